What follows belongs to an exercise in optimizing a design on an open flow for small area, a short achievable clock period and few clock cycles; a production flow would make more cautious choices. Where RTL was checked, it was by simulation tests only, not by an equivalence proof against the original. The runs stand in the order in which they began. Some may have run side by side, so a run need not build on the results above it, and the first need not be the original design. Some runs may be left out. An edit can pass the tests and still lose a function that they never use. For runs 2 and 3, only the layout was checked, not whether the RTL still works. No activity file was given, so power comes from the tool's default toggle rates.

==> flow/run.sh <==
#!/bin/bash
# synth_recipe.tcl (not shown) runs the flow's synth.tcl, then flattens the netlist and writes it again
# the make line also repeats each setting of config.mk as NAME=value (left out here)
make -C /OpenROAD-flow-scripts/flow DESIGN_CONFIG=/design/flow/config.mk WORK_HOME=/design/flow/orfs CLKGATE_MAP_FILE= SYNTH_SCRIPT=/design/flow/synth_recipe.tcl finish
==> flow/config.mk <==
export PLATFORM = sky130hd
export DESIGN_NAME = top_level
export DESIGN_NICKNAME = top_level
export VERILOG_FILES = /design/flow/design.v
export SDC_FILE = /design/flow/constraint.sdc
export NUM_CORES = 4
export LEC_CHECK = 0
export CAP_MARGIN = 20
export CORE_MARGIN = 2
export CORE_UTILIZATION = 40
export SLEW_MARGIN = 40
==> flow/constraint.sdc <==
create_clock -name core_clock -period 7.0 [get_ports {clk}]
set_input_delay 1.4000 -clock core_clock [delete_from_list [all_inputs] [get_ports {clk}]]
set_output_delay 1.4000 -clock core_clock [all_outputs]
set_load 0.01 [all_outputs]
==> flow/design.v <==
module component_register #(
    parameter WIDTH = 8
) (
    input logic clk, rst, en,
    input logic [WIDTH-1:0] data_in,
    output logic [WIDTH-1:0] data_out
);
    always_ff @(posedge clk or posedge rst) begin
        if (rst) begin
            data_out <= '0;
        end else if (en) begin
            data_out <= data_in;
        end
    end
endmodule
module component_delay #(
    parameter WIDTH = 8,
    parameter CYCLES = 4
) (
    input logic clk, rst,
    input logic [WIDTH-1:0] data_in,
    output logic [WIDTH-1:0] data_out,
    output logic [CYCLES:0][WIDTH-1:0] data_all_out
);
    logic [CYCLES:0][WIDTH-1:0] mem;
    for (genvar i = 0; i < CYCLES; i++) begin : reg_array
        component_register #(
            .WIDTH(WIDTH)
        ) reg_array (
            .clk(clk),
            .rst(rst),
            .en(1'b1),
            .data_in(mem[i]),
            .data_out(mem[i+1])
        );
    end
    assign data_out = mem[CYCLES];
    assign mem[0] = data_in;
    for (genvar i = 0; i <= CYCLES; i++) begin : all_out_assign
        assign data_all_out[i] = mem[i];
    end
endmodule
module logic_we (
    input logic clk, rst, we, re, hit,
    output logic cache_we
);
    logic re_miss_reg_out;
    logic we_hit_reg_out;
    logic we_miss_reg_1_out;
    logic we_miss_reg_2_out;
    component_register #(
        .WIDTH(1)
    ) re_miss_reg (
        .clk(clk),
        .rst(rst),
        .en(1'b1),
        .data_in(re_miss_reg_out ? '0 : (re & ~hit)),
        .data_out(re_miss_reg_out)
    );
    component_register #(
        .WIDTH(1)
    ) we_hit_reg (
        .clk(clk),
        .rst(rst),
        .en(1'b1),
        .data_in(we && hit),
        .data_out(we_hit_reg_out)
    );
    component_register #(
        .WIDTH(1)
    ) we_miss_reg_1 (
        .clk(clk),
        .rst(rst),
        .en(1'b1),
        .data_in(we && ~hit),
        .data_out(we_miss_reg_1_out)
    );
    component_register #(
        .WIDTH(1)
    ) we_miss_reg_2 (
        .clk(clk),
        .rst(rst),
        .en(1'b1),
        .data_in(we_miss_reg_1_out),
        .data_out(we_miss_reg_2_out)
    );
    assign cache_we = re_miss_reg_out |
                      (we_hit_reg_out ? '0 : (we && hit)) |
                      ((we_miss_reg_1_out | we_miss_reg_2_out) ? '0 : (we && ~hit));
endmodule
module logic_done #(
    parameter MIN_CYCLES = 2
) (
    input logic clk, rst, we, re, hit,
    output logic op_in_progress, pre_done, done
);
    localparam int READ_HIT_CYCLES = MIN_CYCLES;
    localparam int READ_MISS_CYCLES = MIN_CYCLES+1;
    localparam int WRITE_HIT_CYCLES = MIN_CYCLES;
    localparam int WRITE_MISS_CYCLES = MIN_CYCLES+1;
    logic ones_in_pipe;
    logic read_hit_delay_out;
    logic [READ_HIT_CYCLES:0] read_hit_delay_all_out;
    logic read_hit_ones_in_pipe;
    always_comb begin
        read_hit_ones_in_pipe = '0;
        for (int i = 1; i <= READ_HIT_CYCLES; i++) begin
            read_hit_ones_in_pipe |= read_hit_delay_all_out[i];
        end
    end
    component_delay #(
        .WIDTH(1),
        .CYCLES(READ_HIT_CYCLES)
    ) read_hit_delay (
        .clk(clk),
        .rst(rst),
        .data_in(ones_in_pipe ? '0 : (re & hit)),
        .data_all_out(read_hit_delay_all_out),
        .data_out(read_hit_delay_out)
    );
    logic read_miss_delay_out;
    logic [READ_MISS_CYCLES:0] read_miss_delay_all_out;
    logic read_miss_ones_in_pipe;
    always_comb begin
        read_miss_ones_in_pipe = '0;
        for (int i = 1; i <= READ_MISS_CYCLES; i++) begin
            read_miss_ones_in_pipe |= read_miss_delay_all_out[i];
        end
    end
    component_delay #(
        .WIDTH(1),
        .CYCLES(READ_MISS_CYCLES)
    ) read_miss_delay (
        .clk(clk),
        .rst(rst),
        .data_in(ones_in_pipe ? '0 : (re & ~hit)),
        .data_all_out(read_miss_delay_all_out),
        .data_out(read_miss_delay_out)
    );
    logic write_hit_delay_out;
    logic [WRITE_HIT_CYCLES:0] write_hit_delay_all_out;
    logic write_hit_ones_in_pipe;
    always_comb begin
        write_hit_ones_in_pipe = '0;
        for (int i = 1; i <= WRITE_HIT_CYCLES; i++) begin
            write_hit_ones_in_pipe |= write_hit_delay_all_out[i];
        end
    end
    component_delay #(
        .WIDTH(1),
        .CYCLES(WRITE_HIT_CYCLES)
    ) write_hit_delay (
        .clk(clk),
        .rst(rst),
        .data_in(ones_in_pipe ? '0 : (we & hit)),
        .data_all_out(write_hit_delay_all_out),
        .data_out(write_hit_delay_out)
    );
    logic write_miss_delay_out;
    logic [WRITE_MISS_CYCLES:0] write_miss_delay_all_out;
    logic write_miss_ones_in_pipe;
    always_comb begin
        write_miss_ones_in_pipe = '0;
        for (int i = 1; i <= WRITE_MISS_CYCLES; i++) begin
            write_miss_ones_in_pipe |= write_miss_delay_all_out[i];
        end
    end
    component_delay #(
        .WIDTH(1),
        .CYCLES(WRITE_MISS_CYCLES)
    ) write_miss_delay (
        .clk(clk),
        .rst(rst),
        .data_in(ones_in_pipe ? '0 : (we & ~hit)),
        .data_all_out(write_miss_delay_all_out),
        .data_out(write_miss_delay_out)
    );
    assign done =   read_hit_delay_out |
                    read_miss_delay_out |
                    write_hit_delay_out |
                    write_miss_delay_out;
    assign pre_done =   read_hit_delay_all_out[READ_HIT_CYCLES-1] |
                        read_miss_delay_all_out[READ_MISS_CYCLES-1] |
                        write_hit_delay_all_out[WRITE_HIT_CYCLES-1] |
                        write_miss_delay_all_out[WRITE_MISS_CYCLES-1];
    always_comb begin
        op_in_progress = '0;
        for (int i = 0; i <= READ_HIT_CYCLES; i++) begin
            op_in_progress |= read_hit_delay_all_out[i];
        end
        for (int i = 0; i <= READ_MISS_CYCLES; i++) begin
            op_in_progress |= read_miss_delay_all_out[i];
        end
        for (int i = 0; i <= WRITE_HIT_CYCLES; i++) begin
            op_in_progress |= write_hit_delay_all_out[i];
        end
        for (int i = 0; i <= WRITE_MISS_CYCLES; i++) begin
            op_in_progress |= write_miss_delay_all_out[i];
        end
    end
    assign ones_in_pipe = read_hit_ones_in_pipe | read_miss_ones_in_pipe | write_hit_ones_in_pipe | write_miss_ones_in_pipe;
endmodule
module cache_control #(
    parameter WAYS = 4,
    parameter WIDTH = 8
) (
    input logic clk, rst, we, re, hit,
    input logic [WIDTH-1:0] data_in, data_from_RAM,
    input logic [WIDTH-1:0] data_from_cache,
    output logic op_in_progress, pre_done, done, cache_we,
    output logic [WIDTH-1:0] cache_data_in,
    output logic [WIDTH-1:0] data_out
);
    logic_we logic_we_inst (
        .clk(clk),
        .rst(rst),
        .we(we),
        .re(re),
        .hit(hit),
        .cache_we(cache_we)
    );
    logic_done #(
        .MIN_CYCLES(1)
    ) logic_done_inst (
        .clk(clk),
        .rst(rst),
        .we(we),
        .re(re),
        .hit(hit),
        .op_in_progress(op_in_progress),
        .pre_done(pre_done),
        .done(done)
    );
    assign cache_data_in = we ? data_in : data_from_RAM;
    logic [WIDTH-1:0] which_data;
    assign which_data = re ? (hit ? (data_from_cache) : data_from_RAM) : '0;
    component_register #(
        .WIDTH(WIDTH)
    ) data_out_reg (
        .clk(clk),
        .rst(rst),
        .en(pre_done),
        .data_in(which_data),
        .data_out(data_out)
    );
    component_delay ugh();
endmodule
module cache_data #(
    parameter WIDTH=8,
    parameter WAYS=4,
    parameter TOTAL_SIZE=16
    ) (
    input  logic clk, rst, we,
    input  logic [$clog2(WAYS)-1:0] way,
    input  logic [$clog2(TOTAL_SIZE/WAYS)-1:0] index,
    input  logic [WIDTH-1:0] data_in,
    output logic [WIDTH-1:0] data_out
);
    logic [WIDTH-1:0] mem [0:WAYS-1][0:TOTAL_SIZE/WAYS-1];
    always_ff @(posedge clk or posedge rst) begin
        if (rst) begin
            for (int i = 0; i < WAYS; i++) begin
                for (int j = 0; j < TOTAL_SIZE/WAYS; j++) begin
                    mem[i][j] <= '0;
                end
            end
        end else if (we) begin
            mem[way][index] <= data_in;
        end
    end
    assign data_out = mem[way][index];
endmodule
module cache_tag #(
    parameter WIDTH = 8,
    parameter WAYS = 4,
    parameter TOTAL_SIZE = 16,
    parameter RAM_DEPTH = 256
) (
    input  logic clk,
    input  logic rst,
    input  logic we,
    input  logic [$clog2(WAYS)-1:0] way,
    input  logic [$clog2(TOTAL_SIZE/WAYS)-1:0] index,
    input  logic [$clog2(RAM_DEPTH)-$clog2(TOTAL_SIZE/WAYS)-1:0] tag_in,
    output logic [WAYS-1:0][$clog2(RAM_DEPTH)-$clog2(TOTAL_SIZE/WAYS)-1:0] tag_out  
);
    logic [WIDTH-1:0] tags [0:WAYS-1][0:TOTAL_SIZE/WAYS-1];
    always_ff @(posedge clk or posedge rst) begin
        if (rst) begin
            for(int i = 0; i < WAYS; i++) begin
                for(int j = 0; j < TOTAL_SIZE/WAYS; j++) begin
                    tags[i][j] <= '0;  
                end
            end
        end else begin
            if (we) begin
                tags[way][index] <= tag_in;  
            end
        end
    end
    always_comb begin
        for(int i = 0; i < WAYS; i++) begin
            tag_out[i] = tags[i][index];  
        end
    end
endmodule
module cache_valid #(
    parameter WAYS = 4,
    parameter TOTAL_SIZE = 16
) (
    input logic clk,
    input logic rst,
    input logic we,
    input logic [$clog2(WAYS)-1:0] way,
    input logic [$clog2(TOTAL_SIZE/WAYS)-1:0] index,
    output logic [WAYS-1:0] valid_out  
);
    logic valid_bits [0:WAYS-1][0:TOTAL_SIZE/WAYS-1];
    always_ff @(posedge clk or posedge rst) begin
        if (rst) begin
            for(int i = 0; i < WAYS; i++) begin
                for(int j = 0; j < TOTAL_SIZE/WAYS; j++) begin
                    valid_bits[i][j] <= '0;  
                end
            end
        end else begin
            if (we) begin
                valid_bits[way][index] <= 1'b1;  
            end
        end
    end
    always_comb begin
        for(int i = 0; i < WAYS; i++) begin
            valid_out[i] = valid_bits[i][index];  
        end
    end
endmodule
module cache_hit #(
    parameter WAYS = 4,
    parameter TOTAL_SIZE = 16,
    parameter RAM_DEPTH = 256,
    parameter WIDTH = 8
) (
    input  logic [$clog2(RAM_DEPTH)-1-$clog2(TOTAL_SIZE/WAYS):0] target_tag,
    input  logic [WAYS-1:0][$clog2(RAM_DEPTH)-1-$clog2(TOTAL_SIZE/WAYS):0] tags,
    input  logic [WAYS-1:0] valid_bits,
    input  logic [$clog2(WAYS)-1:0] lru_way,
    output logic hit,
    output logic [$clog2(WAYS)-1:0] chosen_way
);
    always_comb begin
        hit = 0;
        chosen_way = 0;
        for (int i = 0; i < WAYS; i++) begin
            if (valid_bits[i] && (tags[i] == target_tag)) begin
                hit = 1;
                chosen_way = i;
            end
        end
        if (!hit) begin
            chosen_way = lru_way;
        end
    end
endmodule
module cache_lru #(
    parameter WAYS = 4,
    parameter TOTAL_SIZE = 16
) (
    input logic clk, rst, re, we, update,
    input logic [$clog2(WAYS)-1:0] way,
    input logic [$clog2(TOTAL_SIZE/WAYS)-1:0] index,
    output logic [$clog2(WAYS)-1:0] replace_way
);
    logic [$clog2(WAYS)-1:0] last_used [0:WAYS][0:(TOTAL_SIZE/WAYS)-1];
    logic [$clog2(WAYS)-1:0] replace_way_r;
    logic [$clog2(WAYS)-1:0] current_way_addr;
    always_comb begin
        current_way_addr = 0;
        for (int i = 0; i < WAYS; i++) begin
            if (last_used[i][index] == way) begin
                current_way_addr = i;
            end
        end
    end
    assign replace_way = last_used[0][index];
    always_ff @(posedge clk or posedge rst) begin
        if (rst) begin
            for (int i = 0; i < WAYS; i++) begin
                for (int j = 0; j < TOTAL_SIZE/WAYS; j++) begin
                    last_used[i][j] <= i;
                end
            end
        end else if (update) begin
            for (int i = 0; i < WAYS-1; i++) begin
                if (i >= current_way_addr) begin
                    last_used[i][index] <= last_used[i+1][index];
                end
            end
            last_used[WAYS-1][index] <= last_used[current_way_addr][index];
        end
    end
endmodule
module cache_top #(
    parameter WIDTH=8,
    parameter WAYS=4,
    parameter TOTAL_SIZE=16,
    parameter RAM_DEPTH=256
) (
    input  logic clk, rst, we, re,
    input  logic [$clog2(RAM_DEPTH)-1:0] addr,
    input  logic [WIDTH-1:0] data_in,
    input  logic [WIDTH-1:0] RAM_data_in,
    output logic [WIDTH-1:0] RAM_data_out,
    output logic [$clog2(RAM_DEPTH)-1:0] RAM_addr,
    output logic op_in_progress, done, RAM_we,
    output logic [WIDTH-1:0] data_out
);
logic new_operation;
logic we_r, re_r;
logic [$clog2(RAM_DEPTH)-1:0] addr_r;
logic [WIDTH-1:0] data_in_r;
assign new_operation = re | we;
always_ff @(posedge clk or posedge rst) begin
    if (rst) begin
        we_r <= '0;
        re_r <= '0;
        addr_r <= '0;
        data_in_r <= '0;
    end else begin
        if (new_operation) begin
            we_r <= we;
            re_r <= re;
            addr_r <= addr;
            data_in_r <= data_in;
        end else if (done) begin
            we_r <= '0;
            re_r <= '0;
            addr_r <= '0;
            data_in_r <= '0;
        end
    end
end
assign RAM_addr = addr_r;  
assign RAM_data_out = data_in_r;  
logic hit;
logic pre_done;
logic [$clog2(TOTAL_SIZE/WAYS)-1:0] index;  
logic [$clog2(RAM_DEPTH)-$clog2(TOTAL_SIZE/WAYS)-1:0] target_tag;  
logic [WAYS-1:0][$clog2(RAM_DEPTH)-$clog2(TOTAL_SIZE/WAYS)-1:0] tags;  
logic [WAYS-1:0] valid_bit;  
logic [WAYS-1:0] valid_bits;  
logic [$clog2(WAYS)-1:0] chosen_way;  
logic [$clog2(WAYS)-1:0] replace_way;  
logic [WIDTH-1:0] cache_data_out;  
logic [WIDTH-1:0] cache_data_in;  
logic cache_we;  
assign index = addr_r[$clog2(TOTAL_SIZE/WAYS)-1:0];
assign target_tag = addr_r[$clog2(RAM_DEPTH)-1:$clog2(TOTAL_SIZE/WAYS)];
cache_data #(
    .WIDTH(WIDTH),
    .WAYS(WAYS),
    .TOTAL_SIZE(TOTAL_SIZE)
) cache_data_inst (
    .clk(clk),
    .rst(rst),
    .we(cache_we),
    .way(chosen_way),
    .index(index),
    .data_in(cache_data_in),
    .data_out(cache_data_out)
);
cache_tag #(
    .WIDTH($clog2(RAM_DEPTH)),
    .WAYS(WAYS),
    .TOTAL_SIZE(TOTAL_SIZE)
) cache_tag_inst (
    .clk(clk),
    .rst(rst),
    .we(cache_we),
    .way(chosen_way),
    .index(index),
    .tag_in(target_tag),
    .tag_out(tags)
);
cache_valid #(
    .WAYS(WAYS),
    .TOTAL_SIZE(TOTAL_SIZE)
) cache_valid_inst (
    .clk(clk),
    .rst(rst),
    .we(cache_we),
    .way(chosen_way),
    .index(index),
    .valid_out(valid_bits)
);
cache_hit #(
    .WAYS(WAYS),
    .TOTAL_SIZE(TOTAL_SIZE),
    .RAM_DEPTH(RAM_DEPTH),
    .WIDTH(WIDTH)
) cache_hit_inst (
    .target_tag(target_tag),
    .tags(tags),
    .valid_bits(valid_bits),
    .lru_way(replace_way),
    .hit(hit),
    .chosen_way(chosen_way)
);
cache_lru #( 
    .WAYS(WAYS),
    .TOTAL_SIZE(TOTAL_SIZE)
) cache_lru_inst (
    .clk(clk),
    .rst(rst),
    .re(re_r),
    .we(we_r),
    .update(pre_done),
    .way(chosen_way),
    .index(index),
    .replace_way(replace_way)
);
cache_control #(
    .WAYS(WAYS),
    .WIDTH(WIDTH)
) cache_control_inst (
    .clk(clk),
    .rst(rst),
    .we(we_r),
    .re(re_r),
    .hit(hit),
    .data_in(data_in_r),
    .data_from_RAM(RAM_data_in),
    .data_from_cache(cache_data_out),
    .op_in_progress(op_in_progress),
    .pre_done(pre_done),
    .done(done),
    .cache_we(cache_we),
    .cache_data_in(cache_data_in),
    .data_out(data_out)
);
assign RAM_we = we_r;
endmodule
module ram #(
    parameter WIDTH=8,
    parameter DEPTH=256
    ) (
    input  logic clk, rst, we,
    input  logic [WIDTH-1:0] data_in,
    input  logic [$clog2(DEPTH)-1:0] addr,
    output logic [WIDTH-1:0] data_out
);
    logic [WIDTH-1:0] mem [0:DEPTH-1];
    always_ff @(posedge clk or posedge rst) begin
        if (rst) begin
            for (int i = 0; i < DEPTH; i++) begin
                mem[i] <= '0;
            end
            data_out <= '0;
        end else begin
            if (we) begin
                mem[addr] <= data_in;
            end
            data_out <= mem[addr];
        end
    end
endmodule
module top_level #(
    parameter WIDTH=8,
    parameter WAYS=4,
    parameter TOTAL_SIZE=16,
    parameter RAM_DEPTH=256
) (
    input  logic clk, rst, we, re,
    input  logic [$clog2(RAM_DEPTH)-1:0] addr,
    input  logic [WIDTH-1:0] data_in,
    output logic done, op_in_progress,
    output logic [WIDTH-1:0] data_out
);
    logic RAM_we;
    logic [WIDTH-1:0] RAM_data_in, RAM_data_out;
    logic [$clog2(RAM_DEPTH)-1:0] RAM_addr;
    cache_top #(
        .WIDTH(WIDTH),
        .WAYS(WAYS),
        .TOTAL_SIZE(TOTAL_SIZE),
        .RAM_DEPTH(RAM_DEPTH)
    ) cache_top_inst (
        .clk(clk),
        .rst(rst),
        .we(we),
        .re(re),
        .addr(addr),
        .data_in(data_in),
        .RAM_data_in(RAM_data_out),  
        .RAM_data_out(RAM_data_in),  
        .RAM_addr(RAM_addr),
        .op_in_progress(op_in_progress),
        .done(done),
        .RAM_we(RAM_we),
        .data_out(data_out)
    );
    ram #(
        .WIDTH(WIDTH),
        .DEPTH(RAM_DEPTH)
    ) ram_inst (
        .clk(clk),
        .rst(rst),
        .we(RAM_we),
        .addr(RAM_addr),
        .data_in(RAM_data_in),
        .data_out(RAM_data_out)
    );
endmodule
==> flow_metrics.py, run 1 <==
metrics = {
    "global_route": {
        "gr-total-overflow": 0,
        "antenna_found_initial": 129,
        "grt_pass1_vias": 80300,
        "grtUsageTotal": 0.523,
        "grt_pass1_wl_um": 879000,
        "grt_start_max_net_pins": 140,
    },
    "setup_path": {
        "crit_cells": 11,
        "crit_path_frequent_cell": "or2_2",
        "worstPathRequired_ns": 7.77,
        "crit_chain": "or2_2 > or2_2 > nor2_1 > buf_4 > a22o_1 > a221oi_1 > nand3_1 > nor4_2 > nand2_1 > nor3_1 > a31oi_1",
        "critical-path-slowest-cell": "dfrtp_4",
        "cp-end-kind": "flop",
        "worst-setup-path-type": "reg2reg",
        "worst-endpoint-arrival_ns": 6.53,
        "reg2reg_depth": 11,
        "path_delay_family": "simple AND/OR/NAND/NOR gates",
        "critPathBufInv": 1,
        "critPathLaunchType": "flop",
        "max_stage_delay_ns": 0.91,
        "path_max_fanout": 53,
    },
    "floorplan": {
        "io_pins": 30,
        "rows": 186,
        "die_x_um": 512,
        "core_area_um2": 257000,
        "start_util": 0.403,
        "die_h_um": 512,
        "die_area_um2": 263000,
    },
    "timing": {
        "holdWs_ns": 0.368,
        "final.period_utilization": 0.822,
        "fin_tns_setup_ns": 0,
        "skew_ns": 0.102,
        "relSlewSlack": 0.243,
        "fin_crit_ns": 5.76,
        "final-hold-violation-count": 0,
        "slew_viol_final": 0,
        "setup_viol": 0,
        "fmax_mhz": 174,
        "rsz0062_at_grt": "false",
        "tightest_slew_ns": 1.14,
    },
    "power": {
        "p_clk_frac": 0.406,
        "sw_frac_of_total": 0.293,
        "power_density_nw_per_um2": 301,
        "power.leakage_nw": 58.7,
        "max-vdd-ir-drop_mv": 0.265,
        "internal_power_w": 0.0261,
        "p_comb_frac": 0.135,
        "p_sw_w": 0.0108,
        "seq_power_share": 0.458,
    },
    "route": {
        "first_pass_iters": 8,
        "drt_iter0_drc": 14600,
        "wirelength_um": 700000,
        "wl_per_cell_um": 58.0,
        "ant_nets": 0,
        "drc_errors": 0,
        "via_per_inst": 7.28,
        "num_vias": 87900,
    },
    "logic_synthesis": {
        "ys.flop_type": "dfrtp_1",
        "synth.avg_cell_area_um2": 13.2,
        "synth_seq_area_share": 0.572,
        "synth_area_leaders": "dfrtp_1 (57%), mux2_2 (23%), a22oi_1 (5.2%)",
        "syn_area_um2": 103000,
        "synthCells": 7816,
        "synth_cell_types": 81,
        "synth_common_cells": "dfrtp_1 (2,348), mux2_2 (2,156), a22oi_1 (723)",
        "yosysTopAreaCell": "dfrtp_1",
        "synth_top_area_frac": 0.568,
        "yosysMostFrequentCell": "dfrtp_1",
        "syn-num-nets": 7836,
        "ys_async_sr_fraction": 1.00,
        "ys_ff_latch": 2364,
        "yosysWarnings": 15,
        "synth_edf_count": 0,
    },
    "placed_design": {
        "dpl.hpwl_um": 509000,
        "place_congestion": 1.15,
        "port_buffers": 29,
    },
    "clocking": {
        "clkSlewWorstSetupHoldPaths_ns": 0.07,
        "cts_root_buf": "clkbuf_16",
        "htree_num_levels": 5,
        "insertion_delay_ns": 1.01,
        "ctsResizeCount": 0,
        "cts_buffers": 291,
        "cts_setup_buffers": 0,
        "cts_tree": "built",
        "cts_hold_buf": 0,
        "cts.sinks": 2364,
        "clockBufferDepth": 4,
    },
    "finish": {
        "largest-register": "ram_inst.mem",
        "reg_top3": "ram_inst.mem x2048, cache_top_inst.cache_data_inst.mem x128, cache_top_inst.cache_tag_inst.tags x96",
        "area_delta_synth_final_pct": 18.6,
        "layout.nets": 8388,
        "layout-drive-gt1-share": 0.421,
        "largest_reg_flops": 2048,
        "nFillCells": 23000,
    },
    "job": {
        "cap_violations": 0,
    },
    "run_status": {
        "outcome": "finished clean",
    },
    "hold_path": {
        "min_delay_path_depth": 0,
        "hp-class": "reg2reg",
    },
}
## through the flow
step / power, W / instance area (um2) / cells / worst slack (ns) / util
floorplan: 0.0197 / 103000 / 7816 / -27.24 / -
global placement: 0.0217 / 112000 / 11400 / 1.34 / 0.434
detailed placement: 0.0219 / 113000 / 11400 / 1.60 / 0.439
CTS: 0.0366 / 122000 / 11900 / 1.56 / 0.475
global route: 0.0377 / 122000 / 12000 / 1.31 / 0.476
finish: 0.0369 / 123000 / 12100 / 1.24 / 0.478
## worst paths after layout
check                                         startpoint  slack, ns                   end
worst max-delay path            cache_top_inst.addr_r[1]       1.24  ram_inst.data_out[0]
worst min-delay path                                flop       0.37                  flop
worst max register to register  cache_top_inst.addr_r[1]       1.24  ram_inst.data_out[0]
worst min register to register                      flop       0.37                  flop
max in group asynchronous                            rst       4.38   ram_inst.mem[61][4]
min in group asynchronous                            rst       0.71   ram_inst.mem[57][1]
## power by group through the flow
stage	Sequential, W	Combinational [W]	Clock (W)
2_1_floorplan	0.0165	0.00321	0
3_3_place_gp	0.0170	0.00469	0
3_5_place_dp	0.0170	0.00486	0
4_1_cts	0.0168	0.00487	0.0149
5_1_grt	0.0170	0.00522	0.0155
6_report	0.0169	0.00500	0.0150
## area by class of cell
cell class	count	area [um2]	share of cell area
Inverter	21	82.6	0.000673
Multi-Input combinational cell	4974	43300	0.353
Clock buffer	419	8380	0.0683
Antenna cell	130	325	0.00265
Clock inverter	64	729	0.00595
Sequential cell	2364	59200	0.483
Timing Repair Buffer	716	6400	0.0522
Tap cell	3384	4230	0.0345
## worst reg2reg max path, cell delays in order (launching register included)
cell and delay (ns):
dfrtp_4 0.91, or2_2 0.63, or2_2 0.75, nor2_1 0.48, buf_4 0.35, a22o_1 0.37
a221oi_1 0.32, nand3_1 0.45, nor4_2 0.75, nand2_1 0.23, nor3_1 0.25, a31oi_1 0.11
## layer usage
metal | wire [um] | part of all wire | GRT usage
met1 | 254000 | 0.36 | 0.630
met2 | 274000 | 0.39 | 0.696
met3 | 95900 | 0.14 | 0.241
met4 | 75400 | 0.11 | 0.455
met5 | 487 | 0.00070 | 0.000183
## kinds of logic after synthesis
group | after synthesis | share of synthesized area
flops | 2364 | 0.572
mux | 2242 | 0.247
simple gates | 1386 | 0.0645
compound gates | 1315 | 0.0951
buf+inv | 478 | 0.0187
xor+xnor | 31 | 0.00263
## layout by cell type, fill, tap and decap left out, drive strengths merged, types with 144 or more instances in the layout
cell type / synthesis / layout
a22oi: 723 / 723
a221oi: 144 / 144
clkbuf: 377 / 425
dfrtp: 2348 / 2348
mux2: 2181 / 2181
nor2: 448 / 448
buf: 80 / 681
nand2: 406 / 406
a22o: 152 / 152
a21oi: 159 / 159
Testbench counts, summed over its fixed seeds: cycles 40,233.
==> run 2: changes to the inputs <==
==> flow/design.v (replaced) <==
module top_level #(
    parameter WIDTH=8,
    parameter WAYS=4,
    parameter TOTAL_SIZE=16,
    parameter RAM_DEPTH=256
) (
    input  logic clk, rst, we, re,
    input  logic [$clog2(RAM_DEPTH)-1:0] addr,
    input  logic [WIDTH-1:0] data_in,
    output logic done, op_in_progress,
    output logic [WIDTH-1:0] data_out
);
    logic [RAM_DEPTH-1:0][WIDTH-1:0] mem;
    logic [RAM_DEPTH-1:0] valid;
    logic done_r, wr_pend;
    logic [$clog2(RAM_DEPTH)-1:0] waddr_r;
    logic [WIDTH-1:0] wdata_r, dout_r;
    always_ff @(posedge clk or posedge rst) begin
        if (rst) begin
            done_r  <= 1'b0;
            wr_pend <= 1'b0;
            dout_r  <= '0;
        end else begin
            done_r  <= re | we;
            wr_pend <= we;
            dout_r  <= (re && valid[addr]) ? mem[addr] : '0;
        end
    end
    always_ff @(posedge clk) begin
        waddr_r <= addr;
        wdata_r <= data_in;
    end
    always_ff @(posedge clk or posedge rst) begin
        if (rst) valid <= '0;
        else if (wr_pend) valid[waddr_r] <= 1'b1;
    end
    always_ff @(posedge clk) begin
        if (wr_pend) mem[waddr_r] <= wdata_r;
    end
    assign done = done_r;
    assign op_in_progress = done_r;
    assign data_out = dout_r;
endmodule
==> run 2 against run 1 <==
Against the previous run:
- critical path type unchanged
- sequential cell count fell by 34
- setup slack gained 0.91 ns
- wire length is 48% lower
- total power is 8.5% lower
==> flow_metrics.py, run 2 <==
metrics = {
    "logic_synthesis": {
        "syn-num-nets": 6972,
        "ys_ff_latch": 2330,
        "yosysTopAreaCell": "edfxtp_1",
        "ys.flop_type": "edfxtp_1",
        "synth_cell_types": 86,
        "synth_top_area_frac": 0.527,
        "synth_seq_area_share": 0.587,
        "synth_edf_count": 2048,
        "ys_async_sr_fraction": 0.114,
        "yosysWarnings": 1,
        "synth_area_leaders": "edfxtp_1 (53%), mux2_2 (19%), mux4_2 (11%)",
        "synth_common_cells": "edfxtp_1 (2,048), mux2_2 (2,018), mux4_2 (580)",
        "syn_area_um2": 117000,
        "synth.avg_cell_area_um2": 16.8,
        "yosysMostFrequentCell": "edfxtp_1",
        "synthCells": 6947,
    },
    "clocking": {
        "clockBufferDepth": 4,
        "cts.sinks": 2330,
        "cts_tree": "built",
        "cts_setup_buffers": 0,
        "ctsResizeCount": 0,
        "cts_hold_buf": 0,
        "htree_num_levels": 5,
        "cts_root_buf": "clkbuf_16",
        "cts_buffers": 268,
        "insertion_delay_ns": 0.91,
        "clkSlewWorstSetupHoldPaths_ns": 0.06,
    },
    "power": {
        "power.leakage_nw": 44.3,
        "power_w": 0.0337,
        "max-vdd-ir-drop_mv": 0.202,
        "power_density_nw_per_um2": 259,
    },
    "timing": {
        "fmax_mhz": 206,
        "fin_crit_ns": 4.85,
        "rsz0062_at_grt": "false",
        "fin_tns_setup_ns": 0,
        "tightest_slew_ns": 0.981,
        "final-hold-violation-count": 0,
        "setup_viol": 0,
        "relSlewSlack": 0.344,
        "slew_viol_final": 0,
        "skew_ns": 0.0501,
        "final.period_utilization": 0.693,
    },
    "finish": {
        "final_common_cell": "edfxtp_1",
        "nFillCells": 25000,
        "layout-drive-gt1-share": 0.477,
        "reg_top3": "mem x2048, valid x256",
        "largest_reg_flops": 2048,
        "layout_common_cells": "edfxtp_1 (2,048), mux2_2 (2,018), mux4_2 (580), clkbuf_16 (274), nand2_1 (269)",
        "layout.nets": 6934,
        "largest-register": "mem",
        "area_delta_synth_final_pct": 11.7,
    },
    "setup_path": {
        "worst-endpoint-arrival_ns": 5.49,
        "cp-end-kind": "flop",
        "path_max_fanout": 16,
        "critPathLaunchType": "flop",
        "worstPathRequired_ns": 7.64,
        "worst-setup-path-type": "reg2reg",
    },
    "job": {
        "cap_violations": 0,
    },
    "route": {
        "num_vias": 68500,
        "ant_nets": 0,
        "wirelength_um": 363000,
        "wl_per_cell_um": 32.9,
        "via_per_inst": 6.21,
        "first_pass_iters": 7,
        "drc_errors": 0,
        "drt_iter0_drc": 8589,
    },
    "placed_design": {
        "place_congestion": 0.900,
        "port_buffers": 29,
        "dpl.hpwl_um": 235000,
    },
    "floorplan": {
        "die_area_um2": 296000,
        "start_util": 0.401,
        "die_h_um": 544,
        "die_x_um": 544,
        "io_pins": 30,
        "rows": 198,
        "core_area_um2": 291000,
    },
    "global_route": {
        "grt_start_max_net_pins": 167,
        "grtUsageTotal": 0.241,
        "gr-total-overflow": 0,
        "grt_pass1_vias": 67500,
        "grt_pass1_wl_um": 518000,
        "antenna_found_initial": 13,
    },
    "hold_path": {
        "hp-class": "reg2reg",
    },
    "run_status": {
        "outcome": "finished clean",
    },
}
==> run 2: cell type report <==
type                       count  area, um2  area share
sequential                  2330      68500       0.526
multi-input combinational   4094      46000       0.353
tap                         3900       4880      0.0374
antenna                        6       15.0    0.000115
inverter                      12       63.8    0.000490
clock buffer                 347       7200      0.0552
clock inverter               133       1320      0.0101
timing repair buffer         203       2360      0.0181
==> run 2: metrics by stage <==
stage,cells,hold WS [ns],worst slack (ns),util,area (um2)
floorplan,6947,0.423,-20.86,-,117000
global placement,10500,0.433,1.33,0.417,121000
detailed placement,10500,0.439,1.80,0.418,121000
CTS,11000,0.452,2.27,0.447,130000
global route,11000,0.464,2.06,0.448,130000
finish,11000,0.451,2.15,0.449,130000
==> run 2: where the power goes <==
part	internal, W	switching (W)	leakage (nW)
registers	0.0161	0.000444	23.8
logic	0.00139	0.00185	16.4
clock network	0.00796	0.00599	4.14
==> run 2: critical path: stages, from the launching register on <==
cell      delay (ns)
dfxtp_1         0.68
inv_1           0.28
ha_1            0.37
nand2b_1        0.23
or3_1           0.32
nand2_1         0.16
nor2_4          0.65
nand2_2         0.67
nor2_2          0.76
mux2_2          0.41
==> run 2: worst paths after layout <==
kind / start / to / slack (ns) / depth (start not counted)
worst max-delay path: waddr_r[0] / mem[785] / 2.15 / 9
worst min-delay path: valid[44] / valid[44] / 0.45 / 1
worst max register to register: waddr_r[0] / mem[785] / 2.15 / 9
worst min register to register: valid[44] / valid[44] / 0.45 / 1
max in group asynchronous: rst / valid[225] / 4.78 / 3
min in group asynchronous: rst / valid[95] / 1.00 / 2
==> run 2: kinds of logic (layout without fill, tap and decap cells) <==
group                    after synthesis  in the layout  share of synthesized area
adder cells (fa/ha/maj)                5              5                   0.000536
XOR/XNOR                               5              5                   0.000376
AND/OR/NAND/NOR                      790            790                     0.0356
buffers and inverters                523            695                     0.0215
multiplexers                        2768           2768                      0.322
other                                  0              6                          0
AO/OA/AOI/OAI                        526            526                     0.0330
flip-flops                          2330           2330                      0.587
==> run 2: per-layer routing <==
layer,routed length (um),share of wire,vias up,track usage
li1,-,-,27900,-
met1,154000,0.42,37000,0.340
met2,164000,0.45,2950,0.365
met3,29900,0.082,633,0.0482
met4,16200,0.045,8,0.0974
met5,57,0.00016,-,0
==> run 3: changes to the inputs <==
==> flow/design.v (replaced) <==
module top_level #(
    parameter WIDTH=8,
    parameter WAYS=4,
    parameter TOTAL_SIZE=16,
    parameter RAM_DEPTH=256
) (
    input  logic clk, rst, we, re,
    input  logic [$clog2(RAM_DEPTH)-1:0] addr,
    input  logic [WIDTH-1:0] data_in,
    output logic done, op_in_progress,
    output logic [WIDTH-1:0] data_out
);
    logic [RAM_DEPTH-1:0][WIDTH-1:0] mem;
    logic done_r;
    logic [WIDTH-1:0] dout_r;
    logic clr;
    always_ff @(posedge clk or posedge rst) begin
        if (rst) done_r <= 1'b0;
        else     done_r <= re | we;
    end
    always_ff @(posedge clk or posedge rst) begin
        if (rst) clr <= 1'b1;
        else     clr <= 1'b0;
    end
    logic [RAM_DEPTH-1:0] sel;
    always_comb begin
        for (int i = 0; i < RAM_DEPTH; i++)
            sel[i] = (addr == i);
    end
    always_ff @(posedge clk) begin
        dout_r <= re ? mem[addr] : '0;
    end
    logic [WIDTH-1:0] wdata;
    assign wdata = clr ? '0 : data_in;
    for (genvar i = 0; i < RAM_DEPTH; i++) begin : row
        always_ff @(posedge clk) begin
            if (clr || (we && sel[i])) mem[i] <= wdata;
        end
    end
    assign done = done_r;
    assign op_in_progress = done_r;
    assign data_out = dout_r;
endmodule
--- a/flow/config.mk
+++ b/flow/config.mk
@@ -9,3 +9,4 @@
 export CORE_MARGIN = 2
-export CORE_UTILIZATION = 40
+export CORE_UTILIZATION = 55
+export SETUP_SLACK_MARGIN = 4.0
 export SLEW_MARGIN = 40
==> run 3 against run 2 <==
Against the previous run:
- setup slack gained 1.6 ns
- register-to-register slack gained 1.9 ns
- clock power shrank 24%
- first-iteration DRC count shrank 37%
- via count shrank 39%
- maximum frequency grew 47%
- wire length shrank 39%
- total power shrank 19%
- cell area shrank 27%
- sequential cell count shrank 272
- count of clock-buffer cells in the layout shrank 88
- area after synthesis shrank 30%
- critical path type is now in2reg
- critical endpoint is now dout_r[4]
- largest cell class unchanged
==> flow_metrics.py, run 3 <==
metrics = {
    "setup_path": {
        "path_max_fanout": 15,
        "worst-setup-path-type": "in2reg",
        "worstPathRequired_ns": 7.70,
        "cp-end-kind": "flop",
        "worst-endpoint-arrival_ns": 4.00,
        "critPathLaunchType": "input port",
    },
    "floorplan": {
        "io_pins": 30,
        "core_area_um2": 147000,
        "die_x_um": 389,
        "start_util": 0.553,
        "rows": 141,
        "die_area_um2": 151000,
        "die_h_um": 389,
    },
    "placed_design": {
        "place_congestion": 0.865,
        "dpl.hpwl_um": 129000,
        "port_buffers": 29,
    },
    "finish": {
        "largest_reg_flops": 2048,
        "layout.nets": 4179,
        "layout-drive-gt1-share": 0.285,
        "nFillCells": 9874,
        "largest-register": "mem",
        "layout_common_cells": "edfxtp_1 (2,048), mux4_2 (401), mux2i_1 (255), clkbuf_16 (211), a21o_1 (137)",
        "reg_top3": "mem x2048, dout_r x8",
        "area_delta_synth_final_pct": 16.0,
        "final_common_cell": "edfxtp_1",
    },
    "global_route": {
        "grt_use_met2": 0.460,
        "grtUsageMet3": 0.0533,
        "grt_pass1_wl_um": 315000,
        "grt_pass1_vias": 42000,
        "gr-total-overflow": 0,
        "grt-busiest-layer": "met2",
        "grtUsageTotal": 0.294,
        "grt_start_max_net_pins": 185,
        "antenna_found_initial": 14,
        "met1_usage": 0.422,
    },
    "logic_synthesis": {
        "yosysTopAreaCell": "edfxtp_1",
        "ys.flop_type": "edfxtp_1",
        "syn-num-nets": 3985,
        "yosysWarnings": 1,
        "syn_area_um2": 81500,
        "yosysMostFrequentCell": "edfxtp_1",
        "ys_ff_latch": 2058,
        "synth_edf_count": 2048,
        "synth_top_area_frac": 0.754,
        "ys_async_sr_fraction": 0.000972,
        "synth_cell_types": 68,
        "synth.avg_cell_area_um2": 20.6,
        "synthCells": 3965,
        "synth_area_leaders": "edfxtp_1 (75%), mux4_2 (11%), mux2i_1 (3.3%)",
        "synth_common_cells": "edfxtp_1 (2,048), mux4_2 (401), mux2i_1 (269)",
        "synth_seq_area_share": 0.757,
    },
    "timing": {
        "holdWs_ns": 0.720,
        "fin_crit_ns": 3.30,
        "skew_ns": 0.0248,
        "fmax_mhz": 303,
        "rsz0062_at_grt": "true",
        "tightest_slew_ns": 0.967,
        "final.period_utilization": 0.471,
        "final-hold-violation-count": 0,
        "relSlewSlack": 0.354,
        "fin_tns_setup_ns": 0,
        "setup_viol": 0,
        "slew_viol_final": 0,
    },
    "power": {
        "p_clk_frac": 0.387,
        "power.leakage_nw": 33.6,
        "p_comb_frac": 0.082,
        "p_sw_w": 0.00610,
        "max-vdd-ir-drop_mv": 0.229,
        "seq_power_share": 0.530,
        "sw_frac_of_total": 0.223,
        "power_density_nw_per_um2": 289,
        "internal_power_w": 0.0213,
    },
    "route": {
        "drc_errors": 0,
        "wl_per_cell_um": 35.5,
        "via_per_inst": 6.72,
        "first_pass_iters": 5,
        "ant_nets": 0,
        "wirelength_um": 222000,
        "drt_iter0_drc": 5378,
        "num_vias": 42000,
    },
    "clocking": {
        "insertion_delay_ns": 0.82,
        "cts_buffers": 203,
        "cts_root_buf": "clkbuf_16",
        "clockBufferDepth": 3,
        "clkSlewWorstSetupHoldPaths_ns": 0.06,
        "cts_tree": "built",
        "cts.sinks": 2058,
        "htree_num_levels": 4,
    },
    "job": {
        "cap_violations": 0,
    },
    "hold_path": {
        "hp-class": "in2async",
    },
    "run_status": {
        "outcome": "finished clean",
    },
}
==> run 3: changes by cell type after synthesis, moves of 50 or more <==
cell	previous run	this run
mux2_2	2018	25
dfrtp_1	266	1
clkbuf_1	326	104
nand2_1	272	67
mux4_2	580	401
mux2i_1	120	269
a21o_1	33	164
o21bai_1	225	99
nand2_2	64	0
a22oi_1	38	94
nor2_1	110	55
mux2_1	50	0
==> run 3: worst paths after layout <==
path	startpoint	to	slack [ns]	cells after the start
min in group core_clock	mem[1838]	dout_r[6]	1.02	6
setup reg to reg	clr	mem[1242]	4.10	3
hold reg to reg	mem[1838]	dout_r[6]	1.02	6
hold / removal	rst	done_r	0.72	2
max in group asynchronous	rst	clr	6.08	2
setup / recovery	addr[0]	dout_r[4]	3.70	11
==> run 3: cell families after synthesis <==
logic type	after synthesis	share of synthesized area
other	1	0.0000460
AO/OA/AOI/OAI	651	0.0565
AND/OR/NAND/NOR	297	0.0189
multiplexers	695	0.147
flip-flops	2058	0.757
buffers and inverters	263	0.0206
==> run 3: per-stage QoR <==
step           worst slack (ns)  utilization  instances  area [um2]  total power [W]
4_1_cts                    3.72        0.636       6233       93800           0.0274
3_5_place_dp               1.74        0.569       5756       83900           0.0167
6_report                   3.70        0.642       6251       94600           0.0274
5_1_grt                    3.74        0.641       6249       94600           0.0281
2_1_floorplan              2.88            -       3965       81600           0.0159
3_3_place_gp               1.55        0.567       5747       83600           0.0166
==> run 3: what timing repair did <==
| item | CTS | global route |
|---|---|---|
| resized for setup | 361 | 100 |
| endpoints found under the setup margin | 2067 | 1293 |
| hold buffers | 0 | 0 |
| hold endpoints to repair | 0 | 0 |
| cloned | 33 | 4 |
| setup buffers | 80 | 5 |
| pin swaps | 51 | 21 |
==> run 3: metal layers <==
metal | routed length (um) | vias to the layer above
met2 | 106000 | 2181
met4 | 8050 | 6
li1 | - | 17100
met5 | 58 | -
met1 | 88500 | 22400
met3 | 19700 | 395
==> run 3: cell type report <==
class                      count  area [um2]  share of cell area
antenna                        3        7.51           0.0000793
clock inverter               105        1000              0.0106
sequential                  2058       61700               0.652
inverter                       4        20.0            0.000212
tap                         1930        2410              0.0255
multi-input combinational   1646       20100               0.212
timing repair buffer         246        3950              0.0418
clock buffer                 259        5400              0.0570
==> run 3: power by group through the flow <==
stage               logic, W  clock network (W)  registers (W)
floorplan            0.00123                  0         0.0147
global placement     0.00189                  0         0.0147
detailed placement   0.00194                  0         0.0148
CTS                  0.00220             0.0107         0.0145
global route         0.00235             0.0112         0.0146
finish               0.00226             0.0106         0.0145
==> run 3: worst max-delay path, cell delays in order <==
cell and delay (ns):
buf_16 0.10, buf_12 0.16, buf_4 0.23, buf_16 0.20
mux2i_1 0.23, o22ai_1 0.14, nor3_2 0.38, nand4_1 0.34
o21ai_2 0.35, o211ai_1 0.18, and4_1 0.23
==> run 4: changes to the inputs <==
==> flow/design.v (replaced) <==
module top_level #(
    parameter WIDTH=8,
    parameter WAYS=4,
    parameter TOTAL_SIZE=16,
    parameter RAM_DEPTH=256
) (
    input  logic clk, rst, we, re,
    input  logic [$clog2(RAM_DEPTH)-1:0] addr,
    input  logic [WIDTH-1:0] data_in,
    output logic done, op_in_progress,
    output logic [WIDTH-1:0] data_out
);
    logic [RAM_DEPTH-1:0][WIDTH-1:0] mem;
    logic done_r, wr_pend, clr;
    logic [$clog2(RAM_DEPTH)-1:0] waddr_r;
    logic [WIDTH-1:0] wdata_r, lo_r, hi_r;
    always_ff @(posedge clk or posedge rst) begin
        if (rst) begin
            done_r  <= 1'b0;
            wr_pend <= 1'b0;
            clr     <= 1'b1;
        end else begin
            done_r  <= re | we;
            wr_pend <= we;
            clr     <= 1'b0;
        end
    end
    always_ff @(posedge clk) begin
        waddr_r <= addr;
        wdata_r <= data_in;
    end
    always_ff @(posedge clk) begin
        lo_r <= (re && !addr[7]) ? mem[{1'b0, addr[6:0]}] : '0;
        hi_r <= (re &&  addr[7]) ? mem[{1'b1, addr[6:0]}] : '0;
    end
    logic [WIDTH-1:0] wdata;
    assign wdata = clr ? '0 : wdata_r;
    for (genvar i = 0; i < RAM_DEPTH; i++) begin : row
        always_ff @(posedge clk) begin
            if (clr || (wr_pend && waddr_r == i)) mem[i] <= wdata;
        end
    end
    assign done = done_r;
    assign op_in_progress = done_r;
    assign data_out = lo_r | hi_r;
endmodule
--- a/flow/config.mk
+++ b/flow/config.mk
@@ -9,3 +9,5 @@
 export CORE_MARGIN = 2
-export CORE_UTILIZATION = 55
+export CORE_UTILIZATION = 65
+export CTS_CLUSTER_DIAMETER = 60
+export CTS_CLUSTER_SIZE = 25
 export SETUP_SLACK_MARGIN = 4.0
==> run 4 against run 3 <==
Against the previous run:
- clock skew is essentially flat
- cell count decreased by 2.9%
- total power is 4.7% lower
- critical endpoint is now mem[1850]
- largest power group unchanged
- highest routed layer unchanged
==> flow_metrics.py, run 4 <==
metrics = {
    "timing": {
        "rsz0062_at_grt": "true",
        "relSlewSlack": 0.314,
        "final.period_utilization": 0.457,
        "fin_crit_ns": 3.20,
        "tightest_slew_ns": 1.03,
        "skew_ns": 0.0251,
        "fmax_mhz": 313,
        "slew_viol_final": 0,
        "final-hold-violation-count": 0,
        "setup_viol": 0,
        "fin_tns_setup_ns": 0,
    },
    "logic_synthesis": {
        "yosysTopAreaCell": "edfxtp_1",
        "yosysWarnings": 1,
        "synth_area_leaders": "edfxtp_1 (75%), mux4_2 (7.1%), mux2i_1 (6.5%)",
        "yosysMostFrequentCell": "edfxtp_1",
        "synth_cell_types": 51,
        "synthCells": 4250,
        "syn_area_um2": 82200,
        "synth_top_area_frac": 0.748,
        "synth_edf_count": 2048,
        "synth_common_cells": "edfxtp_1 (2,048), mux2i_1 (535), a22oi_1 (293)",
        "ys_async_sr_fraction": 0.00144,
        "synth_seq_area_share": 0.757,
        "ys.flop_type": "edfxtp_1",
        "synth.avg_cell_area_um2": 19.3,
        "ys_ff_latch": 2083,
        "syn-num-nets": 4270,
    },
    "placed_design": {
        "dpl.cell_count": 5761,
        "dpl.hpwl_um": 129000,
        "port_buffers": 29,
        "place_congestion": 1.00,
    },
    "finish": {
        "largest_reg_flops": 2048,
        "layout_common_cells": "edfxtp_1 (2,048), mux2i_1 (531), a22oi_1 (273), mux4_2 (261), a21o_1 (170)",
        "fin_cells": 6071,
        "final_common_cell": "edfxtp_1",
        "layout.nets": 4330,
        "largest-register": "mem",
        "area_delta_synth_final_pct": 10.9,
        "post-route-util": 0.726,
        "layout-drive-gt1-share": 0.204,
    },
    "floorplan": {
        "core_area_um2": 126000,
        "die_h_um": 360,
        "io_pins": 30,
        "die_area_um2": 129000,
        "rows": 130,
        "die_x_um": 360,
        "start_util": 0.655,
    },
    "global_route": {
        "gr-total-overflow": 0,
        "grt_pass1_wl_um": 306000,
        "grt_start_max_net_pins": 177,
        "antenna_found_initial": 6,
        "grtUsageTotal": 0.335,
        "grt_pass1_vias": 40900,
    },
    "clocking": {
        "clkSlewWorstSetupHoldPaths_ns": 0.08,
        "cts_tree": "built",
        "clockBufferDepth": 3,
        "insertion_delay_ns": 0.80,
        "cts.sinks": 2083,
        "cts_buffers": 142,
        "cts_root_buf": "clkbuf_16",
        "htree_num_levels": 4,
    },
    "power": {
        "max-vdd-ir-drop_mv": 0.314,
        "power_density_nw_per_um2": 286,
        "power.leakage_nw": 31.7,
    },
    "route": {
        "num_vias": 42700,
        "wirelength_um": 217000,
        "wl_per_cell_um": 35.8,
        "drc_errors": 0,
        "via_per_inst": 7.03,
        "ant_nets": 0,
        "drt_iter0_drc": 6584,
        "first_pass_iters": 6,
    },
    "setup_path": {
        "worstPathRequired_ns": 7.40,
        "reg2reg_depth": 4,
        "r2r-end": "mem[1850]",
        "worst-endpoint-arrival_ns": 3.60,
        "reg2reg_slack_ns": 3.80,
        "critical-path-slowest-cell": "o21bai_1",
        "cp-end-kind": "flop",
        "critPathLaunchType": "flop",
        "cp-startpoint": "wr_pend",
        "path_max_fanout": 8,
        "worst-setup-path-type": "reg2reg",
        "crit_chain": "inv_1 > nor2_1 > nand3_1 > o21bai_1",
        "max_stage_delay_ns": 0.94,
        "r2r-start": "wr_pend",
    },
    "job": {
        "cap_violations": 0,
    },
    "hold_path": {
        "min_delay_worst_endpoint": "mem[339]",
        "hold_start": "wdata_r[3]",
        "hp-class": "reg2reg",
        "min_delay_path_depth": 1,
    },
    "run_status": {
        "outcome": "finished clean",
    },
}
==> run 4: stage by stage <==
| step | setup WS, ns | hold WS, ns | cell area (um2) | power [W] |
|---|---|---|---|---|
| finish | 3.80 | 0.643 | 91200 | 0.0261 |
| global route | 3.77 | 0.657 | 91100 | 0.0268 |
| CTS | 3.90 | 0.658 | 90600 | 0.0261 |
| detailed placement | 2.01 | 0.655 | 84700 | 0.0174 |
| global placement | 2.04 | 0.643 | 84000 | 0.0173 |
| floorplan | 3.67 | 0.733 | 82300 | 0.0166 |
==> run 4: per-layer routing <==
layer	track usage	part of all wire	vias up
li1	-	-	17600
met5	0	0.000055	-
met4	0.106	0.033	2
met2	0.496	0.46	2480
met3	0.0829	0.12	362
met1	0.502	0.39	22200
==> run 4: what timing repair did <==
action | 4_1_cts | 5_1_grt
resized for setup | 164 | 49
cloned | 18 | 4
setup buffers | 20 | 9
pin swaps | 10 | 9
setup endpoints to repair | 67 | 212
hold buffers | 0 | 0
==> run 4: final cells by class <==
class,instances,area [um2]
inverters,3,15.0
repair buffers,189,2720
diodes,4,10.0
fillers,7498,34400
flip-flops and latches,2083,62300
multi-input cells,1891,19300
clock buffers,152,3650
well taps,1650,2060
clock inverters,99,1110
==> run 4: worst max-delay path: cells and delay by family, from the launching register on <==
| family | cells | cell delay [ns] |
|---|---|---|
| AND/OR/NAND/NOR | 2 | 0.98 |
| AO/OA/AOI/OAI | 1 | 0.94 |
| flip-flops | 1 | 0.64 |
| buffers and inverters | 1 | 0.24 |
==> run 4: where the power goes <==
group / leakage, nW / internal, W / switching (W)
clock: 2.29 / 0.00436 / 0.00441
combinational: 9.38 / 0.000823 / 0.00145
sequential: 20.1 / 0.0148 / 0.000264
total: 31.7 / 0.0200 / 0.00612
==> run 4: how the worst max path moves through the flow <==
stage                     cells after the start  slack, ns        end
after global routing                          4       3.77  mem[1850]
after global placement                        8       2.04    hi_r[6]
after CTS                                     4       3.90  mem[1470]
after detailed placement                      8       2.01    hi_r[6]
final                                         4       3.80  mem[1850]
after floorplan                               3       3.67  mem[1003]
==> run 4: logic make-up after synthesis <==
family | after synthesis | share of synthesized area
flops | 2083 | 0.757
mux | 796 | 0.137
compound gates | 759 | 0.0659
simple gates | 332 | 0.0203
buf+inv | 279 | 0.0205
other cells | 1 | 0.0000456
Testbench counts for the RTL of run 4, summed over its fixed seeds: cycles 24,000.
==> run 5: changes to the inputs <==
--- a/flow/design.v
+++ b/flow/design.v
@@ -1 +1,22 @@
+module andor16n #(parameter W = 8) (
+    input  logic [15:0][W-1:0] d,
+    input  logic [15:0] s,
+    output logic [W-1:0] yn
+);
+    logic [1:0][W-1:0] h;
+    always_comb begin
+        h = '0;
+        for (int k = 0; k < 8; k++) begin
+            h[0] |= d[k] & {W{s[k]}};
+            h[1] |= d[k+8] & {W{s[k+8]}};
+        end
+    end
+    assign yn = ~(h[0] | h[1]);
+endmodule
+module nand4w #(parameter W = 8) (
+    input  logic [W-1:0] a, b, c, d,
+    output logic [W-1:0] y
+);
+    assign y = ~(a & b & c & d);
+endmodule
 module top_level #(
@@ -31,5 +52,17 @@
     end
+    logic [RAM_DEPTH-1:0] sel;
+    always_comb begin
+        for (int i = 0; i < RAM_DEPTH; i++) sel[i] = (addr == i);
+    end
+    logic [15:0][WIDTH-1:0] t1;    
+    logic [3:0][WIDTH-1:0]  t2;    
+    for (genvar i = 0; i < 16; i++) begin : l1
+        andor16n #(.W(WIDTH)) g (.d(mem[16*i+15:16*i]), .s(sel[16*i+15:16*i]), .yn(t1[i]));
+    end
+    for (genvar i = 0; i < 4; i++) begin : l2
+        nand4w #(.W(WIDTH)) g (.a(t1[4*i]), .b(t1[4*i+1]), .c(t1[4*i+2]), .d(t1[4*i+3]), .y(t2[i]));
+    end
     always_ff @(posedge clk) begin
-        lo_r <= (re && !addr[7]) ? mem[{1'b0, addr[6:0]}] : '0;
-        hi_r <= (re &&  addr[7]) ? mem[{1'b1, addr[6:0]}] : '0;
+        lo_r <= re ? (t2[0] | t2[1]) : '0;
+        hi_r <= re ? (t2[2] | t2[3]) : '0;
     end
--- a/flow/config.mk
+++ b/flow/config.mk
@@ -14 +14,2 @@
 export SLEW_MARGIN = 40
+export SYNTH_HIERARCHICAL = 1
==> run 5 against run 4 <==
Against the previous run:
- cell count decreased by 2.0%
- via count increased by 4.0%
- synthesized cell count increased by 1.3%
- largest cell class unchanged
- sequential power about the same
- non-clock buffer count increased by 19
- wire length decreased by 1.4%
- sequential cell count unchanged
- combinational power decreased by 49%
- utilization increased by 1.2 points
- critical endpoint is now hi_r[2]
- still clean
- area after synthesis decreased by 3.2%
- critical path type is now in2reg
==> flow_metrics.py, run 5 <==
metrics = {
    "run_status": {
        "outcome": "finished clean",
    },
    "logic_synthesis": {
        "ys_async_sr_fraction": 0.00144,
        "synth_top_area_frac": 0.773,
        "synth_cell_types": 36,
        "yosysTopAreaCell": "edfxtp_1",
        "synth_common_cells": "edfxtp_1 (2,048), a22o_1 (512), a221oi_1 (480)",
        "yosysWarnings": 8,
        "synth_area_leaders": "edfxtp_1 (77%), a22o_1 (5.6%), a221oi_1 (5.3%)",
        "synth_seq_area_share": 0.782,
        "syn_area_um2": 79600,
        "synth_edf_count": 2048,
        "ys_ff_latch": 2083,
        "synth.avg_cell_area_um2": 18.5,
        "yosysMostFrequentCell": "edfxtp_1",
        "synthCells": 4305,
        "ys.flop_type": "edfxtp_1",
        "syn-num-nets": 4325,
    },
    "setup_path": {
        "worst-setup-path-type": "in2reg",
        "critPathLaunchType": "input port",
        "path_delay_family": "simple AND/OR/NAND/NOR gates",
        "worst-endpoint-arrival_ns": 3.75,
        "max_stage_delay_ns": 0.39,
        "critical-path-slowest-cell": "a221oi_2",
        "critPathBufInv": 2,
        "worstPathRequired_ns": 7.67,
        "cp-end-kind": "flop",
        "path_max_fanout": 17,
        "crit_chain": "buf_6 > nand4bb_4 > buf_12 > nor2_2 > a221oi_2 > and4_1 > nand4_1 > o21a_1",
    },
    "timing": {
        "setup_slack_ns": 3.92,
        "skew_ns": 0.0224,
        "fmax_mhz": 325,
        "slew_viol_final": 0,
        "relSlewSlack": 0.289,
        "final-hold-violation-count": 0,
        "tightest_slew_ns": 1.07,
        "fin_tns_setup_ns": 0,
        "fin_crit_ns": 3.08,
        "rsz0062_at_grt": "true",
        "final.period_utilization": 0.440,
        "setup_viol": 0,
    },
    "clocking": {
        "insertion_delay_ns": 0.76,
        "cts.sinks": 2083,
        "clkSlewWorstSetupHoldPaths_ns": 0.09,
        "htree_num_levels": 4,
        "clockBufferDepth": 3,
        "cts_tree": "built",
        "cts_buffers": 138,
        "cts_root_buf": "clkbuf_16",
    },
    "power": {
        "seq_power_share": 0.604,
        "internal_power_w": 0.0196,
        "p_sw_w": 0.00552,
        "p_comb_frac": 0.046,
        "max-vdd-ir-drop_mv": 0.258,
        "p_clk_frac": 0.350,
        "power.leakage_nw": 27.9,
        "sw_frac_of_total": 0.220,
        "power_density_nw_per_um2": 280,
    },
    "route": {
        "drt_iter0_drc": 6386,
        "drc_errors": 0,
        "via_per_inst": 7.45,
        "ant_nets": 0,
        "wl_per_cell_um": 36.0,
        "wirelength_um": 214000,
        "first_pass_iters": 6,
        "num_vias": 44400,
    },
    "floorplan": {
        "die_h_um": 354,
        "core_area_um2": 122000,
        "die_x_um": 354,
        "io_pins": 30,
        "start_util": 0.655,
        "die_area_um2": 125000,
        "rows": 128,
    },
    "finish": {
        "nFillCells": 6969,
        "largest_reg_flops": 2048,
        "area_delta_synth_final_pct": 12.7,
        "final_common_cell": "edfxtp_1",
        "fin_area_um2": 89700,
        "layout_common_cells": "edfxtp_1 (2,048), a22o_1 (512), a221oi_1 (330), o31ai_2 (193), a221oi_2 (173)",
        "largest-register": "mem",
        "layout.nets": 4240,
        "regArea_um2": 62200,
        "multi_input_area_um2": 17800,
        "post-route-util": 0.738,
        "layout-drive-gt1-share": 0.253,
    },
    "global_route": {
        "grt_pass1_vias": 43300,
        "grt_pass1_wl_um": 304000,
        "antenna_found_initial": 6,
        "grt_use_met2": 0.532,
        "grtUsageTotal": 0.339,
        "met1_usage": 0.482,
        "gr-total-overflow": 0,
        "grtUsageMet3": 0.0705,
        "grt-busiest-layer": "met2",
        "grt_start_max_net_pins": 165,
    },
    "placed_design": {
        "dpl.hpwl_um": 125000,
        "pre_cts_ws_ns": 1.66,
        "place_area_um2": 81400,
        "port_buffers": 29,
        "place_congestion": 0.941,
    },
    "job": {
        "cap_violations": 0,
    },
    "hold_path": {
        "hp-class": "reg2reg",
    },
}
==> run 5: worst paths after layout <==
kind	from	end	slack [ns]	depth (start not counted)
max in group asynchronous	rst	clr	5.75	2
min in group asynchronous	rst	done_r	0.92	2
min	wdata_r[3]	mem[827]	0.68	1
max	addr[2]	hi_r[2]	3.92	8
min reg2reg	wdata_r[3]	mem[827]	0.68	1
max reg2reg	waddr_r[4]	mem[61]	3.95	3
==> run 5: cell type report <==
| class | instances | area share |
|---|---|---|
| diodes | 2 | 0.0000558 |
| well taps | 1625 | 0.0227 |
| flip-flops and latches | 2083 | 0.694 |
| clock inverters | 82 | 0.0126 |
| clock buffers | 162 | 0.0415 |
| inverters | 2 | 0.000377 |
| repair buffers | 208 | 0.0294 |
| repair inverters | 1 | 0.000126 |
| multi-input cells | 1786 | 0.199 |
==> run 5: worst reg2reg max path: stages, from the launching register on <==
cell and delay, ns:
dfxtp_1 0.49, buf_4 0.27, or4_2 1.07, o31ai_2 0.85
==> run 5: power by group through the flow <==
stage	clock network, W	registers (W)	logic [W]
final	0.00880	0.0152	0.00115
after global routing	0.00932	0.0153	0.00119
after CTS	0.00886	0.0152	0.00108
after detailed placement	0	0.0154	0.00103
after global placement	0	0.0154	0.000906
after floorplan	0	0.0153	0.000494
==> run 5: metrics by stage <==
stage | hold slack [ns] | std cells | total power (W)
final | 0.682 | 5951 | 0.0251
after global routing | 0.721 | 5949 | 0.0258
after CTS | 0.690 | 5921 | 0.0251
after detailed placement | 0.675 | 5617 | 0.0164
after global placement | 0.694 | 5588 | 0.0163
after floorplan | 0.668 | 4305 | 0.0158
==> run 5: per-layer routing <==
layer,up-vias,wire [um]
li1,18200,-
met1,23000,80600
met2,2679,103000
met3,415,23700
met4,12,7170
met5,-,69
==> run 5: cell families (layout without fill, tap and decap cells) <==
logic type,Yosys count,count (layout),share of synthesized area
buf+inv,436,455,0.0394
simple gates,489,489,0.0367
compound gates,1296,1296,0.142
other cells,1,3,0.0000471
flops,2083,2083,0.782
==> run 5: what timing repair did <==
action                                  CTS  global route
endpoints found under the setup margin   42           643
setup buffers                            60            22
cloned                                    0             1
pin swaps                                51            25
hold buffers                              0             0
gates resized for setup                 374           170
Testbench counts for the RTL of run 5, summed over its fixed seeds: cycles 24,000.
==> run 6: changes to the inputs <==
--- a/flow/design.v
+++ b/flow/design.v
@@ -14,2 +14,5 @@
     assign yn = ~(h[0] | h[1]);
+endmodule
+module nor2g (input logic a, b, output logic y);
+    assign y = ~(a | b);
 endmodule
@@ -68,2 +71,8 @@
     end
+    logic [15:0] wlon, whin;
+    for (genvar k = 0; k < 16; k++) begin : wdec
+        assign wlon[k] = ~(clr || (wr_pend && waddr_r[3:0] == k));
+        assign whin[k] = ~(clr || waddr_r[7:4] == k);
+    end
+    logic [RAM_DEPTH-1:0] wen;
     logic [WIDTH-1:0] wdata;
@@ -71,4 +80,5 @@
     for (genvar i = 0; i < RAM_DEPTH; i++) begin : row
+        nor2g w (.a(wlon[i % 16]), .b(whin[i / 16]), .y(wen[i]));
         always_ff @(posedge clk) begin
-            if (clr || (wr_pend && waddr_r == i)) mem[i] <= wdata;
+            if (wen[i]) mem[i] <= wdata;
         end
==> run 6 against run 5 <==
Against the previous run:
- critical path depth grew 2
- largest cell class unchanged
- worst hold slack got worse by 0.0061 ns
- sequential share of layout area increased by 2.3 points
- count of clock-buffer cells in the layout down 11
- critical endpoint is now hi_r[6]
- synthesized cell count is 2.0% lower
- total power decreased by 1.3%
- die area is 1.6% lower
- still clean on timing, DRC and antenna
- clock power is 3.6% lower
- maximum frequency decreased by 0.11%
==> flow_metrics.py, run 6 <==
metrics = {
    "timing": {
        "rsz0062_at_grt": "true",
        "final.period_utilization": 0.441,
        "fin_tns_setup_ns": 0,
        "setup_viol": 0,
        "relSlewSlack": 0.433,
        "tightest_slew_ns": 0.850,
        "final-hold-violation-count": 0,
        "fmax_mhz": 324,
        "fin_crit_ns": 3.08,
        "skew_ns": 0.0314,
        "slew_viol_final": 0,
    },
    "clocking": {
        "cts_root_buf": "clkbuf_16",
        "cts_tree": "built",
        "cts.sinks": 2083,
        "cts_buffers": 139,
        "htree_num_levels": 4,
        "insertion_delay_ns": 0.80,
        "cts_hold_buf": 0,
        "clkSlewWorstSetupHoldPaths_ns": 0.09,
        "clockBufferDepth": 3,
    },
    "placed_design": {
        "place_congestion": 0.909,
        "dpl.hpwl_um": 127000,
        "port_buffers": 29,
    },
    "global_route": {
        "grt_start_max_net_pins": 167,
        "gr-total-overflow": 0,
        "grtUsageTotal": 0.341,
        "antenna_found_initial": 15,
        "grt_pass1_wl_um": 294000,
        "grt_pass1_vias": 41100,
    },
    "finish": {
        "area_delta_synth_final_pct": 10.9,
        "layout-drive-gt1-share": 0.201,
        "layout.nets": 4262,
        "layout_common_cells": "edfxtp_1 (2,048), a22o_1 (512), a221oi_1 (371), nor2_1 (315), clkbuf_16 (147)",
        "final_common_cell": "edfxtp_1",
        "largest_reg_flops": 2048,
        "antenna_cells": 0,
        "largest-register": "mem",
        "post-route-util": 0.725,
    },
    "route": {
        "first_pass_iters": 6,
        "ant_nets": 0,
        "drt_iter0_drc": 6975,
        "wirelength_um": 211000,
        "wl_per_cell_um": 35.4,
        "num_vias": 43400,
        "drc_errors": 0,
        "via_per_inst": 7.28,
    },
    "logic_synthesis": {
        "ys.flop_type": "edfxtp_1",
        "ys_async_sr_fraction": 0.00144,
        "syn_area_um2": 78200,
        "yosysMostFrequentCell": "edfxtp_1",
        "synth_edf_count": 2048,
        "synthCells": 4221,
        "yosysWarnings": 8,
        "synth_cell_types": 35,
        "syn-num-nets": 4241,
        "synth_area_leaders": "edfxtp_1 (79%), a22o_1 (5.7%), a221oi_1 (5.4%)",
        "synth_top_area_frac": 0.786,
        "synth_seq_area_share": 0.795,
        "ys_ff_latch": 2083,
        "yosysTopAreaCell": "edfxtp_1",
        "synth_common_cells": "edfxtp_1 (2,048), a22o_1 (512), nor2_1 (502)",
        "synth.avg_cell_area_um2": 18.5,
    },
    "setup_path": {
        "worst-endpoint-arrival_ns": 3.77,
        "cp-end-kind": "flop",
        "worstPathRequired_ns": 7.68,
        "path_max_fanout": 12,
        "worst-setup-path-type": "in2reg",
        "critPathLaunchType": "input port",
    },
    "floorplan": {
        "die_h_um": 351,
        "die_x_um": 351,
        "rows": 127,
        "die_area_um2": 123000,
        "start_util": 0.654,
        "io_pins": 30,
        "core_area_um2": 120000,
    },
    "job": {
        "cap_violations": 0,
    },
    "power": {
        "power_density_nw_per_um2": 286,
        "max-vdd-ir-drop_mv": 0.288,
        "power.leakage_nw": 25.9,
    },
    "run_status": {
        "outcome": "finished clean",
    },
    "hold_path": {
        "hp-class": "reg2reg",
    },
}
## run 6: routing by layer
metal	global-route usage	wire (um)
met1	0.498	80700
met4	0.130	8050
met3	0.0737	24800
met2	0.513	96900
met5	0	66
## run 6: final cells by class
class	count	area (um2)
Clock inverter	93	970
Clock buffer	151	3660
Fill cell	7113	32900
Timing Repair Buffer	206	2470
Multi-Input combinational cell	1810	15400
Sequential cell	2083	62300
Tap cell	1612	2020
Inverter	2	7.51
## run 6: worst paths after layout
path                       slack (ns)  cells past startpoint        end       start
setup / recovery                 3.92                     10    hi_r[6]     addr[5]
hold / removal                   0.68                      1   mem[675]  wdata_r[3]
setup reg to reg                 4.05                      4  mem[2003]  waddr_r[1]
hold reg to reg                  0.68                      1   mem[675]  wdata_r[3]
max in group asynchronous        6.03                      2        clr         rst
min in group asynchronous        0.76                      2     done_r         rst
## run 6: power breakdown
group / internal [W] / switching, W / leakage (nW)
logic: 0.000235 / 0.000909 / 5.29
registers: 0.0148 / 0.000348 / 18.3
clock network: 0.00416 / 0.00432 / 2.23
total: 0.0192 / 0.00557 / 25.9
## run 6: logic make-up after synthesis
logic type | count (synthesis) | synth area share
AOI/OAI and AO/OA | 1072 | 0.121
buffers and inverters | 330 | 0.0351
other | 1 | 0.0000479
DFF | 2083 | 0.795
and+or+nand+nor | 735 | 0.0485
## run 6: through the flow
step / cells / cell area [um2] / setup WS (ns) / total power (W) / hold slack, ns
finish: 5957 / 86800 / 3.92 / 0.0248 / 0.676
global route: 5957 / 86800 / 3.98 / 0.0254 / 0.681
CTS: 5927 / 85600 / 3.92 / 0.0248 / 0.671
detailed placement: 5639 / 79300 / 1.54 / 0.0165 / 0.662
global placement: 5621 / 79000 / 0.865 / 0.0164 / 0.704
floorplan: 4221 / 78300 / 3.76 / 0.0158 / 0.668
## run 6: worst max-delay path, cell delays in order
cell       delay [ns]
buf_6            0.16
buf_6            0.17
nand4bb_4        0.19
buf_12           0.17
nor2_1           0.14
a22o_1           0.26
a221oi_2         0.27
and4_4           0.32
nand4_1          0.36
o21a_1           0.31
## run 6: Yosys stat by module (local to each module, per instance), a selection
| module | times used | cell area (um2) | flops+latches | cells |
|---|---|---|---|---|
| top_level | 1 | 64400 | 2083 | 2525 |
| nor2g | 256 | 3.75 | 0 | 1 |
## run 6: timing repair
| action | 4_1_cts | 5_1_grt |
|---|---|---|
| gates cloned | 3 | 3 |
| setup endpoints to repair | 368 | 154 |
| setup buffers | 41 | 23 |
| resized for setup | 439 | 181 |
| pin swaps | 42 | 28 |
Testbench counts for the RTL of run 6, summed over its fixed seeds: cycles 24,000.
==> run 7: changes to the inputs <==
--- a/flow/design.v
+++ b/flow/design.v
@@ -1,15 +1,16 @@
-module andor16n #(parameter W = 8) (
-    input  logic [15:0][W-1:0] d,
-    input  logic [15:0] s,
-    output logic [W-1:0] yn
+module andor8 #(parameter W = 8) (
+    input  logic [7:0][W-1:0] d,
+    input  logic [7:0] s,
+    output logic [W-1:0] y
 );
-    logic [1:0][W-1:0] h;
     always_comb begin
-        h = '0;
-        for (int k = 0; k < 8; k++) begin
-            h[0] |= d[k] & {W{s[k]}};
-            h[1] |= d[k+8] & {W{s[k+8]}};
-        end
+        y = '0;
+        for (int k = 0; k < 8; k++) y |= d[k] & {W{s[k]}};
     end
-    assign yn = ~(h[0] | h[1]);
+endmodule
+module nor2w #(parameter W = 8) (
+    input  logic [W-1:0] a, b,
+    output logic [W-1:0] y
+);
+    assign y = ~(a | b);
 endmodule
@@ -59,13 +60,17 @@
     end
-    logic [15:0][WIDTH-1:0] t1;    
-    logic [3:0][WIDTH-1:0]  t2;    
-    for (genvar i = 0; i < 16; i++) begin : l1
-        andor16n #(.W(WIDTH)) g (.d(mem[16*i+15:16*i]), .s(sel[16*i+15:16*i]), .yn(t1[i]));
+    logic [31:0][WIDTH-1:0] t1;    
+    logic [15:0][WIDTH-1:0] t2;    
+    logic [3:0][WIDTH-1:0]  t3;    
+    for (genvar i = 0; i < 32; i++) begin : l1
+        andor8 #(.W(WIDTH)) g (.d(mem[8*i+7:8*i]), .s(sel[8*i+7:8*i]), .y(t1[i]));
     end
-    for (genvar i = 0; i < 4; i++) begin : l2
-        nand4w #(.W(WIDTH)) g (.a(t1[4*i]), .b(t1[4*i+1]), .c(t1[4*i+2]), .d(t1[4*i+3]), .y(t2[i]));
+    for (genvar i = 0; i < 16; i++) begin : l2
+        nor2w #(.W(WIDTH)) g (.a(t1[2*i]), .b(t1[2*i+1]), .y(t2[i]));
+    end
+    for (genvar i = 0; i < 4; i++) begin : l3
+        nand4w #(.W(WIDTH)) g (.a(t2[4*i]), .b(t2[4*i+1]), .c(t2[4*i+2]), .d(t2[4*i+3]), .y(t3[i]));
     end
     always_ff @(posedge clk) begin
-        lo_r <= re ? (t2[0] | t2[1]) : '0;
-        hi_r <= re ? (t2[2] | t2[3]) : '0;
+        lo_r <= re ? (t3[0] | t3[1]) : '0;
+        hi_r <= re ? (t3[2] | t3[3]) : '0;
     end
==> run 7 against run 6 <==
Against the previous run:
- cell count rose by 2.3%
- worst hold slack got worse by 0.071 ns
- largest power group unchanged
- wire length down 1.9%
- highest routed layer unchanged
- utilization grew 0.69 points
- cell area down 1.8%
- area after synthesis is 2.5% lower
==> flow_metrics.py, run 7 <==
metrics = {
    "timing": {
        "final.period_utilization": 0.446,
        "tightest_slew_ns": 0.943,
        "rsz0062_at_grt": "true",
        "setup_viol": 0,
        "fmax_mhz": 321,
        "slew_viol_final": 0,
        "skew_ns": 0.0236,
        "relSlewSlack": 0.370,
        "holdWs_ns": 0.605,
        "fin_tns_setup_ns": 0,
        "fin_crit_ns": 3.12,
        "final-hold-violation-count": 0,
    },
    "logic_synthesis": {
        "synth.avg_cell_area_um2": 17.0,
        "synth_seq_area_share": 0.815,
        "syn-num-nets": 4497,
        "synth_common_cells": "edfxtp_1 (2,048), a22oi_1 (1,024), nor2_1 (630)",
        "synth_top_area_frac": 0.806,
        "ys_ff_latch": 2083,
        "yosysWarnings": 8,
        "yosysTopAreaCell": "edfxtp_1",
        "ys_async_sr_fraction": 0.00144,
        "synth_area_leaders": "edfxtp_1 (81%), a22oi_1 (10%), nor2_1 (3.1%)",
        "synth_edf_count": 2048,
        "yosysMostFrequentCell": "edfxtp_1",
        "ys.flop_type": "edfxtp_1",
        "syn_area_um2": 76300,
        "synthCells": 4477,
        "synth_cell_types": 32,
    },
    "setup_path": {
        "reg2reg_depth": 4,
        "cp-end-kind": "flop",
        "worst-setup-path-type": "in2reg",
        "cp-startpoint": "addr[2]",
        "endpoint": "hi_r[1]",
        "critPathLaunchType": "input port",
        "path_max_fanout": 17,
        "worst-endpoint-arrival_ns": 3.77,
        "r2r-end": "mem[56]",
        "reg2reg_slack_ns": 3.95,
        "r2r-start": "wr_pend",
        "worstPathRequired_ns": 7.65,
    },
    "power": {
        "internal_power_w": 0.0194,
        "power.leakage_nw": 25.1,
        "p_sw_w": 0.00547,
        "sw_frac_of_total": 0.220,
        "power_density_nw_per_um2": 293,
        "seq_power_share": 0.607,
        "p_clk_frac": 0.348,
        "max-vdd-ir-drop_mv": 0.271,
        "p_comb_frac": 0.045,
    },
    "route": {
        "drt_iter0_drc": 6656,
        "via_per_inst": 7.14,
        "wl_per_cell_um": 33.9,
        "num_vias": 43500,
        "wirelength_um": 207000,
        "ant_nets": 0,
        "first_pass_iters": 6,
        "drc_errors": 0,
    },
    "clocking": {
        "clockBufferDepth": 3,
        "cts_hold_buf": 0,
        "clkSlewWorstSetupHoldPaths_ns": 0.08,
        "cts_buffers": 138,
        "cts_root_buf": "clkbuf_16",
        "cts_tree": "built",
        "htree_num_levels": 4,
        "insertion_delay_ns": 0.77,
        "cts.sinks": 2083,
    },
    "finish": {
        "layout-drive-gt1-share": 0.157,
        "largest-register": "mem",
        "multi_input_area_um2": 14300,
        "largest_reg_flops": 2048,
        "layout_common_cells": "edfxtp_1 (2,048), a22oi_1 (992), nor2_1 (424), nand4_1 (290), nor2_2 (176)",
        "area_delta_synth_final_pct": 11.6,
        "final_common_cell": "edfxtp_1",
        "regArea_um2": 62300,
        "layout.nets": 4477,
        "nFillCells": 7014,
    },
    "floorplan": {
        "core_area_um2": 116000,
        "die_x_um": 347,
        "io_pins": 30,
        "start_util": 0.656,
        "rows": 125,
        "die_area_um2": 120000,
        "die_h_um": 347,
    },
    "global_route": {
        "grtUsageTotal": 0.343,
        "grt_pass1_wl_um": 293000,
        "antenna_found_initial": 10,
        "grt_start_max_net_pins": 162,
        "gr-total-overflow": 0,
        "grt_pass1_vias": 41400,
    },
    "run_status": {
        "outcome": "finished clean",
    },
    "hold_path": {
        "hp-class": "reg2reg",
    },
    "job": {
        "cap_violations": 0,
    },
    "placed_design": {
        "dpl.hpwl_um": 126000,
        "place_congestion": 0.914,
        "port_buffers": 29,
    },
}
==> run 7: cell types whose count changed after synthesis, sizes merged <==
cell    before   now
a221oi     512     0
a22o       512     0
a22oi        0  1024
and4       128     0
buf        228   164
clkbuf     100   164
nand4       34   290
nor2       515   643
==> run 7: worst min path at each step <==
stage / from / end / slack (ns) / depth (start not counted)
CTS: wdata_r[0] / mem[656] / 0.61 / 1
detailed placement: wdata_r[0] / mem[656] / 0.59 / 1
finish: wdata_r[0] / mem[656] / 0.61 / 1
global route: wdata_r[0] / mem[656] / 0.62 / 1
floorplan: mem[1176] / hi_r[0] / 0.62 / 5
global placement: wdata_r[0] / mem[656] / 0.59 / 1
==> run 7: critical path, stage by stage <==
cell and delay (ns):
buf_4 0.22, nand4bb_2 0.23, buf_12 0.23, nor2_2 0.14
a22oi_1 0.30, nand4_1 0.27, nor2_4 0.26, nand4_1 0.39
o21a_1 0.31
==> run 7: Yosys stat by module, one instance, submodules excluded, a selection <==
module     cells inside  times used
nor2g                 1         256
top_level          2525           1
==> run 7: kinds of logic after synthesis <==
logic type,after synthesis,share of synthesized area
flops,2083,0.815
simple gates,991,0.0623
compound gates,1072,0.105
other cells,1,0.0000491
buf+inv,330,0.0176
==> run 7: what timing repair did <==
action | 4_1_cts | 5_1_grt
setup buffers | 42 | 14
hold endpoints to repair | 0 | 0
gates cloned | 2 | 0
gates resized for setup | 283 | 167
endpoints found under the setup margin | 623 | 253
pin swaps | 38 | 33
==> run 7: metrics by stage <==
step           setup WS (ns)  cells  instance area (um2)   util  total power (W)
3_3_place_gp            1.45   5765                78100  0.671           0.0164
4_1_cts                 3.93   6073                84400  0.725           0.0249
2_1_floorplan           3.76   4477                76400      -           0.0158
3_5_place_dp            1.61   5780                78500  0.675           0.0164
5_1_grt                 3.94   6090                85200  0.732           0.0256
6_report                3.88   6093                85200  0.732           0.0249
==> run 7: cell type report <==
cell class	count	share of cell area
multi-input combinational	2066	0.168
clock buffer	153	0.0433
clock inverter	96	0.0127
sequential	2083	0.731
antenna	3	0.0000881
timing repair buffer	166	0.0228
inverter	2	0.0000881
tap	1524	0.0224
==> run 7: routing by layer <==
| layer | up-vias | global-route usage | wire, um |
|---|---|---|---|
| met3 | 374 | 0.0767 | 23600 |
| met5 | - | 0 | 13 |
| li1 | 18200 | - | - |
| met4 | 2 | 0.133 | 8630 |
| met2 | 2741 | 0.514 | 94900 |
| met1 | 22200 | 0.502 | 79400 |
==> run 7: power by group through the flow <==
stage / Sequential, W / Clock [W] / Combinational (W)
detailed placement: 0.0154 / 0 / 0.00104
finish: 0.0151 / 0.00868 / 0.00112
floorplan: 0.0153 / 0 / 0.000490
CTS: 0.0151 / 0.00876 / 0.00108
global route: 0.0152 / 0.00923 / 0.00116
global placement: 0.0154 / 0 / 0.000989
Testbench counts for the RTL of run 7, summed over its fixed seeds: cycles 24,000.
==> run 8: changes to the inputs <==
--- a/flow/design.v
+++ b/flow/design.v
@@ -10,7 +10,8 @@
 endmodule
-module nor2w #(parameter W = 8) (
+module oai21w #(parameter W = 8) (
     input  logic [W-1:0] a, b,
+    input  logic s,
     output logic [W-1:0] y
 );
-    assign y = ~(a | b);
+    assign y = ~((a | b) & {W{s}});
 endmodule
@@ -40,3 +41,3 @@
     logic [$clog2(RAM_DEPTH)-1:0] waddr_r;
-    logic [WIDTH-1:0] wdata_r, lo_r, hi_r;
+    logic [WIDTH-1:0] wdata_r, lo_rn, hi_rn;
     always_ff @(posedge clk or posedge rst) begin
@@ -56,5 +57,6 @@
     end
-    logic [RAM_DEPTH-1:0] sel;
-    always_comb begin
-        for (int i = 0; i < RAM_DEPTH; i++) sel[i] = (addr == i);
+    logic [15:0] lo1h, hi1h;
+    for (genvar k = 0; k < 16; k++) begin : rdec
+        assign lo1h[k] = (addr[3:0] == k);
+        assign hi1h[k] = (addr[7:4] == k);
     end
@@ -64,6 +66,6 @@
     for (genvar i = 0; i < 32; i++) begin : l1
-        andor8 #(.W(WIDTH)) g (.d(mem[8*i+7:8*i]), .s(sel[8*i+7:8*i]), .y(t1[i]));
+        andor8 #(.W(WIDTH)) g (.d(mem[8*i+7:8*i]), .s(lo1h[8*(i%2)+7:8*(i%2)]), .y(t1[i]));
     end
     for (genvar i = 0; i < 16; i++) begin : l2
-        nor2w #(.W(WIDTH)) g (.a(t1[2*i]), .b(t1[2*i+1]), .y(t2[i]));
+        oai21w #(.W(WIDTH)) g (.a(t1[2*i]), .b(t1[2*i+1]), .s(hi1h[i]), .y(t2[i]));
     end
@@ -73,4 +75,4 @@
     always_ff @(posedge clk) begin
-        lo_r <= re ? (t3[0] | t3[1]) : '0;
-        hi_r <= re ? (t3[2] | t3[3]) : '0;
+        lo_rn <= ~(re ? (t3[0] | t3[1]) : '0);
+        hi_rn <= ~(re ? (t3[2] | t3[3]) : '0);
     end
@@ -92,3 +94,3 @@
     assign op_in_progress = done_r;
-    assign data_out = lo_r | hi_r;
+    assign data_out = ~(lo_rn & hi_rn);
 endmodule
--- a/flow/config.mk
+++ b/flow/config.mk
@@ -12,3 +12,3 @@
 export CTS_CLUSTER_SIZE = 25
-export SETUP_SLACK_MARGIN = 4.0
+export SETUP_SLACK_MARGIN = 4.4
 export SLEW_MARGIN = 40
==> run 8 against run 7 <==
Against the previous run:
- still clean
- critical path depth grew 1
- area after synthesis down 1.7%
- sequential power about the same
- sequential cell count unchanged
- count of clock-buffer cells in the layout is 4 higher
- wire length grew 6.5%
- sequential share of layout area decreased by 1.7 points
- register-to-register slack improved by 0.33 ns
- clock skew grew 0.0039 ns
- combinational power grew 54%
- worst hold slack improved by 0.045 ns
- non-clock buffer count rose by 99
- largest cell class unchanged
==> flow_metrics.py, run 8 <==
metrics = {
    "clocking": {
        "cts_tree": "built",
        "clockBufferDepth": 3,
        "cts.sinks": 2083,
        "clkSlewWorstSetupHoldPaths_ns": 0.08,
        "htree_num_levels": 4,
        "cts_buffers": 138,
        "cts_hold_buf": 0,
        "insertion_delay_ns": 0.78,
        "cts_root_buf": "clkbuf_16",
    },
    "power": {
        "sw_frac_of_total": 0.231,
        "p_comb_frac": 0.068,
        "internal_power_w": 0.0195,
        "p_sw_w": 0.00584,
        "power.leakage_nw": 26.0,
        "power_density_nw_per_um2": 290,
        "p_clk_frac": 0.334,
        "power_w": 0.0253,
        "seq_power_share": 0.598,
        "max-vdd-ir-drop_mv": 0.271,
    },
    "timing": {
        "fin_crit_ns": 2.99,
        "final.period_utilization": 0.427,
        "setup_viol": 0,
        "skew_ns": 0.0275,
        "relSlewSlack": 0.403,
        "rsz0062_at_grt": "true",
        "fmax_mhz": 335,
        "setup_slack_ns": 4.01,
        "fin_tns_setup_ns": 0,
        "slew_viol_final": 0,
        "final-hold-violation-count": 0,
        "tightest_slew_ns": 0.892,
    },
    "hold_path": {
        "hp-class": "reg2reg",
    },
    "setup_path": {
        "path_max_fanout": 6,
        "crit_chain": "buf_12 > nand2b_4 > nor2_4 > buf_12 > buf_16 > a22oi_1 > nand4_1 > o21ai_2 > nand4_1 > o21ai_1",
        "worst-endpoint-arrival_ns": 3.66,
        "critPathBufInv": 3,
        "max_stage_delay_ns": 0.46,
        "path_delay_family": "simple AND/OR/NAND/NOR gates",
        "cp-end-kind": "flop",
        "critical-path-slowest-cell": "nand4_1",
        "worst-setup-path-type": "in2reg",
        "worstPathRequired_ns": 7.67,
        "critPathLaunchType": "input port",
    },
    "floorplan": {
        "die_area_um2": 118000,
        "core_area_um2": 114000,
        "io_pins": 30,
        "die_h_um": 344,
        "start_util": 0.656,
        "rows": 124,
        "die_x_um": 344,
    },
    "route": {
        "first_pass_iters": 6,
        "drc_errors": 0,
        "wirelength_um": 220000,
        "drt_iter0_drc": 7653,
        "num_vias": 44300,
        "via_per_inst": 7.47,
        "ant_nets": 0,
        "wl_per_cell_um": 37.1,
    },
    "logic_synthesis": {
        "synth_area_leaders": "edfxtp_1 (82%), a22oi_1 (10%), nand4_1 (2.4%)",
        "synth.avg_cell_area_um2": 18.0,
        "synth_common_cells": "edfxtp_1 (2,048), a22oi_1 (1,024), nand4_1 (288)",
        "yosysTopAreaCell": "edfxtp_1",
        "ys.flop_type": "edfxtp_1",
        "synth_seq_area_share": 0.830,
        "ys_ff_latch": 2083,
        "synthCells": 4168,
        "ys_async_sr_fraction": 0.00144,
        "synth_edf_count": 2048,
        "yosysMostFrequentCell": "edfxtp_1",
        "yosysWarnings": 8,
        "synth_cell_types": 31,
        "syn-num-nets": 4188,
        "synth_top_area_frac": 0.820,
        "syn_area_um2": 75000,
    },
    "finish": {
        "largest_reg_flops": 2048,
        "post-route-util": 0.763,
        "fin_cells": 5937,
        "final_common_cell": "edfxtp_1",
        "layout_common_cells": "edfxtp_1 (2,048), a22oi_1 (878), nand4_1 (288), clkbuf_16 (148), a22oi_2 (146)",
        "layout-drive-gt1-share": 0.219,
        "largest-register": "mem",
        "layout.nets": 4333,
        "area_delta_synth_final_pct": 16.4,
    },
    "global_route": {
        "grt_start_max_net_pins": 197,
        "grtUsageTotal": 0.373,
        "gr-total-overflow": 0,
        "grt_pass1_vias": 41800,
        "antenna_found_initial": 6,
        "grt_pass1_wl_um": 307000,
    },
    "placed_design": {
        "place_congestion": 0.877,
        "pre_cts_ws_ns": 1.69,
        "dpl.hpwl_um": 119000,
        "port_buffers": 29,
        "dpl.cell_count": 5559,
    },
    "run_status": {
        "outcome": "finished clean",
    },
    "job": {
        "cap_violations": 0,
    },
}
-- run 8: cells by family (layout without fill, tap and decap cells) --
family,after synthesis,count (layout),synth area share
compound gates,1200,1200,0.115
other cells,1,6,0.0000500
simple gates,620,623,0.0424
buf+inv,264,513,0.0133
flops,2083,2083,0.830
-- run 8: metal layers --
metal  part of all wire  global-route usage
met1               0.36               0.538
met2               0.46               0.564
met3               0.14              0.0863
met4              0.043               0.149
met5                  0                   0
-- run 8: area by class of cell --
type,instances,area [um2]
Antenna cell,5,12.5
Tap cell,1512,1890
Timing Repair Buffer,265,4210
Sequential cell,2083,62300
Clock buffer,157,3640
Fill cell,6178,27100
Multi-Input combinational cell,1824,14300
Inverter,1,3.75
Clock inverter,90,983
-- run 8: per-stage QoR --
stage          hold slack (ns)  area (um2)
2_1_floorplan            0.636       75100
3_3_place_gp             0.725       77600
3_5_place_dp             0.696       78000
4_1_cts                  0.695       86300
5_1_grt                  0.645       87200
6_report                 0.650       87300
-- run 8: power groups by stage --
stage	clock network [W]	registers [W]	logic, W
2_1_floorplan	0	0.0153	0.000714
3_3_place_gp	0	0.0153	0.00132
3_5_place_dp	0	0.0154	0.00139
4_1_cts	0.00849	0.0151	0.00161
5_1_grt	0.00895	0.0152	0.00176
6_report	0.00846	0.0151	0.00172
-- run 8: worst paths after layout --
check                      slack (ns)         to       start  depth (start not counted)
setup / recovery                 4.01   hi_rn[5]     addr[2]                         10
hold / removal                   0.65  mem[1359]  wdata_r[7]                          1
setup reg to reg                 4.28  mem[1238]  waddr_r[0]                          4
hold reg to reg                  0.65  mem[1359]  wdata_r[7]                          1
max in group asynchronous        5.86        clr         rst                          2
min in group asynchronous        0.89     done_r         rst                          2
-- run 8: timing repair --
item / CTS / global route
setup buffers: 67 / 11
gates cloned: 41 / 4
setup endpoints to repair: 2347 / 1016
resized for setup: 706 / 159
pin swaps: 191 / 82
-- run 8: Yosys stat by module, one instance, submodules excluded, excerpt --
module     cells inside  times used  flops+latches
top_level          2216           1           2083
nor2g                 1         256              0
-- run 8: worst register-to-register path: stages (launching register included) --
cell and delay [ns]:
dfxtp_1 0.75, nor2_4 0.18, a31oi_4 0.71, buf_4 0.59, nor2_2 0.22
Testbench counts for the RTL of run 8, summed over its fixed seeds: cycles 24,000.
==> run 9: changes to the inputs <==
--- a/flow/design.v
+++ b/flow/design.v
@@ -41,3 +41,4 @@
     logic [$clog2(RAM_DEPTH)-1:0] waddr_r;
-    logic [WIDTH-1:0] wdata_r, lo_rn, hi_rn;
+    logic [WIDTH-1:0] wdata_r;
+    logic [3:0][WIDTH-1:0] part_rn;
     always_ff @(posedge clk or posedge rst) begin
@@ -75,4 +76,3 @@
     always_ff @(posedge clk) begin
-        lo_rn <= ~(re ? (t3[0] | t3[1]) : '0);
-        hi_rn <= ~(re ? (t3[2] | t3[3]) : '0);
+        for (int q = 0; q < 4; q++) part_rn[q] <= ~(t3[q] & {WIDTH{re}});
     end
@@ -94,3 +94,3 @@
     assign op_in_progress = done_r;
-    assign data_out = ~(lo_rn & hi_rn);
+    assign data_out = ~(part_rn[0] & part_rn[1] & part_rn[2] & part_rn[3]);
 endmodule
==> run 9 against run 8 <==
Against the previous run:
- still clean on timing, DRC and antenna
- wire length increased by 11%
- critical endpoint is now data_out[4]
- sequential share of layout area is 0.16 points lower
- critical path depth decreased by 8
- non-clock buffer count rose by 37
- synthesized cell count rose by 0.77%
- via count is 4.1% higher
==> flow_metrics.py, run 9 <==
metrics = {
    "setup_path": {
        "worstPathRequired_ns": 5.60,
        "path_max_fanout": 2,
        "worst-setup-path-type": "reg2out",
        "worst-endpoint-arrival_ns": 1.63,
        "critPathLaunchType": "flop",
        "cp-end-kind": "output port",
    },
    "floorplan": {
        "die_area_um2": 119000,
        "io_pins": 30,
        "rows": 124,
        "start_util": 0.657,
        "die_h_um": 345,
        "die_x_um": 345,
        "core_area_um2": 115000,
    },
    "timing": {
        "final.period_utilization": 0.434,
        "tightest_slew_ns": 0.871,
        "setup_viol": 0,
        "fmax_mhz": 329,
        "rsz0062_at_grt": "true",
        "relSlewSlack": 0.417,
        "fin_tns_setup_ns": 0,
        "slew_viol_final": 0,
        "fin_crit_ns": 3.03,
        "skew_ns": 0.0328,
        "final-hold-violation-count": 0,
    },
    "clocking": {
        "cts.sinks": 2099,
        "cts_buffers": 135,
        "htree_num_levels": 4,
        "cts_hold_buf": 0,
        "clkSlewWorstSetupHoldPaths_ns": 0.08,
        "clockBufferDepth": 3,
        "cts_tree": "built",
        "cts_root_buf": "clkbuf_16",
        "insertion_delay_ns": 0.78,
    },
    "logic_synthesis": {
        "yosysMostFrequentCell": "edfxtp_1",
        "syn_area_um2": 75400,
        "synth_xor_area_frac": 0,
        "synth_compound_area_frac": 0.113,
        "ys.flop_type": "edfxtp_1",
        "synth.area.mux_share": 0,
        "synth_seq_area_share": 0.830,
        "synthCells": 4200,
        "synth_top_area_frac": 0.816,
        "ys_ff_latch": 2099,
        "synth_edf_count": 2048,
        "synthAdderAreaFrac": 0,
        "synth_cell_types": 29,
        "synth_common_cells": "edfxtp_1 (2,048), a22oi_1 (1,024), nand4_1 (296)",
        "synthSimpleGateAreaFrac": 0.0440,
        "syn-num-nets": 4220,
        "yosysTopAreaCell": "edfxtp_1",
        "synth_area_leaders": "edfxtp_1 (82%), a22oi_1 (10%), nand4_1 (2.5%)",
        "yosysWarnings": 8,
        "synth.avg_cell_area_um2": 17.9,
        "ys_async_sr_fraction": 0.00143,
        "synth_top_family_by_area": "compound AO/OA/AOI/OAI gates",
    },
    "route": {
        "num_vias": 46100,
        "drc_errors": 0,
        "wl_per_cell_um": 40.8,
        "drt_iter0_drc": 9179,
        "ant_nets": 0,
        "first_pass_iters": 9,
        "via_per_inst": 7.69,
        "wirelength_um": 245000,
    },
    "placed_design": {
        "place_congestion": 0.844,
        "port_buffers": 29,
        "dpl.hpwl_um": 117000,
        "dpl.cell_count": 5573,
    },
    "finish": {
        "final_common_cell": "edfxtp_1",
        "layout-drive-gt1-share": 0.218,
        "reg_top3": "mem x2048, part_rn x32",
        "layout.nets": 4395,
        "largest_reg_flops": 2048,
        "layout_common_cells": "edfxtp_1 (2,048), a22oi_1 (947), nand4_1 (296), nor2_2 (210), clkbuf_16 (179)",
        "largest-register": "mem",
        "fin_cells": 6003,
        "nFillCells": 6114,
        "area_delta_synth_final_pct": 16.7,
    },
    "power": {
        "power.leakage_nw": 26.4,
        "max-vdd-ir-drop_mv": 0.270,
        "power_density_nw_per_um2": 290,
    },
    "global_route": {
        "antenna_found_initial": 10,
        "gr-total-overflow": 0,
        "grtUsageTotal": 0.378,
        "grt_pass1_vias": 42300,
        "grt_pass1_wl_um": 310000,
        "grt_start_max_net_pins": 126,
    },
    "run_status": {
        "outcome": "finished clean",
    },
    "job": {
        "cap_violations": 0,
    },
    "hold_path": {
        "hp-class": "reg2reg",
    },
}
==> run 9: cell count changes in the layout (fill, tap and decap cells not counted), sizes merged, moves of 6 or more <==
cell    change
a21oi       +6
clkinv      -7
inv        +10
nand4       +8
o21ai      -16
clkbuf     +28
dfxtp      +16
nand2      +24
==> run 9: critical path, cell delays in order, from the launching register on <==
cell and delay, ns:
dfxtp_4 0.45, nand4_1 0.21, buf_2 0.21
==> run 9: through the flow <==
stage	hold slack (ns)	cell area [um2]	power, W	util	worst slack, ns
global route	0.680	87900	0.0261	0.767	4.01
detailed placement	0.631	78200	0.0169	0.682	2.29
global placement	0.633	77800	0.0167	0.679	1.53
floorplan	0.623	75400	0.0161	-	3.79
CTS	0.647	85400	0.0253	0.745	3.98
finish	0.667	87900	0.0255	0.767	3.97
==> run 9: kinds of logic after synthesis <==
group | count (synthesis)
flip-flops | 2099
AND/OR/NAND/NOR | 650
buffers and inverters | 266
other | 1
AO/OA/AOI/OAI | 1184
==> run 9: final cells by class <==
cell class / count / area [um2] / share of cell area
Antenna cell: 9 / 22.5 / 0.000256
Clock buffer: 153 / 3640 / 0.0413
Clock inverter: 91 / 1020 / 0.0116
Inverter: 1 / 3.75 / 0.0000427
Multi-Input combinational cell: 1836 / 13800 / 0.157
Sequential cell: 2099 / 62600 / 0.712
Tap cell: 1512 / 1890 / 0.0215
Timing Repair Buffer: 302 / 4960 / 0.0564
==> run 9: path summary, 6_finish.rpt <==
check / start / endpoint / slack [ns] / cells past startpoint
max in group asynchronous: rst / clr / 5.86 / 2
min in group asynchronous: rst / done_r / 0.87 / 2
min: wdata_r[5] / mem[1453] / 0.67 / 1
max: part_rn[4] / data_out[4] / 3.97 / 2
max reg2reg: wr_pend / mem[284] / 4.32 / 4
min reg2reg: wdata_r[5] / mem[1453] / 0.67 / 1
==> run 9: power breakdown <==
group | switching, W | internal [W]
Clock | 0.00435 | 0.00422
Combinational | 0.00133 | 0.000433
Sequential | 0.000327 | 0.0149
Total | 0.00600 | 0.0195
==> run 9: layer usage <==
layer / part of all wire / track usage / routed length (um)
met1: 0.33 / 0.526 / 80500
met2: 0.45 / 0.573 / 111000
met3: 0.16 / 0.101 / 40000
met4: 0.054 / 0.166 / 13300
met5: 0.00018 / 0 / 43
==> run 9: per-module statistics from Yosys (local to each module, per instance), excerpt <==
module / flops+latches / cells
nor2g: 0 / 1
top_level: 2099 / 2248
==> run 9: what timing repair did <==
action | CTS | global route
hold endpoints to repair | 0 | 0
buffers inserted | 43 | 54
cloned | 33 | 47
pin swaps | 45 | 102
resized for setup | 470 | 320
endpoints found under the setup margin | 1608 | 1953
Testbench counts for the RTL of run 9, summed over its fixed seeds: cycles 24,000.
==> run 10: changes to the inputs <==
--- a/flow/design.v
+++ b/flow/design.v
@@ -8,2 +8,10 @@
         for (int k = 0; k < 8; k++) y |= d[k] & {W{s[k]}};
+    end
+endmodule
+module dec4 (
+    input  logic [3:0] a,
+    output logic [15:0] y
+);
+    for (genvar k = 0; k < 16; k++) begin : d
+        assign y[k] = (a == k);
     end
@@ -41,4 +49,3 @@
     logic [$clog2(RAM_DEPTH)-1:0] waddr_r;
-    logic [WIDTH-1:0] wdata_r;
-    logic [3:0][WIDTH-1:0] part_rn;
+    logic [WIDTH-1:0] wdata_r, lo_rn, hi_rn;
     always_ff @(posedge clk or posedge rst) begin
@@ -58,7 +65,8 @@
     end
-    logic [15:0] lo1h, hi1h;
-    for (genvar k = 0; k < 16; k++) begin : rdec
-        assign lo1h[k] = (addr[3:0] == k);
-        assign hi1h[k] = (addr[7:4] == k);
+    logic [3:0][15:0] lo1h;
+    logic [15:0] hi1h;
+    for (genvar q = 0; q < 4; q++) begin : rdec
+        dec4 lo (.a(addr[3:0]), .y(lo1h[q]));
     end
+    dec4 rdec_hi (.a(addr[7:4]), .y(hi1h));
     logic [31:0][WIDTH-1:0] t1;    
@@ -67,3 +75,3 @@
     for (genvar i = 0; i < 32; i++) begin : l1
-        andor8 #(.W(WIDTH)) g (.d(mem[8*i+7:8*i]), .s(lo1h[8*(i%2)+7:8*(i%2)]), .y(t1[i]));
+        andor8 #(.W(WIDTH)) g (.d(mem[8*i+7:8*i]), .s(lo1h[i/8][8*(i%2)+7:8*(i%2)]), .y(t1[i]));
     end
@@ -76,3 +84,4 @@
     always_ff @(posedge clk) begin
-        for (int q = 0; q < 4; q++) part_rn[q] <= ~(t3[q] & {WIDTH{re}});
+        lo_rn <= ~(re ? (t3[0] | t3[1]) : '0);
+        hi_rn <= ~(re ? (t3[2] | t3[3]) : '0);
     end
@@ -94,3 +103,3 @@
     assign op_in_progress = done_r;
-    assign data_out = ~(part_rn[0] & part_rn[1] & part_rn[2] & part_rn[3]);
+    assign data_out = ~(lo_rn & hi_rn);
 endmodule
==> run 10 against run 9 <==
Against the previous run:
- still clean on timing, DRC and antenna
- non-clock buffer count is 45 lower
- cell count decreased by 0.42%
- area after synthesis grew 1.1%
- synthesized cell count increased by 0.57%
==> flow_metrics.py, run 10 <==
metrics = {
    "run_status": {
        "outcome": "finished clean",
    },
    "global_route": {
        "grt_pass1_wl_um": 299000,
        "grt_start_max_net_pins": 154,
        "grtUsageMet3": 0.0692,
        "grtUsageTotal": 0.350,
        "grt_use_met2": 0.534,
        "grt_pass1_vias": 42200,
        "gr-total-overflow": 0,
        "grt-busiest-layer": "met2",
        "met1_usage": 0.511,
        "antenna_found_initial": 5,
    },
    "timing": {
        "tightest_slew_ns": 0.907,
        "fin_crit_ns": 2.89,
        "setup_slack_ns": 4.11,
        "fmax_mhz": 346,
        "skew_ns": 0.0301,
        "rsz0062_at_grt": "true",
        "final-hold-violation-count": 0,
        "setup_viol": 0,
        "fin_tns_setup_ns": 0,
        "final.period_utilization": 0.413,
        "relSlewSlack": 0.395,
        "slew_viol_final": 0,
    },
    "floorplan": {
        "die_area_um2": 120000,
        "rows": 125,
        "start_util": 0.655,
        "die_x_um": 346,
        "core_area_um2": 116000,
        "die_h_um": 346,
        "io_pins": 30,
    },
    "hold_path": {
        "hp-class": "reg2reg",
        "min_delay_path_depth": 1,
    },
    "logic_synthesis": {
        "ys_ff_latch": 2083,
        "synth_common_cells": "edfxtp_1 (2,048), a22oi_1 (1,024), nand4_1 (288)",
        "yosysMostFrequentCell": "edfxtp_1",
        "syn_area_um2": 76200,
        "ys.flop_type": "edfxtp_1",
        "synth_edf_count": 2048,
        "synthCells": 4224,
        "yosysWarnings": 8,
        "synth_area_leaders": "edfxtp_1 (81%), a22oi_1 (10%), nand4_1 (2.4%)",
        "syn-num-nets": 4244,
        "ys_async_sr_fraction": 0.00144,
        "yosysTopAreaCell": "edfxtp_1",
        "synth_cell_types": 35,
        "synth_seq_area_share": 0.817,
        "synth_top_area_frac": 0.807,
        "synth.avg_cell_area_um2": 18.0,
    },
    "power": {
        "p_comb_frac": 0.068,
        "p_sw_w": 0.00594,
        "p_clk_frac": 0.341,
        "sw_frac_of_total": 0.232,
        "internal_power_w": 0.0197,
        "power_density_nw_per_um2": 292,
        "max-vdd-ir-drop_mv": 0.290,
        "power.leakage_nw": 26.3,
        "seq_power_share": 0.591,
    },
    "route": {
        "drt_iter0_drc": 7421,
        "first_pass_iters": 8,
        "ant_nets": 0,
        "drc_errors": 0,
        "via_per_inst": 7.35,
        "num_vias": 43900,
        "wl_per_cell_um": 35.4,
        "wirelength_um": 211000,
    },
    "finish": {
        "largest_reg_flops": 2048,
        "layout-drive-gt1-share": 0.223,
        "area_delta_synth_final_pct": 15.3,
        "largest-register": "mem",
        "fin_cells": 5978,
        "layout.nets": 4369,
        "final_common_cell": "edfxtp_1",
        "layout_common_cells": "edfxtp_1 (2,048), a22oi_1 (885), nand4_1 (288), nor2_2 (156), clkbuf_16 (154)",
    },
    "clocking": {
        "cts.sinks": 2083,
        "cts_root_buf": "clkbuf_16",
        "clkSlewWorstSetupHoldPaths_ns": 0.08,
        "insertion_delay_ns": 0.80,
        "clockBufferDepth": 3,
        "htree_num_levels": 4,
        "cts_tree": "built",
        "cts_buffers": 139,
    },
    "setup_path": {
        "path_max_fanout": 8,
        "worstPathRequired_ns": 7.70,
        "reg2reg_depth": 4,
        "worst-setup-path-type": "in2reg",
        "cp-end-kind": "flop",
        "worst-endpoint-arrival_ns": 3.59,
        "critPathLaunchType": "input port",
    },
    "placed_design": {
        "dpl.hpwl_um": 118000,
        "dpl.cell_count": 5610,
        "pre_cts_ws_ns": 2.14,
        "port_buffers": 29,
        "place_congestion": 0.890,
    },
    "job": {
        "cap_violations": 0,
    },
}
[run 10: cell types whose count changed in the layout (fill, tap and decap cells not counted), moves of 19 or more]
cell	before	now
nor2_2	210	156
clkbuf_16	179	154
and4bb_4	0	19
a22oi_2	77	139
nand2_1	32	0
nor2_1	34	67
buf_16	55	33
nor4b_4	0	20
a22oi_1	947	885
[run 10: Yosys stat by module (local to each module, per instance), excerpt]
module,copies in the design,cell area (um2),flip-flops and latches
nor2g,256,3.75,0
dec4,5,277,0
top_level,1,62700,2083
[run 10: cells by family after synthesis]
group | Yosys count | synth area share
buffers and inverters | 284 | 0.0161
AOI/OAI and AO/OA | 1200 | 0.113
and+or+nand+nor | 656 | 0.0542
other | 1 | 0.0000492
DFF | 2083 | 0.817
[run 10: final cells by class]
type,instances,area (um2)
diodes,1,2.50
clock buffers,147,3640
clock inverters,98,1180
fillers,6528,28300
inverters,1,3.75
multi-input cells,1867,15000
flip-flops and latches,2083,62300
well taps,1524,1910
repair buffers,257,3900
[run 10: metrics by stage]
step	total power (W)	util	area, um2	hold WS, ns
global placement	0.0167	0.674	78300	0.652
finish	0.0256	0.756	87900	0.662
floorplan	0.0160	-	76200	0.629
detailed placement	0.0168	0.676	78500	0.655
CTS	0.0256	0.745	86600	0.659
global route	0.0263	0.756	87900	0.678
[run 10: power by group through the flow]
stage / Sequential, W / Clock, W / Combinational [W]
after global routing: 0.0152 / 0.00924 / 0.00181
after detailed placement: 0.0154 / 0 / 0.00143
after global placement: 0.0153 / 0 / 0.00137
after CTS: 0.0151 / 0.00879 / 0.00164
final: 0.0151 / 0.00875 / 0.00175
after floorplan: 0.0153 / 0 / 0.000760
[run 10: worst paths after layout]
| kind | startpoint | to | slack [ns] |
|---|---|---|---|
| setup reg to reg | waddr_r[2] | mem[668] | 4.41 |
| hold / removal | wdata_r[0] | mem[1848] | 0.66 |
| hold reg to reg | wdata_r[0] | mem[1848] | 0.66 |
| setup / recovery | addr[2] | lo_rn[6] | 4.11 |
| max in group asynchronous | rst | clr | 5.85 |
| min in group asynchronous | rst | wr_pend | 0.85 |
[run 10: repair_timing]
action,4_1_cts,5_1_grt
gates resized for setup,646,220
pin swaps,139,116
hold buffers,0,0
gates cloned,38,11
buffers inserted,50,21
setup endpoints to repair,2028,1666
[run 10: metal layers]
layer | wire [um] | vias up
met4 | 8040 | 2
met1 | 78700 | 22500
met5 | 13 | -
li1 | - | 18000
met3 | 26100 | 414
met2 | 98600 | 3077
[run 10: critical path, cell delays in order]
cell	delay, ns
buf_16	0.14
buf_8	0.15
clkbuf_16	0.15
and4_4	0.24
buf_8	0.15
a22oi_2	0.18
nand4_1	0.27
o21ai_2	0.26
nand4_1	0.37
o21ai_1	0.26
Testbench counts for the RTL of run 10, summed over its fixed seeds: cycles 24,000.
==> run 11: changes to the inputs <==
--- a/flow/config.mk
+++ b/flow/config.mk
@@ -13,3 +13,3 @@
 export SETUP_SLACK_MARGIN = 4.4
-export SLEW_MARGIN = 40
+export SLEW_MARGIN = 10
 export SYNTH_HIERARCHICAL = 1
==> run 11 against run 10 <==
Against the previous run:
- sequential power barely moved
- still clean
- register-to-register slack got worse by 0.03 ns
- highest routed layer is now met4
- area after synthesis did not move
- maximum frequency down 1.5%
- synthesized cell count did not move
- largest cell class unchanged
- cell count up 0.50%
- total power is 1.0% lower
- global-route usage decreased by 0.71 points
- count of clock-buffer cells in the layout rose by 8
- worst hold slack better by 0.0030 ns
- clock power shrank 3.3%
==> flow_metrics.py, run 11 <==
metrics = {
    "run_status": {
        "outcome": "finished clean",
    },
    "logic_synthesis": {
        "synth_common_cells": "edfxtp_1 (2,048), a22oi_1 (1,024), nand4_1 (288)",
        "ys_async_sr_fraction": 0.00144,
        "yosysWarnings": 8,
        "synth_area_leaders": "edfxtp_1 (81%), a22oi_1 (10%), nand4_1 (2.4%)",
        "yosysTopAreaCell": "edfxtp_1",
        "synth_edf_count": 2048,
        "ys.flop_type": "edfxtp_1",
        "syn_area_um2": 76200,
        "ys_ff_latch": 2083,
        "synth_seq_area_share": 0.817,
        "yosysMostFrequentCell": "edfxtp_1",
        "syn-num-nets": 4244,
        "synthCells": 4224,
        "synth_cell_types": 35,
        "synth.avg_cell_area_um2": 18.0,
        "synth_top_area_frac": 0.807,
    },
    "setup_path": {
        "path_delay_family": "simple AND/OR/NAND/NOR gates",
        "critPathLaunchType": "input port",
        "reg2reg_depth": 4,
        "r2r-end": "mem[1649]",
        "worst-setup-path-type": "in2reg",
        "worst-endpoint-arrival_ns": 3.61,
        "critical-path-slowest-cell": "nand4_1",
        "critPathBufInv": 4,
        "cp-end-kind": "flop",
        "max_stage_delay_ns": 0.39,
        "reg2reg_slack_ns": 4.38,
        "path_max_fanout": 8,
        "worstPathRequired_ns": 7.67,
        "crit_chain": "buf_16 > buf_16 > buf_8 > and4bb_4 > buf_12 > a22oi_2 > nand4_1 > o21ai_2 > nand4_1 > o21ai_2",
        "r2r-start": "wr_pend",
    },
    "power": {
        "power_w": 0.0254,
        "power_density_nw_per_um2": 289,
        "max-vdd-ir-drop_mv": 0.317,
        "power.leakage_nw": 26.4,
    },
    "route": {
        "wirelength_um": 213000,
        "via_per_inst": 7.39,
        "drc_errors": 0,
        "ant_nets": 0,
        "wl_per_cell_um": 35.5,
        "first_pass_iters": 8,
        "drt_iter0_drc": 7160,
        "num_vias": 44400,
    },
    "placed_design": {
        "pre_cts_ws_ns": 1.91,
        "place_congestion": 0.890,
        "place_area_um2": 78500,
        "port_buffers": 29,
        "dpl.hpwl_um": 117000,
    },
    "floorplan": {
        "io_pins": 30,
        "core_area_um2": 116000,
        "start_util": 0.655,
        "die_x_um": 346,
        "rows": 125,
        "die_area_um2": 120000,
        "die_h_um": 346,
    },
    "finish": {
        "layout-drive-gt1-share": 0.217,
        "area_delta_synth_final_pct": 15.3,
        "largest_reg_flops": 2048,
        "layout.nets": 4400,
        "final_common_cell": "edfxtp_1",
        "largest-register": "mem",
        "fin_area_um2": 87900,
        "layout_common_cells": "edfxtp_1 (2,048), a22oi_1 (907), nand4_1 (288), clkbuf_16 (159), a22oi_2 (117)",
        "antenna_cells": 0,
    },
    "clocking": {
        "htree_num_levels": 4,
        "clockBufferDepth": 3,
        "cts.sinks": 2083,
        "cts_tree": "built",
        "clkSlewWorstSetupHoldPaths_ns": 0.08,
        "cts_root_buf": "clkbuf_16",
        "insertion_delay_ns": 0.77,
        "cts_hold_buf": 0,
        "cts_buffers": 138,
    },
    "global_route": {
        "gr-total-overflow": 0,
        "grt_start_max_net_pins": 193,
        "antenna_found_initial": 2,
        "grt_pass1_vias": 41900,
        "grt_pass1_wl_um": 294000,
        "grtUsageTotal": 0.342,
    },
    "timing": {
        "final-hold-violation-count": 0,
        "fin_tns_setup_ns": 0,
        "final.period_utilization": 0.420,
        "setup_slack_ns": 4.06,
        "fmax_mhz": 341,
        "relSlewSlack": 0.260,
        "setup_viol": 0,
        "skew_ns": 0.0292,
        "rsz0062_at_grt": "true",
        "tightest_slew_ns": 1.11,
        "fin_crit_ns": 2.94,
        "slew_viol_final": 0,
    },
    "hold_path": {
        "min_delay_worst_endpoint": "mem[1816]",
        "hold_start": "wdata_r[0]",
        "min_delay_path_depth": 1,
        "hp-class": "reg2reg",
    },
    "job": {
        "cap_violations": 0,
    },
}
[run 11: cell count changes in the layout (fill, tap and decap cells not counted), sizes merged, moves of 3 or more]
cell | previous run | this run
nor2b | 14 | 17
bufinv | 13 | 10
inv | 36 | 39
clkbuf | 158 | 174
buf | 221 | 242
clkinv | 36 | 30
clkinvlp | 14 | 11
[run 11: cell type report]
class,count,area (um2)
clock buffers,155,3590
clock inverters,89,1020
fillers,6522,28300
inverters,1,3.75
multi-input cells,1870,14900
flip-flops and latches,2083,62300
well taps,1524,1910
repair buffers,286,4140
[run 11: routing by layer]
| layer | vias to the layer above | part of all wire | GRT usage | wire, um |
|---|---|---|---|---|
| li1 | 18100 | - | - | - |
| met1 | 22800 | 0.38 | 0.498 | 80100 |
| met2 | 3121 | 0.46 | 0.525 | 98700 |
| met3 | 436 | 0.12 | 0.0718 | 25900 |
| met4 | 0 | 0.041 | 0.118 | 8740 |
| met5 | - | 0 | 0 | 0 |
[run 11: Yosys stat by module (local to each module, per instance), excerpt]
module | cells inside | cell area, um2
dec4 | 20 | 277
nor2g | 1 | 3.75
top_level | 2172 | 62700
[run 11: cell families (layout without fill, tap and decap cells)]
group / after synthesis / in the layout / share of synthesized area
AO/OA/AOI/OAI: 1200 / 1200 / 0.113
other: 1 / 1 / 0.0000492
buffers and inverters: 284 / 531 / 0.0161
AND/OR/NAND/NOR: 656 / 669 / 0.0542
flip-flops: 2083 / 2083 / 0.817
[run 11: power by group]
group	leakage, nW	internal [W]	switching, W
registers	18.3	0.0148	0.000327
logic	5.81	0.000469	0.00130
clock network	2.23	0.00423	0.00423
[run 11: through the flow]
| stage | util | hold WS, ns | instances |
|---|---|---|---|
| after floorplan | - | 0.629 | 4224 |
| after global placement | 0.674 | 0.652 | 5603 |
| after detailed placement | 0.675 | 0.650 | 5610 |
| after CTS | 0.740 | 0.661 | 5939 |
| after global routing | 0.756 | 0.680 | 6008 |
| final | 0.756 | 0.665 | 6008 |
[run 11: repair_timing]
item,in CTS,in global routing
setup endpoints to repair,2760,2501
setup buffers,54,42
cloned,31,27
gates resized for setup,590,271
pin swaps,115,131
[run 11: worst max-delay path by stage]
| stage | from | end | slack (ns) | cells past startpoint |
|---|---|---|---|---|
| after detailed placement | addr[1] | hi_rn[2] | 1.91 | 8 |
| after CTS | addr[1] | hi_rn[2] | 4.16 | 9 |
| after floorplan | clr | mem[0] | 3.79 | 2 |
| final | addr[1] | lo_rn[6] | 4.06 | 10 |
| after global placement | addr[1] | hi_rn[2] | 1.82 | 9 |
| after global routing | addr[6] | lo_rn[3] | 4.13 | 6 |

what the ideal ports hide:
In the flow no input, the clock included, has a driving cell. The finished layouts below were timed again as built, in two steps. Step 1: set_driving_cell puts a clkbuf_16 on clk and a buf_2 on each other input, an assumption about the parent block. Step 2 moves the port delays by t, midway between the first and last clock arrival at a register: inputs arrive t later, outputs are due t later. That takes back most of the time a late clock gives input paths. a / b / c = ideal ports / drivers / drivers and shift; a / b = the first two.
| run | shift t [ns] | setup slack, ns | worst setup path at the end | pins driven straight from the clock port |
|---|---|---|---|---|
| run 1 | 1.062 | 1.245 / 1.245 / 1.245 | register to register | 1 |
| run 2 | 1.001 | 2.150 / 2.150 / 1.669 | input to register | 1 |
| run 3 | 0.893 | 3.705 / 3.528 / 2.636 | input to register | 1 |
| run 4 | 0.865 | 3.804 / 3.637 / 2.772 | input to register | 1 |
| run 5 | 0.839 | 3.919 / 3.938 / 3.109 | input to register | 1 |
| run 6 | 0.863 | 3.915 / 3.833 / 2.970 | input to register | 1 |
| run 7 | 0.832 | 3.880 / 3.835 / 3.003 | input to register | 1 |
| run 8 | 0.839 | 4.011 / 4.017 / 3.177 | input to register | 1 |
| run 9 | 0.833 | 3.965 / 3.890 / 3.297 | input to register | 1 |
| run 10 | 0.861 | 4.108 / 3.808 / 2.948 | input to register | 1 |
| run 11 | 0.838 | 4.063 / 3.827 / 2.989 | input to register | 1 |
After both steps every run listed still meets setup and hold. For run 10, which loses most, drivers alone change the setup slack by -0.300 ns; drivers and shift together by -1.160 ns.
